What follows belongs to an exercise in optimizing a design on an open flow for small area; a production flow would make more cautious choices. In this exercise RTL edits were held to simulation tests only and were not proved equivalent to the original. Order is by start time. A run may have started before the one above it ended, and the first run may already hold edits. Some runs may be left out. An edit can pass the tests and still lose a function that they never use. Power is estimated from default activity; no workload was simulated.

**flow/constraint.sdc**
```tcl
create_clock -name core_clock -period 20.0 [get_ports {clk}]
set_input_delay 4.0000 -clock core_clock [delete_from_list [all_inputs] [get_ports {clk}]]
set_output_delay 4.0000 -clock core_clock [all_outputs]
set_load 0.01 [all_outputs]
```
**flow/run.sh**
```bash
#!/bin/bash
# synth_recipe.tcl (not shown) runs the flow's synth.tcl, then flattens the netlist and writes it again
# the make line also repeats each setting of config.mk as NAME=value (left out here)
make -C /OpenROAD-flow-scripts/flow DESIGN_CONFIG=/design/flow/config.mk WORK_HOME=/design/flow/orfs CLKGATE_MAP_FILE= SYNTH_SCRIPT=/design/flow/synth_recipe.tcl finish
```
**flow/config.mk**
```make
export PLATFORM = sky130hd
export DESIGN_NAME = binary_calculator
export DESIGN_NICKNAME = binary_calculator
export VERILOG_FILES = /design/flow/design.v
export SDC_FILE = /design/flow/constraint.sdc
export NUM_CORES = 8
export LEC_CHECK = 0
export CAP_MARGIN = 20
export CORE_MARGIN = 2
export CORE_UTILIZATION = 40
export SLEW_MARGIN = 20
```
**flow/design.v**
```verilog
module DFF (clk, reset,
  d, q);
  input      clk;
  input      reset;
  input      d;
  output reg q;
  always @(posedge clk or posedge reset)
  begin
    if (reset) begin
      q <= 1'b0;
    end else begin
      q <= d;
    end
  end
endmodule
module DEC_INPUT_KEY(
    input input_key,
    input valid_cmd,
    input reset,
    input clk,
    output active,
    output mode);
    localparam IDLE = 3'b 000;
    localparam S1 = 3'b 001;
    localparam S2 = 3'b 011;
    localparam S3 = 3'b 010;
    localparam S4 = 3'b 110;
    localparam S5 = 3'b 111;
    localparam S6 = 3'b 101;
    wire s0, s1, s2;
    wire s0v, s1v, s2v ;
    assign s2v = ~s2 & s1 & ~s0 & valid_cmd & ~input_key | s2 & s1 & ~s0 & valid_cmd | s2 & s0;
    assign s1v = ~s2 & ~s1 & s0 & valid_cmd & ~input_key | ~s2 & s1 & s0 & valid_cmd & input_key | s1 & ~s0 & valid_cmd & ~input_key | s2 & s1 & s0;
    assign s0v = ~s2 & ~s1 & ~s0 & valid_cmd & input_key | ~s2 & ~s1 & s0 & valid_cmd & ~input_key | s2 & s1 & ~s0 & valid_cmd | s2 & s0;
    DFF d0(clk, reset, s0v, s0);
    DFF d1(clk, reset, s1v, s1);
    DFF d2(clk, reset, s2v, s2);
    assign mode = s2 & ~s1 & s0;
    assign active = s2 & s0;
endmodule
module MUX #(parameter WIDTH = 8)
    (input [WIDTH-1:0] in_1,
    input [WIDTH-1:0] in_2,
    input sel,
    output reg [WIDTH-1:0] out);
    always @(*) begin
        case (sel)
            1'b0: out = in_1;
            1'b1: out = in_2;
            default: out = {WIDTH{1'bx}};
        endcase
    end
endmodule
module CAT_32(input [7:0] A,
              input [7:0] B,
              input [7:0] C,
              input [3:0] D,
              input [3:0] E,
              output reg [31:0] out
             ); 
  always @(*)
    begin
        out = {E, D, C, B, A};
    end
endmodule
module M_ALU(
    input [7:0] A,
    input [7:0] B,
    input [3:0] SEL_TMP,
    output reg [7:0] ALU_OUT_TMP,
    output reg [3:0] FLAG_TMP
);
reg zf;
reg cf;
reg of;
reg uf;
reg [7:0] neg;
always @(*) begin
zf = 1'b0;
cf = 1'b0;
of = 1'b0;
uf = 1'b0;
neg = ~B + 1;
ALU_OUT_TMP = 8'h00;
    case(SEL_TMP)
        4'h0:
            {cf, ALU_OUT_TMP} = A + B;
        4'h1: begin
            if(A < B)
                uf = 1;
            ALU_OUT_TMP = A + neg;
            end
        4'h2: begin
            if(A > 8'hF && B > 8'hF)
                of = 1;
            ALU_OUT_TMP = A * B;
        end
        4'h3: begin
            if(A < B)
                uf = 1;
            ALU_OUT_TMP = (B == 8'h00) ? 8'hFF : A / B;
        end
        4'h4: begin
            {cf, ALU_OUT_TMP} = A << B;
        end
        4'h5: begin
            {ALU_OUT_TMP, cf} = A >> B;
        end
        4'h6:
            ALU_OUT_TMP = A & B;
        4'h7:
            ALU_OUT_TMP = A | B;
        4'h8:
            ALU_OUT_TMP = A ^ B;
        4'h9:
            ALU_OUT_TMP = A ~^ B;
        4'hA:
            ALU_OUT_TMP = ~(A & B);
        4'hB:
            ALU_OUT_TMP = ~(A | B);
        default: begin
            ALU_OUT_TMP = 8'h00;
            FLAG_TMP = 4'h0;
        end
    endcase
    if(ALU_OUT_TMP == 0 && SEL_TMP <= 4'hB)
        zf = 1;
    FLAG_TMP = {uf, of, cf, zf};
end
endmodule
module CONTROL_RW_FLOW(
    input valid_cmd,
    input rw,
    input active,
    input mode,
    input tx_done,
    input reset,
    input clk,
    output reg ac_mem,
    output reg rw_mem,
    output reg p_load,
    output reg tx_dat,
    output reg busy);
    localparam IDLE = 3'b 000;
    localparam S1 = 3'b 001;
    localparam S2 = 3'b 011;
    localparam S3 = 3'b 010;
    localparam S4 = 3'b 110;
    localparam S5 = 3'b 111;
    localparam S6 = 3'b 101;
    reg [2:0] s_c;
    reg [2:0] s_v;
    always @(valid_cmd, rw, active, mode, tx_done, s_c) begin
        s_v = IDLE;
        case(s_c)
            IDLE:
                if(valid_cmd == 1 & rw == 0 & active == 1 & mode == 1)
                    s_v = S1;
                else if(valid_cmd == 1 & rw == 1 & active == 1 & mode == 1)
                    s_v = S4;
                else if(valid_cmd == 1 & active == 1 & mode == 0)
                    s_v = S5;
            S1:
                if(active == 1 & mode == 1)
                    s_v = S2;
                else
                    s_v = IDLE;
            S2:
                if(active == 1 & mode == 1)
                    s_v = S3;
                else
                    s_v = IDLE;
            S3:
                if(active == 1 & mode == 1 & tx_done == 0)
                    s_v = S3;
                else
                    s_v = IDLE;
            S4:
                s_v = IDLE;
            S5:
                if(active == 1 & mode == 0)
                    s_v = S6;
                else
                    s_v = IDLE;
            S6:
                if(active == 1 & mode == 0 & tx_done == 0)
                    s_v = S6;
                else
                    s_v = IDLE;
            default:
                s_v = IDLE;
        endcase
    end
    always @(posedge clk, posedge reset) begin
        if(reset) s_c <= IDLE;
        else s_c <= s_v;
    end
    always @(s_c)
        case(s_c)
            IDLE:
            begin ac_mem = 0; rw_mem = 0; p_load = 0; tx_dat = 0; busy = 0; end
            S1:
            begin ac_mem = 1; rw_mem = 0; p_load = 0; tx_dat = 0; busy = 1; end
            S2:
            begin ac_mem = 0; rw_mem = 0; p_load = 1; tx_dat = 0; busy = 1; end
            S3:
            begin ac_mem = 0; rw_mem = 0; p_load = 0; tx_dat = 1; busy = 1; end
            S4:
            begin ac_mem = 1; rw_mem = 1; p_load = 0; tx_dat = 0; busy = 0; end
            S5:
            begin ac_mem = 0; rw_mem = 0; p_load = 1; tx_dat = 0; busy = 1; end
            S6:
            begin ac_mem = 0; rw_mem = 0; p_load = 0; tx_dat = 1; busy = 1; end
            default:
            begin ac_mem = 0; rw_mem = 0; p_load = 0; tx_dat = 0; busy = 0; end
        endcase
endmodule
module MEMORY #(parameter WIDTH = 8)
    (input [31:0] Din,
    input [WIDTH-1:0] Addr,
    input rw,
    input Valid,
    input reset,
    input clk,
    output reg [31:0] Dout);
    localparam DEPTH = 1 << WIDTH;
    wire [32*DEPTH-1:0] Mem_flat;
    genvar g;
    generate
        for(g = 0; g < DEPTH; g = g + 1) begin : word
            reg [31:0] q;
            always @(posedge clk, posedge reset) begin
                if(reset)
                    q <= 32'h0;
                else if(Valid && rw && Addr == g)
                    q <= Din;
            end
            assign Mem_flat[32*g +: 32] = q;
        end
    endgenerate
    always @(posedge clk, posedge reset) begin
        if(reset)
            Dout <= 32'h0;
        else if(Valid && !rw)
            Dout <= Mem_flat[32*Addr +: 32];
    end
endmodule
module DIV_FREQ(
    input [15:0] Din,
    input conf_div,
    input enable,
    input reset,
    input clk,
    output tick
);
    reg [15:0] t;
    reg [15:0] count;
    wire [15:0] last = (t == 16'h0) ? 16'h0 : t - 16'h1;
    assign tick = enable && (count == last);
    always @(posedge clk, posedge reset) begin
        if(reset) begin
            t <= 16'h1;
            count <= 16'h0;
        end
        else begin
            if(!enable && conf_div)
                t <= Din;
            if(!enable || tick)
                count <= 16'h0;
            else
                count <= count + 16'h1;
        end
    end
endmodule
module REG_SHIFT_PLOAD(
    input [31:0] Din,
    input p_load,
    input start_tx,
    input reset,
    input clk,
    input tick,
    output reg tx_done,
    output reg tx_busy,
    output reg Dout
);
    reg [5:0] pos;
    reg [31:0] buffer;
    always @(posedge clk, posedge reset) begin
        if(reset) begin
            buffer <= 32'h0;
            pos <= 6'd0;
            tx_busy <= 1'b0;
            tx_done <= 1'b0;
            Dout <= 1'b0;
        end
        else begin
            tx_done <= 1'b0;
            if(p_load && !start_tx) begin
                buffer <= Din;
                pos <= 6'd0;
                tx_busy <= 1'b0;
                Dout <= 1'b0;
            end
            else if(start_tx && tick) begin
                if(pos < 6'd32) begin
                    tx_busy <= 1'b1;
                    Dout <= buffer[pos[4:0]];
                    pos <= pos + 6'd1;
                end
                else if(pos == 6'd32) begin
                    tx_done <= 1'b1;
                    tx_busy <= 1'b0;
                    Dout <= 1'b0;
                    pos <= 6'd33;
                end
            end
        end
    end
endmodule
module binary_calculator(
    input clk,
    input reset,
    input [7:0] in_a,
    input [7:0] in_b,
    input [3:0] sel,
    input input_key,
    input valid_cmd,
    input rw,
    input [7:0] addr,
    input conf_div,
    input [15:0] Din,
    output calc_active,
    output calc_mode,
    output busy,
    output Dout_valid,
    output Dout);
    wire rw_tmp;
    assign rw_tmp = (calc_active) & rw;
    wire [7:0] m1_out;
    wire [7:0] m2_out;
    wire [3:0] m3_out;
    MUX m1(in_a, 8'b0, reset, m1_out);
    MUX m2(in_b, 8'b0, reset, m2_out);
    MUX #(.WIDTH (4)) m3 (sel, 4'b0, reset, m3_out);
    wire [7:0] alu_out_tmp;
    wire [3:0] flag_tmp;
    M_ALU m_alu (m1_out, m2_out, m3_out, alu_out_tmp, flag_tmp);
    wire [31:0] data_tmp;
    CAT_32 buffer(m1_out, m2_out, alu_out_tmp, flag_tmp, m3_out,data_tmp);
    DEC_INPUT_KEY dec_input_key(input_key, valid_cmd,reset, clk, calc_active, calc_mode);
    wire tx_done;
    wire ctrl_ac_mem;
    wire ctrl_rw_mem;
    wire p_load;
    wire tx_dat;
    CONTROL_RW_FLOW control_rw_flow(valid_cmd, rw_tmp, calc_active, calc_mode, tx_done, reset, clk, ctrl_ac_mem, ctrl_rw_mem, p_load, tx_dat, busy);
    wire [31:0] D_OUT;
    MEMORY memory(data_tmp, addr, ctrl_rw_mem, ctrl_ac_mem, reset, clk, D_OUT);
    wire [31:0] m4_out;
    MUX #(.WIDTH(32)) m4 (data_tmp, D_OUT, calc_mode, m4_out);
    wire tx_tick;
    DIV_FREQ div_freq(Din, conf_div, tx_dat, reset, clk, tx_tick);
    REG_SHIFT_PLOAD reg_shift_pload (m4_out, p_load, tx_dat, reset, clk, tx_tick, tx_done, Dout_valid, Dout);
endmodule
```
==> impl_results.md, run 1 <==
- Crit start category: primary input
- # rows: 349
- Power Total: 0.03527 W
- Yosys reg bits: 8303
- Synth unique cells: 82
- Post-route cell area: 401200 sq um
- Final WS setup: 3.167 ns
- CP max stage delay: 0.78 ns
- Antenna violations before repair: 101
- Cell area after synthesis: 361100 sq um
- DR vias/cell: 5.721
- CTS HTree Levels: 6
- Maximum vdd drop: 0.00009677 V
- CTS Hold Bufs: 0
- Pwr/cell area: 87.91 nW/um^2
- Number of hold violations in the final report: 0
- Crit path max-delay family: compound AO/OA/AOI/OAI gates
- Synth Area per Inst: 11.20 sq um
- Max Root-Sink Buffers: 4
- Max Slew Vio Count: 0
- FF-to-FF setup slack: 14.70 ns
- Vias in the first global route: 247600
- Slowest CP cell: buf_4
- Largest net degree at the start of global routing: 208
- Final HPWL from detailed placement: 692300 microns
- Post-synth EDFFs: 0
- HP Class: register to register
- Reg2reg start: control_rw_flow.s_c[1]
- Mapped Cells: 32250
- Final WL: 1153000 microns
- Die Ht: 954.1 microns
- Final Util: 0.4451
- # Max-Cap Violations: 0
- Number of sinks on the clock net: 8303
- Fin crit share: 0.8417
- Proportion of layout cells with a drive suffix above 1: 0.1624
- Placer Congestion: 0.9431
- Core Area: 901300 sq um
- Hold path depth: 2
- Die area: 910400 sq um
- RSZ-0062 raised after global routing: no
- Register clock-pin slew on the reported worst setup and hold paths: 0.06 ns
- R2R depth: 9
- Global-route usage over all layers: 0.2517
- Crit path time final: 16.83 ns
- GRT overflow: 0
- Via count: 248400
- Reg-to-reg endpoint: memory.word[88].q[29]
- IO buf count: 54
- Slew HR: 0.08448
- CTS tree: done
- DRC: 0
- Buffers plus inverters on the worst setup path: 7
- First-pass GRT wire length: 1713000 microns
- DR iter-0 viols: 25900
- Setup TNS: 0 ns
- Skew-Pair Late Insertion Delay: 1.26 ns
- Width of the die: 954.1 microns
- Pre-CTS WS: 1.761 ns
- DR pass1 iterations: 6
- Max Clock Freq: 0.05941 GHz
- Area grow syn2layout: 11.10%
- Crit Path Max Fanout: 99
- Top FF cell, synth: dfrtp_1
- Cell mode on critical path: ha_1
- Initial core utilization: 0.4006
- Sequential area share after synthesis: 0.5754
- Resize count post-CTS: 0
- Root buffer cell: clkbuf_16
- Drt wl/cell: 26.56 microns
- Kind of critical path: primary input to register
- Postcts setup bufs: 0
- Placed instance area: 371500 sq um
- Setup Skew: 0.1482 ns
- Fraction of registers with async set or reset after synthesis: 1.000
- Hold path startpoint: memory.word[85].q[8]
- Hold Path End: memory.word[85].q[8]
- Worst-Margin Slew: 1.373 ns
- Fin nets: 30840
- Antenna-violating nets left: 0
- Io pins: 55
- P_leak: 172.0 nW
- Worst Setup End Kind: register
- TritonCTS Buffers: 851
- # setup viols final: 0
- Status: timing/DRC/antenna clean
- Data required time at the worst endpoint: 20.97 ns
- Warnings from Yosys: 10
- Syn nets: 32400
- Critical Path AT: 17.81 ns
## Yosys cell counts (13+ instances only)
| master | number | area share |
|---|---|---|
| a211oi_1 | 23 | 0.00048 |
| a21oi_1 | 136 | 0.0019 |
| a22o_1 | 17 | 0.00041 |
| a22oi_1 | 122 | 0.0025 |
| a31oi_1 | 17 | 0.00029 |
| and2_1 | 20 | 0.00035 |
| buf_1 | 238 | 0.0025 |
| buf_2 | 197 | 0.0027 |
| clkbuf_1 | 2757 | 0.029 |
| dfrtp_1 | 8302 | 0.58 |
| fa_1 | 14 | 0.00078 |
| ha_1 | 80 | 0.0028 |
| inv_1 | 60 | 0.00062 |
| mux2_2 | 44 | 0.0014 |
| mux2i_1 | 79 | 0.0022 |
| mux4_2 | 2578 | 0.16 |
| nand2_1 | 8603 | 0.089 |
| nand2b_1 | 27 | 0.00047 |
| nand3_1 | 49 | 0.00068 |
| nand4_1 | 29 | 0.00050 |
| nor2_1 | 185 | 0.0019 |
| nor2b_1 | 18 | 0.00031 |
| nor3_1 | 47 | 0.00065 |
| nor4_1 | 18 | 0.00031 |
| o21ai_0 | 8277 | 0.11 |
| o22ai_1 | 25 | 0.00043 |
| or2_2 | 13 | 0.00023 |
| or3_1 | 13 | 0.00023 |
| xnor2_1 | 35 | 0.00085 |
| xor2_1 | 21 | 0.00051 |
## worst min-delay path, cell delays in order (launching register included)
cell,delay [ns]
dfrtp_1,0.34
nand2_1,0.04
o21ai_0,0.06
## worst max-delay path by stage
stage | cells past startpoint | slack [ns] | from | to
floorplan | 53 | -19.26 | reset | memory.word[0].q[24]
global placement | 47 | 1.52 | reset | memory.word[64].q[24]
detailed placement | 48 | 1.76 | reset | memory.word[65].q[24]
CTS | 48 | 2.95 | reset | memory.word[65].q[24]
global route | 49 | 2.20 | reset | memory.word[70].q[24]
finish | 50 | 3.17 | reset | memory.word[65].q[24]
## registers in the layout, indices dropped and copies added, names as in the netlist
name,count
memory.word.q,8192
memory.Dout,32
reg_shift_pload.buffer,32
div_freq.count,16
div_freq.t,16
reg_shift_pload.pos,6
control_rw_flow.s_c,3
dec_input_key.d0.q,1
dec_input_key.d1.q,1
dec_input_key.d2.q,1
reg_shift_pload.Dout,1
reg_shift_pload.tx_busy,1
reg_shift_pload.tx_done,1
## final cells by class
class	instances	area (sq um)
flip-flops and latches	8303	207800
clock buffers	1290	25380
diodes	81	202.7
clock inverters	265	3657
well taps	11930	14930
repair buffers	787	6788
fillers	82570	500100
multi-input cells	20690	142200
inverters	66	262.8
## through the flow
step	std cells	hold WS [ns]
6_report	43420	0.4722
5_1_grt	43340	0.4865
4_1_cts	43320	0.4721
3_5_place_dp	41760	0.4572
3_3_place_gp	41760	0.4551
2_1_floorplan	32250	0.4391
## layer usage
metal / track usage / vias up / part of all wire
met4: 0.1012 / 38 / 0.047
met2: 0.3914 / 9026 / 0.45
met1: 0.3390 / 127900 / 0.41
met3: 0.06628 / 2110 / 0.092
li1: - / 109300 / -
met5: 0 / - / 0.00022
## placed cells by master, fill, tap and decap left out, types with 38 or more instances in the layout
master,Yosys,final
dfrtp_1,8302,8302
nand2_1,8603,8336
diode_2,0,81
ha_1,80,76
mux4_2,2578,2578
nand2_2,0,254
nand3_1,49,45
clkdlybuf4s50_1,0,46
clkinv_2,0,136
clkbuf_8,0,229
nor2_1,185,154
bufinv_16,0,51
a21oi_1,136,136
a22oi_1,122,122
inv_1,60,59
clkbuf_1,2757,203
mux2_2,44,38
mux2i_1,79,74
buf_4,0,672
o21ai_0,8277,8262
nor3_1,47,39
clkbuf_16,0,858
## logic make-up (layout without fill, tap and decap cells)
kind of cell / count (synthesis) / count (layout) / share of synthesized area
buf+inv: 3261 / 2408 / 0.03463
simple gates: 9080 / 9080 / 0.09642
fa+ha+maj: 94 / 94 / 0.003548
compound gates: 8755 / 8755 / 0.1240
other cells: 0 / 81 / 0
mux: 2701 / 2701 / 0.1644
xor+xnor: 60 / 60 / 0.001608
flops: 8303 / 8303 / 0.5754
## where the power goes
part	leakage, nW	internal (W)	switching [W]
logic	41.8	0.000497	0.00149
registers	116	0.0168	0.0000354
clock network	14.2	0.00943	0.00698
==> inputs of run 2 (changes only) <==
==> flow/design.v (replaced) <==
module DFF (clk, reset,
  d, q);
  input      clk;
  input      reset;
  input      d;
  output reg q;
  always @(posedge clk or posedge reset)
  begin
    if (reset) begin
      q <= 1'b0;
    end else begin
      q <= d;
    end
  end
endmodule
module DEC_INPUT_KEY(
    input input_key,
    input valid_cmd,
    input reset,
    input clk,
    output active,
    output mode);
    localparam IDLE = 3'b 000;
    localparam S1 = 3'b 001;
    localparam S2 = 3'b 011;
    localparam S3 = 3'b 010;
    localparam S4 = 3'b 110;
    localparam S5 = 3'b 111;
    localparam S6 = 3'b 101;
    wire s0, s1, s2;
    wire s0v, s1v, s2v ;
    assign s2v = ~s2 & s1 & ~s0 & valid_cmd & ~input_key | s2 & s1 & ~s0 & valid_cmd | s2 & s0;
    assign s1v = ~s2 & ~s1 & s0 & valid_cmd & ~input_key | ~s2 & s1 & s0 & valid_cmd & input_key | s1 & ~s0 & valid_cmd & ~input_key | s2 & s1 & s0;
    assign s0v = ~s2 & ~s1 & ~s0 & valid_cmd & input_key | ~s2 & ~s1 & s0 & valid_cmd & ~input_key | s2 & s1 & ~s0 & valid_cmd | s2 & s0;
    DFF d0(clk, reset, s0v, s0);
    DFF d1(clk, reset, s1v, s1);
    DFF d2(clk, reset, s2v, s2);
    assign mode = s2 & ~s1 & s0;
    assign active = s2 & s0;
endmodule
module INS_SLOT(
    input i0,
    input i1,
    input hold,
    input d0,
    input d1,
    input p,
    output y);
    assign y = ~((i0 & d0) | (i1 & d1) | (hold & p));
endmodule
module CAT_32(input [7:0] A,
              input [7:0] B,
              input [7:0] C,
              input [3:0] D,
              input [3:0] E,
              output reg [31:0] out
             ); 
  always @(*)
    begin
        out = {E, D, C, B, A};
    end
endmodule
module M_ALU(
    input [7:0] A,
    input [7:0] B,
    input [3:0] SEL_TMP,
    output reg [7:0] ALU_OUT_TMP,
    output reg [3:0] FLAG_TMP
);
reg zf;
reg cf;
reg of;
reg uf;
reg [7:0] neg;
always @(*) begin
zf = 1'b0;
cf = 1'b0;
of = 1'b0;
uf = 1'b0;
neg = ~B + 1;
ALU_OUT_TMP = 8'h00;
    case(SEL_TMP)
        4'h0:
            {cf, ALU_OUT_TMP} = A + B;
        4'h1: begin
            if(A < B)
                uf = 1;
            ALU_OUT_TMP = A + neg;
            end
        4'h2: begin
            if(A > 8'hF && B > 8'hF)
                of = 1;
            ALU_OUT_TMP = A * B;
        end
        4'h3: begin
            if(A < B)
                uf = 1;
            ALU_OUT_TMP = (B == 8'h00) ? 8'hFF : A / B;
        end
        4'h4: begin
            {cf, ALU_OUT_TMP} = A << B;
        end
        4'h5: begin
            {ALU_OUT_TMP, cf} = A >> B;
        end
        4'h6:
            ALU_OUT_TMP = A & B;
        4'h7:
            ALU_OUT_TMP = A | B;
        4'h8:
            ALU_OUT_TMP = A ^ B;
        4'h9:
            ALU_OUT_TMP = A ~^ B;
        4'hA:
            ALU_OUT_TMP = ~(A & B);
        4'hB:
            ALU_OUT_TMP = ~(A | B);
        default: begin
            ALU_OUT_TMP = 8'h00;
            FLAG_TMP = 4'h0;
        end
    endcase
    if(ALU_OUT_TMP == 0 && SEL_TMP <= 4'hB)
        zf = 1;
    FLAG_TMP = {uf, of, cf, zf};
end
endmodule
module CONTROL_RW_FLOW(
    input valid_cmd,
    input rw,
    input active,
    input mode,
    input tx_done,
    input reset,
    input clk,
    output wr_mem,
    output rd_load,
    output dir_load,
    output tx_dat,
    output busy);
    localparam IDLE = 3'd0;
    localparam RD1  = 3'd1;    
    localparam RD2  = 3'd2;    
    localparam WR   = 3'd3;    
    localparam DIR  = 3'd4;    
    localparam TX   = 3'd5;    
    reg [2:0] s;
    reg [2:0] s_v;
    always @(*) begin
        s_v = IDLE;
        case(s)
            IDLE:
                if(valid_cmd & active)
                    s_v = mode ? (rw ? WR : RD1) : DIR;
            RD1: s_v = RD2;
            RD2: s_v = TX;
            DIR: s_v = TX;
            TX:  s_v = tx_done ? IDLE : TX;
            default: s_v = IDLE;
        endcase
    end
    always @(posedge clk, posedge reset)
        if(reset) s <= IDLE;
        else s <= s_v;
    assign wr_mem = (s == WR);
    assign rd_load = (s == RD1);
    assign dir_load = (s == DIR);
    assign tx_dat = (s == TX);
    assign busy = (s == RD1) | (s == RD2) | (s == DIR) | (s == TX);
endmodule
module MEMORY(
    input [19:0] Din,
    input [7:0] Addr,
    input we,               
    input re,               
    input rd_on,            
    input dl,               
    input reset,
    input clk,
    output reg [19:0] Dout,
    output reg Dout_ok);
    reg [20*256-1:0] ring;
    reg [255:0] ok;         
    reg [7:0] t;
    wire [7:0] y = Addr + t;
    reg [19:0] e_d [0:1];
    reg [7:0] e_pos [0:1];      
    reg [1:0] e_p;              
    reg last;                   
    reg hasw;                   
    wire [7:0] n0 = e_pos[0] + 8'd1;
    wire [7:0] n1 = e_pos[1] + 8'd1;
    wire go0 = e_p[0] & (n0[1:0] == 2'd0);
    wire go1 = e_p[1] & (n1[1:0] == 2'd0);
    wire match = (y == e_pos[last]);
    wire go_last = last ? go1 : go0;
    always @(posedge clk, posedge reset) begin
        if(reset) begin
            t <= 8'd0;
            e_p <= 2'b00;
            last <= 1'b0;
            hasw <= 1'b0;
        end
        else begin
            t <= t + 8'd1;
            if(we) begin
                last <= ~last;
                hasw <= 1'b1;
                e_p[~last] <= 1'b1;
                e_p[last] <= e_p[last] & ~go_last & ~match;
            end
            else begin
                if(go0) e_p[0] <= 1'b0;
                if(go1) e_p[1] <= 1'b0;
            end
        end
    end
    always @(posedge clk) begin
        e_pos[0] <= (we && last == 1'b1) ? y + 8'd1 : n0;
        e_pos[1] <= (we && last == 1'b0) ? y + 8'd1 : n1;
        if(we && last == 1'b1) e_d[0] <= Din;
        if(we && last == 1'b0) e_d[1] <= Din;
    end
    reg [2:0] cc;
    wire clr = ~cc[2];
    always @(posedge clk, posedge reset)
        if(reset) cc <= 3'd0;
        else if(clr) cc <= cc + 3'd1;
    wire [19:0] e0n = ~e_d[0];
    wire [19:0] e1n = ~e_d[1];
    genvar g, h;
    generate
        for(g = 0; g < 64; g = g + 1) begin : seg
            wire i0 = go0 && (n0[7:2] == g);
            wire i1 = go1 && (n1[7:2] == g);
            wire hold = ~(i0 | i1);
            wire [19:0] prev = ring[20*((4*g+255)%256) +: 20];
            wire [19:0] ins;
            for(h = 0; h < 20; h = h + 1) begin : b
                if(g % 2 == 0)
                    INS_SLOT u(i0, i1, hold, e0n[h], e1n[h], prev[h], ins[h]);
                else
                    INS_SLOT u(i0, i1, hold, e_d[0][h], e_d[1][h], prev[h], ins[h]);
            end
            always @(posedge clk) begin
                ring[20*4*g +: 20] <= ins;
                ring[20*(4*g+1) +: 60] <= ring[20*4*g +: 60];
                ok[4*g] <= (ok[(4*g+255)%256] & ~clr) | i0 | i1;
                ok[4*g+1 +: 3] <= ok[4*g +: 3];
            end
        end
    endgenerate
    reg [7:0] x;
    always @(posedge clk)
        x <= re ? y + 8'd1 : x + 8'd1;
    wire byp = hasw & match;
    reg pick;       
    always @(posedge clk, posedge reset)
        if(reset) pick <= 1'b0;
        else if(re) pick <= ~byp;
        else if(!rd_on) pick <= 1'b0;
    function integer lq(input integer j);
        case(j)
            0, 1: lq = 1;
            2, 3, 4, 5: lq = 2;
            6, 7, 8, 9, 10, 11, 12, 13: lq = 3;
            20: lq = 1;
            default: lq = 4;
        endcase
    endfunction
    wire [20:0] tap;
    wire [20:0] cap;
    genvar j, k;
    generate
        for(j = 0; j < 21; j = j + 1) begin : col
            localparam Q = lq(j);
            wire [(256 >> Q) - 1:0] hit;
            for(k = 0; k < (256 >> Q); k = k + 1) begin : tp
                assign hit[k] = (x[7:Q] == k) &&
                                ((j == 20) ? ok[k << Q] : (ring[20*(k << Q) + j] ^ (((k << Q) >> 2) % 2 == 1)));
            end
            assign tap[j] = |hit;
            assign cap[j] = pick && (x[Q-1:0] == 0);
        end
    endgenerate
    wire [19:0] e_last = last ? e_d[1] : e_d[0];
    integer b;
    always @(posedge clk) begin
        if(dl) begin
            Dout <= Din;
            Dout_ok <= 1'b1;
        end
        else if(re && byp) begin
            Dout <= e_last;
            Dout_ok <= 1'b1;
        end
        else begin
            for(b = 0; b < 20; b = b + 1)
                if(cap[b]) Dout[b] <= tap[b];
            if(cap[20]) Dout_ok <= tap[20];
        end
    end
endmodule
module DIV_FREQ(
    input [15:0] Din,
    input conf_div,
    input enable,
    input reset,
    input clk,
    output tick
);
    reg [15:0] t;
    reg [15:0] count;
    wire [15:0] last = (t == 16'h0) ? 16'h0 : t - 16'h1;
    assign tick = enable && (count == last);
    always @(posedge clk, posedge reset) begin
        if(reset) begin
            t <= 16'h1;
            count <= 16'h0;
        end
        else begin
            if(!enable && conf_div)
                t <= Din;
            if(!enable || tick)
                count <= 16'h0;
            else
                count <= count + 16'h1;
        end
    end
endmodule
module REG_SHIFT_PLOAD(
    input [19:0] Din,
    input Din_ok,
    input load,
    input start_tx,
    input reset,
    input clk,
    input tick,
    output tx_done,
    output tx_busy,
    output Dout
);
    reg [5:0] pos;
    always @(posedge clk, posedge reset) begin
        if(reset)
            pos <= 6'd0;
        else if(load)
            pos <= 6'd0;
        else if(start_tx && tick)
            pos <= pos + 6'd1;
    end
    wire [7:0] a = Din[7:0];
    wire [7:0] b = Din[15:8];
    wire [3:0] s = Din[19:16];
    wire [7:0] r;
    wire [3:0] f;
    M_ALU alu(a, b, s, r, f);
    wire [31:0] word = {s, f, r, b, a};
    wire [31:0] rot = {word[30:0], word[31]};
    assign tx_busy = pos[5] ? (pos[4:0] == 5'd0) : (pos[4:0] != 5'd0);
    assign Dout = tx_busy & Din_ok & rot[pos[4:0]];
    assign tx_done = (pos == 6'd33);
endmodule
module binary_calculator(
    input clk,
    input reset,
    input [7:0] in_a,
    input [7:0] in_b,
    input [3:0] sel,
    input input_key,
    input valid_cmd,
    input rw,
    input [7:0] addr,
    input conf_div,
    input [15:0] Din,
    output calc_active,
    output calc_mode,
    output busy,
    output Dout_valid,
    output Dout);
    DEC_INPUT_KEY dec_input_key(input_key, valid_cmd, reset, clk, calc_active, calc_mode);
    wire tx_done, wr_mem, rd_load, dir_load, tx_dat;
    CONTROL_RW_FLOW control_rw_flow(valid_cmd, rw, calc_active, calc_mode, tx_done, reset, clk,
                                    wr_mem, rd_load, dir_load, tx_dat, busy);
    wire [19:0] cmd = {sel, in_b, in_a};
    wire [19:0] opd;
    wire opd_ok;
    MEMORY memory(cmd, addr, wr_mem, rd_load, busy, dir_load, reset, clk, opd, opd_ok);
    wire tx_tick;
    DIV_FREQ div_freq(Din, conf_div, tx_dat, reset, clk, tx_tick);
    REG_SHIFT_PLOAD reg_shift_pload(opd, opd_ok, rd_load | dir_load, tx_dat, reset, clk, tx_tick,
                                    tx_done, Dout_valid, Dout);
endmodule
--- a/flow/config.mk
+++ b/flow/config.mk
@@ -11 +11,2 @@
 export SLEW_MARGIN = 20
+export SYNTH_HIERARCHICAL = 1
==> run 2 against run 1 <==
Against the previous run:
- critical endpoint is now Dout
- area after synthesis down 61%
- final area fell by 58%
- combinational power shrank about 80%
- register-to-register slack lost 0.65 ns
- non-clock buffer count is 216 lower
- still clean
- synthesized cell count is 70% lower
- sequential power down 32%
- sequential share of layout area grew 14 points
- largest cell class unchanged
- first-iteration DRC count shrank 15%
==> impl_results.md, run 2 <==
- Die Ht: 600.7 microns
- Commonest non-fill, non-tap cells in the layout: 5394 x dfxtp_1, 1296 x a222oi_1, 530 x clkbuf_16
- Synth cell count leaders: 5401 x dfxtp_1, 1296 x a222oi_1, 407 x nor2_1, 340 x nand2_1, 127 x clkbuf_1
- Max Root-Sink Buffers: 4
- Top FF cell, synth: dfxtp_1
- Final WL: 631400 microns
- Initial core utilization: 0.4011
- R2R depth: 10
- Main combinational cell family by area after synthesis: compound AO/OA/AOI/OAI gates
- Maximum vdd drop: 0.00008554 V
- Post-synthesis compound-gate area fraction: 0.1349
- Hold path startpoint: memory.ring[3162]
- Pre-CTS WS: 1.457 ns
- Via count: 98200
- HP Class: register to register
- Simple logic cell fraction of the synthesized area: 0.04240
- CTS tree: done
- Skew-Pair Late Insertion Delay: 1.09 ns
- DR pass1 iterations: 13
- GRT overflow: 0
- Final non-filler cell total: 15680
- Pwr/cell area: 129.2 nW/um^2
- Largest register by flop count: memory.ring
- Fraction of registers with async set or reset after synthesis: 0.01087
- GR Util met1: 0.4487
- Data required time at the worst endpoint: 16.00 ns
- Met2 usage in global routing: 0.4802
- Critical Path AT: 14.77 ns
- RSZ-0062 raised after global routing: no
- Adder-cell share of the synthesized area: 0.01089
- Crit start category: register
- Sequential area share after synthesis: 0.7823
- Crit path time final: 18.77 ns
- Slew HR: 0.1292
- Synth Area per Inst: 14.78 sq um
- Number of hold violations in the final report: 0
- Vias in the first global route: 91920
- # setup viols final: 0
- Internal: 0.01727 W
- P_leak: 66.26 nW
- Max Slew Vio Count: 0
- DRC: 0
- TritonCTS Buffers: 519
- Status: timing/DRC/antenna clean
- Most frequent cell after synthesis: dfxtp_1
- Final WS setup: 1.234 ns
- Max Clock Freq: 0.05329 GHz
- Post-synth EDFFs: 60
- First-pass GRT wire length: 831700 microns
- Area of all sequential standard cells: 111400 sq um
- Drt wl/cell: 40.27 microns
- Antenna-violating nets left: 0
- Worst-Margin Slew: 1.306 ns
- Kind of critical path: register to output pin
- Die area: 360900 sq um
- Filler cell count: 30550
- Yosys top cell area share: 0.7591
- Slowest CP cell: clkdlybuf4s50_1
- Global-route usage over all layers: 0.3367
- Busiest grt layer: met2
- Placer Congestion: 1.000
- Number of sinks on the clock net: 5521
- Mux cell area share after synthesis: 0.01068
- Setup TNS: 0 ns
- # Max-Cap Violations: 0
- Hold path depth: 0
- Register clock-pin slew on the reported worst setup and hold paths: 0.06 ns
- Biggest regs: memory.ring: 5120 flops, memory.ok: 256 flops, memory.e_d: 40 flops
- Io pins: 55
- Post-Synth XOR/XNOR Area: 0.007871
- Multi-input logic area: 30430 sq um
- Met3 Track Usage GR: 0.1303
- Synth top area cells: dfxtp_1 76%, a222oi_1 9.1%, edfxtp_1 1.3%
- Hold Worst Slack: 0.2668 ns
- CTS HTree Levels: 6
- CP max stage delay: 0.60 ns
- Clock Power Share: 0.458
- Switching share of power: 0.2157
- Flop pwr share: 0.524
- Dpl cells: 14710
- Antenna violations before repair: 93
- P_sw: 0.004751 W
- IO buf count: 54
- # rows: 219
- Synth unique cells: 112
- Core Area: 355100 sq um
- Worst Setup End Kind: output pin
- Fin nets: 10650
- DR vias/cell: 6.262
- Final HPWL from detailed placement: 416600 microns
- Yosys reg bits: 5521
- Fin crit share: 0.9383
- Root buffer cell: clkbuf_16
- Syn nets: 9799
- Cell area after synthesis: 142400 sq um
- Warnings from Yosys: 16
- Setup Skew: 0.08627 ns
- Largest net degree at the start of global routing: 68
- Proportion of layout cells with a drive suffix above 1: 0.1564
- Width of the die: 600.7 microns
- Number of flip-flops in the largest register: 5120
- Reg2reg start: memory.x[3]
- Share of power burned in combinational logic: 0.018
- Top cell type by total area after synthesis: dfxtp_1
- Worst setup startpoint: memory.Dout[12]
- Most common cell after layout, fill and taps aside: dfxtp_1
- Final Util: 0.4800
- Mapped Cells: 9634
- DR iter-0 viols: 22040
- Crit Path Max Fanout: 8
- Area grow syn2layout: 19.68%
-- run 2: cell count changes in the layout (fill, tap and decap cells not counted), moves of 253 or more --
cell,delta
a222oi_1,+1295
clkbuf_16,-328
dfrtp_1,-8245
dfxtp_1,+5394
mux4_2,-2571
nand2_1,-7997
nand2_2,-253
o21ai_0,-8152
-- run 2: metrics by stage --
step / power [W] / cell area, sq um
2_1_floorplan: 0.01191 / 142400
3_3_place_gp: 0.01215 / 152600
3_5_place_dp: 0.01216 / 152800
4_1_cts: 0.02201 / 170300
5_1_grt: 0.02252 / 170400
6_report: 0.02202 / 170500
-- run 2: path summary, 6_finish.rpt --
path | to | slack [ns]
setup / recovery | Dout | 1.23
hold / removal | memory.ring[3182] | 0.27
setup reg to reg | memory.Dout[4] | 14.05
hold reg to reg | memory.ring[3182] | 0.27
max in group asynchronous | memory.last | 15.95
min in group asynchronous | dec_input_key.d0.q | 3.31
-- run 2: per-layer routing --
metal / share of wire / vias up / routed length (microns)
met2: 0.41 / 8220 / 258600
met5: 0.00029 / - / 182
li1: - / 38810 / -
met1: 0.39 / 49500 / 244300
met4: 0.054 / 26 / 34070
met3: 0.15 / 1646 / 94340
-- run 2: cell families after synthesis --
group,count (synthesis)
compound gates,2154
xor+xnor,119
fa+ha+maj,115
buf+inv,348
flops,5521
mux,132
simple gates,1245
-- run 2: critical path: cells and delay by family (launching register included) --
kind                       cells  cell delay, ns
AOI/OAI and AO/OA             22            5.41
and+or+nand+nor               13            2.68
adders and majority gates      7            2.07
buffers and inverters          8            1.80
muxes                          4            1.24
DFF                            1            0.57
-- run 2: modules after synthesis, one instance, submodules excluded --
module	times used	cells
INS_SLOT	1280	1
DFF	3	2
REG_SHIFT_PLOAD	1	64
CONTROL_RW_FLOW	1	21
DEC_INPUT_KEY	1	18
binary_calculator	1	1
M_ALU	1	609
DIV_FREQ	1	252
MEMORY	1	7383
-- run 2: power by group through the flow --
| stage | logic [W] | registers [W] | clock network [W] |
|---|---|---|---|
| 5_1_grt | 0.000417 | 0.0116 | 0.0105 |
| 3_3_place_gp | 0.000379 | 0.0118 | 0 |
| 4_1_cts | 0.000386 | 0.0115 | 0.0101 |
| 2_1_floorplan | 0.000235 | 0.0117 | 0 |
| 3_5_place_dp | 0.000383 | 0.0118 | 0 |
| 6_report | 0.000399 | 0.0115 | 0.0101 |
-- run 2: layout make-up --
cell class                      count  area share
Sequential cell                  5521      0.6538
Multi-Input combinational cell   3765      0.1785
Clock buffer                      759     0.08983
Tap cell                         4751     0.03487
Timing Repair Buffer              571     0.02686
Clock inverter                    167     0.01314
Inverter                          109    0.002444
Antenna cell                       38   0.0005578
-- run 2: repair_timing --
action	CTS	global route
hold buffers	0	0
setup buffers	0	0
endpoints found under the setup margin	0	1
endpoints found under the hold margin	0	0
resized for setup	0	4
==> inputs of run 3 (changes only) <==
--- a/flow/design.v
+++ b/flow/design.v
@@ -67,61 +67,50 @@
     output reg [7:0] ALU_OUT_TMP,
-    output reg [3:0] FLAG_TMP
-);
-reg zf;
-reg cf;
-reg of;
-reg uf;
-reg [7:0] neg;
-always @(*) begin
-zf = 1'b0;
-cf = 1'b0;
-of = 1'b0;
-uf = 1'b0;
-neg = ~B + 1;
-ALU_OUT_TMP = 8'h00;
-    case(SEL_TMP)
-        4'h0:
-            {cf, ALU_OUT_TMP} = A + B;
-        4'h1: begin
-            if(A < B)
-                uf = 1;
-            ALU_OUT_TMP = A + neg;
+    output [3:0] FLAG_TMP);
+    function [8:0] radd(input [7:0] x, input [7:0] y, input ci);
+        integer i; reg c;
+        begin
+            c = ci;
+            for(i = 0; i < 8; i = i + 1) begin
+                radd[i] = x[i] ^ y[i] ^ c;
+                c = (x[i] & y[i]) | (x[i] & c) | (y[i] & c);
             end
-        4'h2: begin
-            if(A > 8'hF && B > 8'hF)
-                of = 1;
-            ALU_OUT_TMP = A * B;
-        end
-        4'h3: begin
-            if(A < B)
-                uf = 1;
-            ALU_OUT_TMP = (B == 8'h00) ? 8'hFF : A / B;
-        end
-        4'h4: begin
-            {cf, ALU_OUT_TMP} = A << B;
-        end
-        4'h5: begin
-            {ALU_OUT_TMP, cf} = A >> B;
-        end
-        4'h6:
-            ALU_OUT_TMP = A & B;
-        4'h7:
-            ALU_OUT_TMP = A | B;
-        4'h8:
-            ALU_OUT_TMP = A ^ B;
-        4'h9:
-            ALU_OUT_TMP = A ~^ B;
-        4'hA:
-            ALU_OUT_TMP = ~(A & B);
-        4'hB:
-            ALU_OUT_TMP = ~(A | B);
-        default: begin
-            ALU_OUT_TMP = 8'h00;
-            FLAG_TMP = 4'h0;
+            radd[8] = c;
         end
-    endcase
-    if(ALU_OUT_TMP == 0 && SEL_TMP <= 4'hB)
-        zf = 1;
-    FLAG_TMP = {uf, of, cf, zf};
-end
+    endfunction
+    wire sub = SEL_TMP[0];
+    wire [8:0] as = radd(A, B ^ {8{sub}}, sub);
+    wire lt = ~as[8];           
+    reg [7:0] prod;
+    integer k;
+    always @(*) begin
+        prod = A & {8{B[0]}};
+        for(k = 1; k < 8; k = k + 1)
+            prod = radd(prod, (A & {8{B[k]}}) << k, 1'b0);
+    end
+    wire [7:0] quo = (B == 8'h00) ? 8'hFF : A / B;
+    wire [7:0] ra = {A[0], A[1], A[2], A[3], A[4], A[5], A[6], A[7]};
+    wire [8:0] sh = {1'b0, (SEL_TMP[0] ? ra : A)} << B;
+    reg cf;
+    always @(*) begin
+        cf = 1'b0;
+        case(SEL_TMP)
+            4'h0: begin ALU_OUT_TMP = as[7:0]; cf = as[8]; end
+            4'h1: ALU_OUT_TMP = as[7:0];
+            4'h2: ALU_OUT_TMP = prod;
+            4'h3: ALU_OUT_TMP = quo;
+            4'h4: begin ALU_OUT_TMP = sh[7:0]; cf = sh[8]; end
+            4'h5: begin ALU_OUT_TMP = {1'b0, sh[0], sh[1], sh[2], sh[3], sh[4], sh[5], sh[6]}; cf = sh[7]; end
+            4'h6: ALU_OUT_TMP = A & B;
+            4'h7: ALU_OUT_TMP = A | B;
+            4'h8: ALU_OUT_TMP = A ^ B;
+            4'h9: ALU_OUT_TMP = ~(A ^ B);
+            4'hA: ALU_OUT_TMP = ~(A & B);
+            4'hB: ALU_OUT_TMP = ~(A | B);
+            default: ALU_OUT_TMP = 8'h00;
+        endcase
+    end
+    wire uf = (SEL_TMP == 4'h1 || SEL_TMP == 4'h3) && lt;
+    wire of = (SEL_TMP == 4'h2) && (A[7:4] != 4'h0) && (B[7:4] != 4'h0);
+    wire zf = (ALU_OUT_TMP == 8'h0) && (SEL_TMP <= 4'hB);
+    assign FLAG_TMP = {uf, of, cf, zf};
 endmodule
@@ -312,19 +301,19 @@
     reg [15:0] t;
-    reg [15:0] count;
-    wire [15:0] last = (t == 16'h0) ? 16'h0 : t - 16'h1;
-    assign tick = enable && (count == last);
-    always @(posedge clk, posedge reset) begin
-        if(reset) begin
+    reg [15:0] count;    
+    function [15:0] inc16(input [15:0] v);
+        integer i; reg c;
+        begin c = 1'b1; for(i=0;i<16;i=i+1) begin inc16[i] = v[i] ^ c; c = c & v[i]; end end
+    endfunction
+    wire [15:0] inc = inc16(count);
+    assign tick = enable && ((inc == t) || (t == 16'h0));
+    always @(posedge clk, posedge reset)
+        if(reset)
             t <= 16'h1;
+        else if(!enable && conf_div)
+            t <= Din;
+    always @(posedge clk)
+        if(!enable || tick)
             count <= 16'h0;
-        end
-        else begin
-            if(!enable && conf_div)
-                t <= Din;
-            if(!enable || tick)
-                count <= 16'h0;
-            else
-                count <= count + 16'h1;
-        end
-    end
+        else
+            count <= inc;
 endmodule
--- a/flow/config.mk
+++ b/flow/config.mk
@@ -10,2 +10,5 @@
 export CORE_UTILIZATION = 40
+export CTS_BUF_LIST = sky130_fd_sc_hd__clkbuf_8
+export CTS_CLUSTER_DIAMETER = 100
+export CTS_CLUSTER_SIZE = 16
 export SLEW_MARGIN = 20
==> run 3 against run 2 <==
Against the previous run:
- still clean on timing, DRC and antenna
- die area is 0.93% lower
- flip-flop and latch count unchanged
- fmax rose by 0.30%
- wire length shrank 4.6%
==> impl_results.md, run 3 <==
- Fraction of registers with async set or reset after synthesis: 0.007970
- Yosys top cell area share: 0.7686
- Most common cell after layout, fill and taps aside: dfxtp_1
- Register clock-pin slew on the reported worst setup and hold paths: 0.10 ns
- IO buf count: 54
- Top cell type by total area after synthesis: dfxtp_1
- CTS Hold Bufs: 0
- Area grow syn2layout: 10.85%
- CP max stage delay: 0.55 ns
- Largest net degree at the start of global routing: 73
- Width of the die: 597.9 microns
- Number of sinks on the clock net: 5521
- Setup Skew: 0.07918 ns
- Buffers plus inverters on the worst setup path: 4
- Sequential area share after synthesis: 0.7892
- Final WS setup: 1.290 ns
- Top FF cell, synth: dfxtp_1
- Cell area after synthesis: 141100 sq um
- Critical Path AT: 14.71 ns
- Pwr/cell area: 109.7 nW/um^2
- Placer Congestion: 1.032
- Initial core utilization: 0.4010
- Crit path max-delay family: compound AO/OA/AOI/OAI gates
- Commonest non-fill, non-tap cells in the layout: 5410 x dfxtp_1, 1304 x a222oi_1, 398 x buf_4
- Synth cell count leaders: 5417 x dfxtp_1, 1304 x a222oi_1, 366 x nor2_1, 313 x nand2_1, 142 x clkbuf_1
- Global-route usage over all layers: 0.3257
- Yosys reg bits: 5521
- Reg-to-reg endpoint: memory.Dout[0]
- Via count: 93390
- Pre-CTS WS: 1.772 ns
- Final HPWL from detailed placement: 398000 microns
- RSZ-0062 raised after global routing: no
- Syn nets: 9585
- Maximum vdd drop: 0.00005818 V
- Die area: 357500 sq um
- DR pass1 iterations: 14
- # rows: 218
- Max Root-Sink Buffers: 4
- Worst-Margin Slew: 1.351 ns
- Antenna violations before repair: 67
- Antenna-violating nets left: 0
- Slew HR: 0.09943
- Synth top area cells: dfxtp_1 77%, a222oi_1 9.3%, edfxtp_1 1.3%
- GRT overflow: 0
- Vias in the first global route: 87390
- Skew-Pair Late Insertion Delay: 1.21 ns
- Hold path startpoint: memory.ring[5078]
- Most frequent cell after synthesis: dfxtp_1
- Crit start category: register
- DRC: 0
- Warnings from Yosys: 16
- Biggest regs: memory.ring: 5120 flops, memory.ok: 256 flops, memory.e_d: 40 flops
- R2R depth: 10
- Fin nets: 10200
- Proportion of layout cells with a drive suffix above 1: 0.1185
- Mapped Cells: 9417
- Hold path depth: 0
- Drt wl/cell: 40.85 microns
- Max Clock Freq: 0.05345 GHz
- Cell mode on critical path: ha_1
- DR iter-0 viols: 20650
- Number of hold violations in the final report: 0
- Max Slew Vio Count: 0
- CTS HTree Levels: 5
- Slowest CP cell: a2111oi_1
- CTS tree: done
- FF-to-FF setup slack: 14.33 ns
- Core Area: 351900 sq um
- Setup TNS: 0 ns
- Synth Area per Inst: 14.98 sq um
- Worst Setup End Kind: output pin
- Kind of critical path: register to output pin
- Postcts setup bufs: 0
- Number of flip-flops in the largest register: 5120
- Final non-filler cell total: 14740
- Dpl cells: 14260
- # Max-Cap Violations: 0
- Synth unique cells: 113
- Data required time at the worst endpoint: 16.00 ns
- Final WL: 602200 microns
- Die Ht: 597.9 microns
- Io pins: 55
- DR vias/cell: 6.335
- # setup viols final: 0
- Reg2reg start: memory.x[6]
- Resize count post-CTS: 0
- Crit path time final: 18.71 ns
- First-pass GRT wire length: 791000 microns
- Largest register by flop count: memory.ring
- Root buffer cell: clkbuf_8
- TritonCTS Buffers: 387
- Fin crit share: 0.9355
- HP Class: register to register
- Hold Path End: memory.ring[5098]
- Post-synth EDFFs: 60
- Crit Path Max Fanout: 12
- Status: timing/DRC/antenna clean
- P_leak: 59.57 nW
[run 3: changes by cell type after synthesis, sizes merged, moves of 14 or more]
cell and delta:
dfxtp +16, o21ai -16, a22oi +18, nand3 -29, nand2 -27, nor2 -42, dfrtp -16, clkbuf +14
buf -21, a221oi -20
[run 3: worst register-to-register path, stage by stage (launching register included)]
cell and delay, ns:
dfxtp_2 0.34, buf_4 0.54, buf_4 0.69, mux2i_1 1.13, o32ai_1 0.17, a221oi_1 0.30
a41oi_1 0.14, nor4_1 0.69, nand3_1 0.18, a2111oi_2 1.00, a211oi_1 0.18
[run 3: how the worst max path moves through the flow]
stage | depth (start not counted) | startpoint | end
floorplan | 51 | memory.Dout[11] | Dout
CTS | 51 | memory.Dout[12] | Dout
global placement | 51 | memory.Dout[12] | Dout
finish | 51 | memory.Dout[12] | Dout
global route | 52 | memory.Dout[12] | Dout
detailed placement | 51 | memory.Dout[12] | Dout
[run 3: power by group]
group / internal (W) / leakage (nW) / switching (W)
logic: 0.000137 / 10.3 / 0.000231
registers: 0.0113 / 46.2 / 0.000199
clock network: 0.00181 / 3.10 / 0.00344
total: 0.0133 / 59.6 / 0.00387
[run 3: routing by layer]
metal / GRT usage / part of all wire / wire, microns
met1: 0.4305 / 0.38 / 231000
met2: 0.4719 / 0.41 / 248700
met3: 0.1248 / 0.15 / 89810
met4: 0.1430 / 0.054 / 32310
met5: 0 / 0.00053 / 321
[run 3: kinds of logic (layout without fill, tap and decap cells)]
group	Yosys count	in the layout	synth area share
DFF	5521	5521	0.7892
and+or+nand+nor	1118	1118	0.03860
xor gates and xnor gates	112	112	0.007103
other	0	33	0
muxes	126	126	0.01073
AOI/OAI and AO/OA	2079	2079	0.1324
adders and majority gates	118	118	0.01169
buffers and inverters	343	1013	0.01036
[run 3: layout make-up]
type / count / area, sq um
Antenna cell: 33 / 82.58
Tap cell: 4620 / 5781
Sequential cell: 5521 / 111400
Inverter: 110 / 420.4
Multi-Input combinational cell: 3553 / 29290
Clock inverter: 55 / 478.0
Clock buffer: 391 / 5381
Timing Repair Buffer: 457 / 3603
Fill cell: 31380 / 195500
[run 3: stage by stage]
step	utilization	hold WS [ns]	total power (W)	cell area [sq um]
floorplan	-	0.3096	0.01188	141100
global placement	0.4273	0.3095	0.01212	150400
detailed placement	0.4275	0.3121	0.01213	150400
CTS	0.4442	0.2648	0.01713	156300
global route	0.4443	0.2632	0.01760	156300
finish	0.4445	0.2804	0.01715	156400
[run 3: Yosys stat by module (local to each module, per instance), excerpt]
module             times used  cells inside
MEMORY                      1          7359
DIV_FREQ                    1           114
binary_calculator           1             1
REG_SHIFT_PLOAD             1            64
CONTROL_RW_FLOW             1            23
M_ALU                       1           552
INS_SLOT                 1280             1
DEC_INPUT_KEY               1            18
==> inputs of run 4 (changes only) <==
--- a/flow/design.v
+++ b/flow/design.v
@@ -50,2 +50,14 @@
 endmodule
+module TAP3(input s0, input d0, input s1, input d1, input s2, input d2, output y);
+    assign y = ~((s0 & d0) | (s1 & d1) | (s2 & d2));
+endmodule
+module TAP2(input s0, input d0, input s1, input d1, output y);
+    assign y = ~((s0 & d0) | (s1 & d1));
+endmodule
+module TAP1(input s0, input d0, output y);
+    assign y = ~(s0 & d0);
+endmodule
+module TAP2I(input n0, input d0, input n1, input d1, output y);
+    assign y = ~((n0 | d0) & (n1 | d1));
+endmodule
 module CAT_32(input [7:0] A,
@@ -228,3 +240,3 @@
             for(h = 0; h < 20; h = h + 1) begin : b
-                if(g % 2 == 0)
+                if(g % 2 == 1)
                     INS_SLOT u(i0, i1, hold, e0n[h], e1n[h], prev[h], ins[h]);
@@ -236,3 +248,6 @@
                 ring[20*(4*g+1) +: 60] <= ring[20*4*g +: 60];
-                ok[4*g] <= (ok[(4*g+255)%256] & ~clr) | i0 | i1;
+                if(g % 2 == 0)
+                    ok[4*g] <= ~((ok[(4*g+255)%256] & ~clr) | i0 | i1);
+                else
+                    ok[4*g] <= (~ok[(4*g+255)%256] & ~clr) | i0 | i1;
                 ok[4*g+1 +: 3] <= ok[4*g +: 3];
@@ -265,8 +280,52 @@
             localparam Q = lq(j);
-            wire [(256 >> Q) - 1:0] hit;
-            for(k = 0; k < (256 >> Q); k = k + 1) begin : tp
-                assign hit[k] = (x[7:Q] == k) &&
-                                ((j == 20) ? ok[k << Q] : (ring[20*(k << Q) + j] ^ (((k << Q) >> 2) % 2 == 1)));
+            localparam N = 256 >> Q;
+            localparam NN = (Q == 1) ? N / 2 : (Q == 2) ? N / 2 : 0;    
+            localparam NI = N - NN;                                      
+            wire [N-1:0] s;
+            wire [N-1:0] d;
+            for(k = 0; k < N; k = k + 1) begin : tp
+                assign s[k] = (x[7:Q] == k);
+                assign d[k] = (j == 20) ? ok[k << Q] : ring[20*(k << Q) + j];
+            end
+            wire [NI-1:0] si, di;
+            wire [(NN > 0 ? NN : 1)-1:0] sn, dn;
+            for(k = 0; k < N; k = k + 1) begin : gt
+                if(((k << Q) >> 2) % 2 == 0) begin : inv
+                    localparam I = (Q == 1) ? (k / 4) * 2 + k % 4 : (Q == 2) ? k / 2 : k;
+                    assign si[I] = ~s[k];
+                    assign di[I] = d[k];
+                end
+                else begin : tru
+                    localparam I = (Q == 1) ? (k / 4) * 2 + k % 4 - 2 : k / 2;
+                    assign sn[I] = s[k];
+                    assign dn[I] = d[k];
+                end
+            end
+            if(NN == 0) begin : z
+                assign sn = 1'b0;
+                assign dn = 1'b0;
+            end
+            wire [NI/2-1:0] po;
+            for(k = 0; k < NI / 2; k = k + 1) begin : pi
+                TAP2I u(si[2*k], di[2*k], si[2*k+1], di[2*k+1], po[k]);
+            end
+            localparam N3 = NN / 3;
+            localparam NR = NN % 3;
+            wire [(N3 > 0 ? N3 : 1) + 1 - 1:0] ne;
+            for(k = 0; k < N3; k = k + 1) begin : pt
+                TAP3 u(sn[3*k], dn[3*k], sn[3*k+1], dn[3*k+1], sn[3*k+2], dn[3*k+2], ne[k]);
+            end
+            if(N3 == 0) begin : z3
+                assign ne[0] = 1'b1;
+            end
+            if(NR == 2) begin : r2
+                TAP2 u(sn[3*N3], dn[3*N3], sn[3*N3+1], dn[3*N3+1], ne[(N3 > 0 ? N3 : 1)]);
+            end
+            else if(NR == 1) begin : r1
+                TAP1 u(sn[3*N3], dn[3*N3], ne[(N3 > 0 ? N3 : 1)]);
+            end
+            else begin : r0
+                assign ne[(N3 > 0 ? N3 : 1)] = 1'b1;
             end
-            assign tap[j] = |hit;
+            assign tap[j] = (|po) | ~(&ne);
             assign cap[j] = pick && (x[Q-1:0] == 0);
==> run 4 against run 3 <==
Against the previous run:
- sequential power about the same
- synthesized cell count shrank 1.5%
- via count down 4.6%
- final cell count shrank 0.83%
- fmax decreased by 1.5%
- final area fell by 1.0%
- area after synthesis decreased by 0.60%
- sequential share of layout area increased by 0.71 points
- clock skew up 0.029 ns
- die area decreased by 0.60%
- wire length down 16%
- critical endpoint unchanged
==> impl_results.md, run 4 <==
- Skew-Pair Late Insertion Delay: 1.20 ns
- Number of hold violations in the final report: 0
- TritonCTS Buffers: 384
- P_leak: 58.65 nW
- Number of sinks on the clock net: 5521
- Antenna-violating nets left: 0
- Io pins: 55
- Yosys top cell area share: 0.7732
- Kind of critical path: register to output pin
- Flop pwr share: 0.669
- Area grow syn2layout: 10.40%
- Filler cell count: 30810
- Final WL: 503100 microns
- Fin crit share: 0.9496
- Die Ht: 596.1 microns
- Switching share of power: 0.2262
- Worst Setup End Kind: output pin
- GRT overflow: 0
- Placer Congestion: 1.043
- Core Area: 349200 sq um
- Clock Power Share: 0.303
- Hold path depth: 0
- Synth unique cells: 99
- Sequential area share after synthesis: 0.7939
- # rows: 217
- # Max-Cap Violations: 0
- Dpl cells: 14130
- Pwr/cell area: 110.5 nW/um^2
- Placed instance area: 148800 sq um
- Global-route usage over all layers: 0.2724
- Wire length on met1: 201300 microns
- Biggest regs: memory.ring: 5120 flops, memory.ok: 256 flops, memory.e_d: 40 flops
- Via count: 89110
- Largest register by flop count: memory.ring
- Hold Worst Slack: 0.2278 ns
- Register clock-pin slew on the reported worst setup and hold paths: 0.12 ns
- Crit path time final: 18.99 ns
- Synth cell count leaders: 5417 x dfxtp_1, 1383 x a222oi_1, 351 x nor2_1, 341 x o22ai_1, 227 x nand2_1
- Setup Skew: 0.1081 ns
- Slew HR: 0.03289
- Fraction of registers with async set or reset after synthesis: 0.007970
- Highest metal used: met5
- R2R depth: 12
- Data required time at the worst endpoint: 16.00 ns
- Top FF cell, synth: dfxtp_1
- Most common cell after layout, fill and taps aside: dfxtp_1
- Top cell type by total area after synthesis: dfxtp_1
- Met3 wire length: 66210 microns
- Width of the die: 596.1 microns
- Crit path max-delay family: compound AO/OA/AOI/OAI gates
- # setup viols final: 0
- IO buf count: 54
- DRC: 0
- Drt wl/cell: 34.41 microns
- Crit start category: register
- Number of flip-flops in the largest register: 5120
- DR vias/cell: 6.096
- Critical Path AT: 14.99 ns
- P_sw: 0.003870 W
- Routed wl met2: 207700 microns
- Largest net degree at the start of global routing: 61
- Status: timing/DRC/antenna clean
- Cell mode on critical path: ha_1
- Syn nets: 9447
- Antenna violations before repair: 45
- CP max stage delay: 0.68 ns
- CTS Hold Bufs: 0
- Buffers plus inverters on the worst setup path: 3
- First-pass GRT wire length: 684600 microns
- Final HPWL from detailed placement: 333600 microns
- HP Class: register to register
- Max Root-Sink Buffers: 4
- Most frequent cell after synthesis: dfxtp_1
- Post-synth EDFFs: 60
- Internal: 0.01324 W
- Maximum vdd drop: 0.00006819 V
- CTS HTree Levels: 5
- DR pass1 iterations: 13
- Critical path depth in cells: 49
- CTS tree: done
- Commonest non-fill, non-tap cells in the layout: 5415 x dfxtp_1, 1383 x a222oi_1, 387 x clkbuf_8
- Slowest CP cell: edfxtp_1
- Mapped Cells: 9279
- Die area: 355400 sq um
- Max Slew Vio Count: 0
- Final non-filler cell total: 14620
- Fin nets: 10090
- DR iter-0 viols: 17400
- Post-route cell area: 154800 sq um
- Share of power burned in combinational logic: 0.028
- Initial core utilization: 0.4017
- Worst-Margin Slew: 1.451 ns
- Root buffer cell: clkbuf_8
- Cell area after synthesis: 140200 sq um
- Crit Path Max Fanout: 12
- Max Clock Freq: 0.05265 GHz
- Proportion of layout cells with a drive suffix above 1: 0.09756
- Synth top area cells: dfxtp_1 77%, a222oi_1 9.9%, o22ai_1 1.5%
- Synth Area per Inst: 15.11 sq um
- Yosys reg bits: 5521
- Warnings from Yosys: 16
- Vias in the first global route: 85620
run 4: changes by cell type after synthesis, moves of 35 or more:
cell / delta
o22ai_1: +275
a22oi_1: -128
nand2_1: -86
a222oi_1: +79
nor4_1: +59
a21oi_1: -52
a221oi_1: -50
clkbuf_1: -47
a22o_1: -46
inv_1: +44
a211oi_1: +39
nor3_1: -38
and2_1: +37
o22a_1: +35
run 4: per-module statistics from Yosys (local to each module, per instance):
module / area [sq um] / flip-flops and latches
DEC_INPUT_KEY: 97.59 / 0
TAP3: 10.01 / 0
MEMORY: 117600 / 5477
DIV_FREQ: 1470 / 32
INS_SLOT: 10.01 / 0
M_ALU: 4129 / 0
TAP1: 3.754 / 0
DFF: 28.78 / 1
binary_calculator: 6.256 / 0
REG_SHIFT_PLOAD: 653.1 / 6
TAP2: 12.51 / 0
CONTROL_RW_FLOW: 202.7 / 3
TAP2I: 6.256 / 0
run 4: worst reg2reg max path, delay by kind of cell (launching register included):
| kind | cells | cell delay, ns |
|---|---|---|
| buf+inv | 2 | 0.68 |
| compound gates | 3 | 1.53 |
| flops | 1 | 0.73 |
| simple gates | 7 | 2.55 |
run 4: logic make-up (layout without fill, tap and decap cells):
kind of cell / count (synthesis) / after routing / synth area share
compound gates: 2099 / 2099 / 0.1341
xor+xnor: 102 / 102 / 0.006664
mux: 86 / 86 / 0.007806
flops: 5521 / 5521 / 0.7939
other cells: 0 / 56 / 0
buf+inv: 298 / 982 / 0.008716
fa+ha+maj: 118 / 118 / 0.01176
simple gates: 1055 / 1055 / 0.03708
run 4: final cells by class:
type / count / area (sq um) / area share
inverters: 157 / 608.1 / 0.003927
well taps: 4599 / 5754 / 0.03716
clock buffers: 387 / 5326 / 0.03440
repair buffers: 394 / 3159 / 0.02040
clock inverters: 44 / 520.5 / 0.003362
flip-flops and latches: 5521 / 111400 / 0.7192
diodes: 56 / 140.1 / 0.0009050
multi-input cells: 3460 / 27970 / 0.1807
run 4: layer usage:
metal / vias to the layer above / track usage
met5: - / 0.003922
met4: 28 / 0.1359
met3: 1147 / 0.08702
met2: 5955 / 0.3889
met1: 45150 / 0.3697
li1: 36830 / -
run 4: worst paths after layout:
path                            slack (ns)                  to               from
worst max-delay path                  1.01                Dout    memory.Dout[15]
worst min-delay path                  0.23   memory.ring[2556]  memory.ring[2536]
worst max register to register       14.18      memory.Dout[0]        memory.x[4]
worst min register to register        0.23   memory.ring[2556]  memory.ring[2536]
max in group asynchronous            15.98         memory.last              reset
min in group asynchronous             3.26  dec_input_key.d2.q              reset
run 4: metrics by stage:
step / setup TNS (ns) / setup WS, ns / util / power, W
after floorplan: 0 / 4.131 / - / 0.01192
after global placement: 0 / 1.189 / 0.4258 / 0.01213
after detailed placement: 0 / 1.693 / 0.4261 / 0.01214
after CTS: 0 / 0.4265 / 0.4428 / 0.01711
after global routing: -0.02074 / -0.02074 / 0.4433 / 0.01759
final: 0 / 1.007 / 0.4435 / 0.01711
run 4: power groups by stage:
stage	registers (W)	clock network [W]	logic, W
floorplan	0.0116	0	0.000323
global placement	0.0117	0	0.000448
detailed placement	0.0117	0	0.000459
CTS	0.0114	0.00522	0.000462
global route	0.0115	0.00562	0.000503
finish	0.0114	0.00519	0.000481
run 4: repair_timing:
item	4_1_cts	5_1_grt
resized for setup	0	3
endpoints found under the setup margin	0	1
setup buffers	0	0
==> inputs of run 5 (changes only) <==
--- a/flow/design.v
+++ b/flow/design.v
@@ -62,2 +62,5 @@
 endmodule
+module TAP1I(input n0, input d0, output y);
+    assign y = ~(n0 | d0);
+endmodule
 module CAT_32(input [7:0] A,
@@ -104,2 +107,19 @@
     wire [8:0] sh = {1'b0, (SEL_TMP[0] ? ra : A)} << B;
+    reg [3:0] tt;
+    always @(*)
+        case(SEL_TMP)
+            4'h6: tt = 4'b1000;
+            4'h7: tt = 4'b1110;
+            4'h8: tt = 4'b0110;
+            4'h9: tt = 4'b1001;
+            4'hA: tt = 4'b0111;
+            default: tt = 4'b0001;
+        endcase
+    wire [7:0] lg;
+    genvar gi;
+    generate
+        for(gi = 0; gi < 8; gi = gi + 1) begin : lgb
+            assign lg[gi] = tt[{A[gi], B[gi]}];
+        end
+    endgenerate
     reg cf;
@@ -114,8 +134,3 @@
             4'h5: begin ALU_OUT_TMP = {1'b0, sh[0], sh[1], sh[2], sh[3], sh[4], sh[5], sh[6]}; cf = sh[7]; end
-            4'h6: ALU_OUT_TMP = A & B;
-            4'h7: ALU_OUT_TMP = A | B;
-            4'h8: ALU_OUT_TMP = A ^ B;
-            4'h9: ALU_OUT_TMP = ~(A ^ B);
-            4'hA: ALU_OUT_TMP = ~(A & B);
-            4'hB: ALU_OUT_TMP = ~(A | B);
+            4'h6, 4'h7, 4'h8, 4'h9, 4'hA, 4'hB: ALU_OUT_TMP = lg;
             default: ALU_OUT_TMP = 8'h00;
@@ -180,3 +195,3 @@
     input clk,
-    output reg [19:0] Dout,
+    output [19:0] Dout,
     output reg Dout_ok);
@@ -221,4 +236,2 @@
         e_pos[1] <= (we && last == 1'b0) ? y + 8'd1 : n1;
-        if(we && last == 1'b1) e_d[0] <= Din;
-        if(we && last == 1'b0) e_d[1] <= Din;
     end
@@ -257,5 +270,14 @@
     reg [7:0] x;
+    wire [7:0] xe = re ? y : x;
+    always @(posedge clk)
+        x <= xe + 8'd1;
+    wire match_o = (y == e_pos[~last]);
+    wire byp_l = hasw & match;
+    wire byp_o = e_p[~last] & match_o;
+    wire byp = byp_l | byp_o;
+    reg cur;
     always @(posedge clk)
-        x <= re ? y + 8'd1 : x + 8'd1;
-    wire byp = hasw & match;
+        if(dl) cur <= 1'b0;
+        else if(re) cur <= byp_l ? last : ~last;
+    assign Dout = cur ? e_d[1] : e_d[0];
     reg pick;       
@@ -265,86 +287,92 @@
         else if(!rd_on) pick <= 1'b0;
-    function integer lq(input integer j);
-        case(j)
-            0, 1: lq = 1;
-            2, 3, 4, 5: lq = 2;
-            6, 7, 8, 9, 10, 11, 12, 13: lq = 3;
-            20: lq = 1;
-            default: lq = 4;
-        endcase
+    function integer tq(input integer j);
+        if(j < 16) tq = j + 3;
+        else if(j < 20) tq = 19;
+        else tq = 3;
     endfunction
-    wire [20:0] tap;
-    wire [20:0] cap;
+    function integer ninv(input integer q, input integer m);
+        integer i;
+        begin
+            ninv = 0;
+            for(i = 0; i < m; i = i + 1)
+                if(((i * q) / 4) % 2 == 0) ninv = ninv + 1;
+        end
+    endfunction
+    wire [255:0] at;
     genvar j, k;
     generate
+        for(k = 0; k < 256; k = k + 1) begin : dc
+            assign at[k] = (xe == k);
+        end
+    endgenerate
+    wire [20:0] tap;
+    generate
         for(j = 0; j < 21; j = j + 1) begin : col
-            localparam Q = lq(j);
-            localparam N = 256 >> Q;
-            localparam NN = (Q == 1) ? N / 2 : (Q == 2) ? N / 2 : 0;    
-            localparam NI = N - NN;                                      
-            wire [N-1:0] s;
-            wire [N-1:0] d;
-            for(k = 0; k < N; k = k + 1) begin : tp
-                assign s[k] = (x[7:Q] == k);
-                assign d[k] = (j == 20) ? ok[k << Q] : ring[20*(k << Q) + j];
-            end
+            localparam Q = tq(j);
+            localparam M = (256 + Q - 1) / Q;
+            localparam NI = ninv(Q, M);
+            localparam NT = M - NI;
             wire [NI-1:0] si, di;
-            wire [(NN > 0 ? NN : 1)-1:0] sn, dn;
-            for(k = 0; k < N; k = k + 1) begin : gt
-                if(((k << Q) >> 2) % 2 == 0) begin : inv
-                    localparam I = (Q == 1) ? (k / 4) * 2 + k % 4 : (Q == 2) ? k / 2 : k;
-                    assign si[I] = ~s[k];
-                    assign di[I] = d[k];
+            wire [(NT > 0 ? NT : 1)-1:0] st, dt;
+            for(k = 0; k < M; k = k + 1) begin : tp
+                localparam S = k * Q;
+                wire d = (j == 20) ? ok[S] : ring[20*S + j];
+                if(((S / 4) % 2) == 0) begin : inv
+                    assign si[ninv(Q, k)] = ~at[S];
+                    assign di[ninv(Q, k)] = d;
                 end
                 else begin : tru
-                    localparam I = (Q == 1) ? (k / 4) * 2 + k % 4 - 2 : k / 2;
-                    assign sn[I] = s[k];
-                    assign dn[I] = d[k];
+                    assign st[k - ninv(Q, k)] = at[S];
+                    assign dt[k - ninv(Q, k)] = d;
                 end
             end
-            if(NN == 0) begin : z
-                assign sn = 1'b0;
-                assign dn = 1'b0;
-            end
-            wire [NI/2-1:0] po;
-            for(k = 0; k < NI / 2; k = k + 1) begin : pi
+            if(NT == 0) begin : z
+                assign st = 1'b0;
+                assign dt = 1'b0;
+            end
+            localparam N2 = NI / 2;
+            wire [N2:0] po;
+            for(k = 0; k < N2; k = k + 1) begin : pi
                 TAP2I u(si[2*k], di[2*k], si[2*k+1], di[2*k+1], po[k]);
             end
-            localparam N3 = NN / 3;
-            localparam NR = NN % 3;
-            wire [(N3 > 0 ? N3 : 1) + 1 - 1:0] ne;
-            for(k = 0; k < N3; k = k + 1) begin : pt
-                TAP3 u(sn[3*k], dn[3*k], sn[3*k+1], dn[3*k+1], sn[3*k+2], dn[3*k+2], ne[k]);
+            if(NI % 2 == 1) begin : pi1
+                TAP1I u(si[NI-1], di[NI-1], po[N2]);
+            end
+            else begin : pi0
+                assign po[N2] = 1'b0;
             end
-            if(N3 == 0) begin : z3
-                assign ne[0] = 1'b1;
+            localparam N3 = NT / 3;
+            wire [N3:0] ne;
+            for(k = 0; k < N3; k = k + 1) begin : pt
+                TAP3 u(st[3*k], dt[3*k], st[3*k+1], dt[3*k+1], st[3*k+2], dt[3*k+2], ne[k]);
             end
-            if(NR == 2) begin : r2
-                TAP2 u(sn[3*N3], dn[3*N3], sn[3*N3+1], dn[3*N3+1], ne[(N3 > 0 ? N3 : 1)]);
+            if(NT % 3 == 2) begin : r2
+                TAP2 u(st[3*N3], dt[3*N3], st[3*N3+1], dt[3*N3+1], ne[N3]);
             end
-            else if(NR == 1) begin : r1
-                TAP1 u(sn[3*N3], dn[3*N3], ne[(N3 > 0 ? N3 : 1)]);
+            else if(NT % 3 == 1) begin : r1
+                TAP1 u(st[3*N3], dt[3*N3], ne[N3]);
             end
             else begin : r0
-                assign ne[(N3 > 0 ? N3 : 1)] = 1'b1;
+                assign ne[N3] = 1'b1;
             end
             assign tap[j] = (|po) | ~(&ne);
-            assign cap[j] = pick && (x[Q-1:0] == 0);
         end
     endgenerate
-    wire [19:0] e_last = last ? e_d[1] : e_d[0];
-    integer b;
+    wire rd0 = re & ~byp & last;        
+    wire rd1 = re & ~byp & ~last;       
     always @(posedge clk) begin
-        if(dl) begin
-            Dout <= Din;
-            Dout_ok <= 1'b1;
-        end
-        else if(re && byp) begin
-            Dout <= e_last;
+        if((we && last == 1'b1) || dl) e_d[0] <= Din;
+        else if(rd0) e_d[0] <= tap[19:0];
+        else if(pick && !cur) e_d[0] <= e_d[0] | tap[19:0];
+        if(we && last == 1'b0) e_d[1] <= Din;
+        else if(rd1) e_d[1] <= tap[19:0];
+        else if(pick && cur) e_d[1] <= e_d[1] | tap[19:0];
+    end
+    always @(posedge clk) begin
+        if(dl)
             Dout_ok <= 1'b1;
-        end
-        else begin
-            for(b = 0; b < 20; b = b + 1)
-                if(cap[b]) Dout[b] <= tap[b];
-            if(cap[20]) Dout_ok <= tap[20];
-        end
+        else if(re)
+            Dout_ok <= byp | tap[20];
+        else if(pick)
+            Dout_ok <= Dout_ok | tap[20];
     end
--- a/flow/config.mk
+++ b/flow/config.mk
@@ -9,6 +9,7 @@
 export CORE_MARGIN = 2
-export CORE_UTILIZATION = 40
+export CORE_UTILIZATION = 60
 export CTS_BUF_LIST = sky130_fd_sc_hd__clkbuf_8
-export CTS_CLUSTER_DIAMETER = 100
+export CTS_CLUSTER_DIAMETER = 70
 export CTS_CLUSTER_SIZE = 16
+export PLACE_DENSITY = 0.8
 export SLEW_MARGIN = 20
==> run 5 against run 4 <==
Against the previous run:
- the layout now fails its checks (capacitance limit, slew limit)
- first-iteration DRC count rose by 41%
- non-clock buffer count rose by 66
- count of clock-buffer cells in the layout rose by 14
- synthesized cell count fell by 2.9%
- clock skew rose by 0.0078 ns
- sequential share of layout area rose by 1.5 points
- total power fell by 1.9%
- global-route usage rose by 19 points
- core utilization rose by 22 points
- sequential power barely moved
- highest routed layer unchanged
==> impl_results.md, run 5 <==
- Final HPWL from detailed placement: 360500 microns
- Final Util: 0.6617
- # Max-Cap Violations: 1
- SO Faults: capacitance limit, slew limit
- Status: complete, but fails checks
- Commonest non-fill, non-tap cells in the layout: 5417 x dfxtp_1, 1375 x a222oi_1, 410 x nor2_1
- Initial core utilization: 0.6046
- Maximum vdd drop: 0.0001127 V
- CTS HTree Levels: 5
- Number of sinks on the clock net: 5502
- Max Clock Freq: 0.05308 GHz
- Fraction of registers with async set or reset after synthesis: 0.007997
- Setup Skew: 0.1158 ns
- Synth Area per Inst: 15.30 sq um
- Skew-Pair Late Insertion Delay: 1.19 ns
- Multi-input logic area: 26320 sq um
- RSZ-0062 raised after global routing: no
- Most frequent cell after synthesis: dfxtp_1
- Global-route usage over all layers: 0.4651
- # rows: 175
- DR vias/cell: 7.221
- Most common cell after layout, fill and taps aside: dfxtp_1
- Synth top area cells: dfxtp_1 79%, a222oi_1 10%, nor2_1 1.2%
- Fin nets: 9901
- Synth unique cells: 107
- TritonCTS Buffers: 397
- Fin crit share: 0.9419
- Via count: 92770
- Critical Path AT: 14.84 ns
- Area of all sequential standard cells: 110800 sq um
- Kind of critical path: register to output pin
- Pwr/cell area: 111.2 nW/um^2
- Crit start category: register
- IO buf count: 54
- DR iter-0 viols: 24530
- Sequential area share after synthesis: 0.8038
- Placer Congestion: 1.116
- Vias in the first global route: 85700
- Drt wl/cell: 43.55 microns
- Yosys reg bits: 5502
- Post-route cell area: 150800 sq um
- Biggest regs: memory.ring: 5120 flops, memory.ok: 256 flops, memory.e_d: 40 flops
- Slowest CP cell: or4b_2
- DR pass1 iterations: 14
- Width of the die: 483.2 microns
- Setup TNS: 0 ns
- Root buffer cell: clkbuf_8
- Warnings from Yosys: 16
- Max Root-Sink Buffers: 4
- Proportion of layout cells with a drive suffix above 1: 0.1055
- Cell mode on critical path: ha_1
- Placed instance area: 144700 sq um
- # setup viols final: 0
- Synth cell count leaders: 5418 x dfxtp_1, 1375 x a222oi_1, 447 x nor2_1, 252 x nand2_1, 184 x o22ai_1
- Die area: 233500 sq um
- Post-synth EDFFs: 40
- DRC: 0
- First-pass GRT wire length: 738400 microns
- Worst-Margin Slew: 1.557 ns
- Worst Setup End Kind: output pin
- Yosys top cell area share: 0.7871
- Syn nets: 9162
- Area grow syn2layout: 9.449%
- Register clock-pin slew on the reported worst setup and hold paths: 0.11 ns
- CTS tree: done
- Cell area after synthesis: 137800 sq um
- Top FF cell, synth: dfxtp_1
- Largest net degree at the start of global routing: 48
- Slew HR: -0.04048
- FF-to-FF setup slack: 12.58 ns
- Antenna violations before repair: 107
- P_leak: 58.31 nW
- Max Slew Vio Count: 7
- Data required time at the worst endpoint: 16.00 ns
- Crit Path Max Fanout: 19
- HP Class: register to register
- Crit path time final: 18.84 ns
- Largest register by flop count: memory.ring
- Antenna-violating nets left: 0
- Top cell type by total area after synthesis: dfxtp_1
- CTS Hold Bufs: 0
- Number of hold violations in the final report: 0
- Filler cell count: 15530
- GRT overflow: 0
- Mapped Cells: 9007
- Number of flip-flops in the largest register: 5120
- Die Ht: 483.2 microns
- CP max stage delay: 0.63 ns
- Core Area: 227900 sq um
- Final WL: 559500 microns
- Io pins: 55
## run 5: power breakdown
group	internal, W	switching (W)
registers	0.0112	0.000124
clock network	0.00183	0.00331
logic	0.000113	0.000234
## run 5: Yosys stat by module, one instance, submodules excluded
module             cells inside  area (sq um)  times used
M_ALU                       539          4049           1
TAP2I                         1         6.256         172
TAP2                          1         12.51           5
binary_calculator             1         6.256           1
DFF                           2         28.78           3
DEC_INPUT_KEY                18         97.59           1
INS_SLOT                      1         10.01        1280
TAP3                          1         10.01          95
CONTROL_RW_FLOW              21         202.7           1
TAP1I                         1         3.754          11
TAP1                          1         3.754          11
MEMORY                     6670        116300           1
REG_SHIFT_PLOAD              64         635.6           1
DIV_FREQ                    114          1470           1
## run 5: worst max-delay path: cells and delay by family (launching register included)
kind,cells,cell delay (ns)
simple gates,10,2.64
compound gates,29,6.20
buf+inv,5,1.33
fa+ha+maj,7,2.16
mux,3,0.81
flops,1,0.56
## run 5: cell families after synthesis
| kind of cell | Yosys count | share of synthesized area |
|---|---|---|
| compound gates | 1906 | 0.1263 |
| xor+xnor | 117 | 0.008290 |
| fa+ha+maj | 106 | 0.01086 |
| buf+inv | 232 | 0.007091 |
| flops | 5502 | 0.8038 |
| mux | 89 | 0.008226 |
| simple gates | 1055 | 0.03546 |
## run 5: repair_timing
action                                  CTS  global route
pin swaps                                 0             2
setup buffers                             0             4
endpoints found under the setup margin    1             1
gates resized for setup                   1             5
## run 5: layout make-up
class | instances | area share
Antenna cell | 60 | 0.0009955
Clock buffer | 401 | 0.03659
Clock inverter | 30 | 0.001767
Inverter | 112 | 0.002845
Multi-Input combinational cell | 3273 | 0.1745
Sequential cell | 5502 | 0.7344
Tap cell | 3009 | 0.02496
Timing Repair Buffer | 460 | 0.02389
## run 5: final timing paths
path                                           end            startpoint  cells past startpoint
worst max-delay path                          Dout            memory.cur                     54
worst min-delay path              memory.ring[226]      memory.ring[206]                      0
worst max register to register    memory.e_d[1][3]  control_rw_flow.s[2]                     13
worst min register to register    memory.ring[226]      memory.ring[206]                      0
max in group asynchronous             memory.cc[2]                 reset                      2
min in group asynchronous       dec_input_key.d2.q                 reset                      2
## run 5: stage by stage
step                std cells  hold WS [ns]  power [W]  setup WS (ns)
global placement        12340        0.3095    0.01184          1.135
CTS                     12780        0.2637    0.01670         0.1240
floorplan                9007        0.3096    0.01164          2.501
finish                  12850        0.2357    0.01678          1.162
detailed placement      12350        0.3121    0.01185          1.209
global route            12790        0.2694    0.01714        0.07791
## run 5: layer usage
metal	vias to the layer above	part of all wire	wire length, microns	global-route usage
li1	35630	-	-	-
met1	45600	0.35	197800	0.6039
met3	2105	0.17	94670	0.1953
met5	-	0.00055	308	0.001633
met4	46	0.085	47770	0.3329
met2	9388	0.39	219000	0.6215

## re-timing with driven ports
Ports are ideal in the flow. The routed layouts listed here were re-timed in OpenROAD.
Step 1 assumes that a clkbuf_16 drives the clock port and a buf_2 every other input.
Step 2 adds t to the input delays and takes it off the output delays; t is the mean of the earliest and latest rising clock arrival at the registers after step 1. Input paths then give back, and output paths get back, about the clock's delay inside the block.
Three values: ideal ports, drivers, drivers and shift; two values: the first two.
run | t (ns) | setup WS [ns] | worst register clock-pin slew, ns
run 1 | 1.329 | 3.167 / 3.286 / 1.957 | 0.07 / 0.07
run 2 | 1.154 | 1.234 / 1.121 / 2.274 | 0.07 / 0.07
run 3 | 1.261 | 1.290 / 1.178 / 2.440 | 0.12 / 0.12
run 4 | 1.230 | 1.007 / 0.906 / 2.136 | 0.12 / 0.12
run 5 | 1.216 | 1.162 / 1.071 / 2.287 | 0.12 / 0.12
For run 1, which loses most, drivers alone change the setup slack by +0.119 ns; drivers and shift together by -1.210 ns.
